From an optimization exercise on the open Yosys and OpenROAD flow, aimed at small area; shortcuts taken in it are not production practice. At most, simulation tests tie the RTL to the original design; equivalence was not proved. The runs stand in the order in which they began. Some may have run side by side, so a run need not build on the results above it, and the first need not be the original design. Some runs may be left out. An edit can pass the tests and still lose a function that they never use. Function not checked in run 1: the RTL went through the layout flow alone. No driver is modelled on the clock port, so clocking that relies on it looks cheaper here than on a real chip. Power is estimated from default activity; no workload was simulated.

==> design/flow/run.sh <==
#!/bin/bash
# synth_recipe.tcl (not shown) runs the flow's synth.tcl, then flattens the netlist and writes it again
# the make line also repeats each setting of config.mk as NAME=value (left out here)
make -C /OpenROAD-flow-scripts/flow DESIGN_CONFIG=/design/flow/config.mk WORK_HOME=/design/flow/orfs CLKGATE_MAP_FILE= SYNTH_SCRIPT=/design/flow/synth_recipe.tcl finish
==> design/flow/config.mk <==
export PLATFORM = sky130hd
export DESIGN_NAME = fifo_top
export DESIGN_NICKNAME = fifo_top
export VERILOG_FILES = /design/flow/design.v
export SDC_FILE = /design/flow/constraint.sdc
export NUM_CORES = 4
export LEC_CHECK = 0
export CAP_MARGIN = 20
export CORE_MARGIN = 2
export CORE_UTILIZATION = 40
export SLEW_MARGIN = 20
==> design/flow/constraint.sdc <==
create_clock -name core_clock -period 6.0 [get_ports {clk}]
set_input_delay 1.2000 -clock core_clock [delete_from_list [all_inputs] [get_ports {clk}]]
set_output_delay 1.2000 -clock core_clock [all_outputs]
set_load 0.01 [all_outputs]
==> design/flow/design.v <==
module syncFIFO
#(parameter SIZE = 16, parameter DATA_WIDTH = 4, parameter FALL_THROUGH = 1, localparam ADDR_WIDTH = $clog2(SIZE))
(
	input logic clk,
	input logic rst,
	input logic en,
	input logic rw,
	input logic[ADDR_WIDTH - 1 : 0] addr,
	input logic [DATA_WIDTH - 1 : 0] in,
	output logic empty,
	output logic full,
	output logic[DATA_WIDTH - 1 : 0] out
);
logic [DATA_WIDTH - 1 : 0] mem [0 : SIZE - 1];
logic [ADDR_WIDTH : 0] tailPtr;
logic [ADDR_WIDTH : 0] headPtr;
logic[DATA_WIDTH - 1 : 0] out_r;
logic[DATA_WIDTH - 1 : 0] out_t;
assign empty = tailPtr == headPtr;
assign full = tailPtr[ADDR_WIDTH - 1 : 0] == headPtr[ADDR_WIDTH - 1 : 0] && tailPtr[ADDR_WIDTH] != headPtr[ADDR_WIDTH];
assign out_t = empty ? 'b0 : mem[headPtr[ADDR_WIDTH - 1 : 0]];
assign out = FALL_THROUGH ? out_t : out_r;
always_ff @(posedge clk or posedge rst)
begin
	if(rst)
	begin  
	for(int i = 0; i < SIZE; i++)
		mem[i] <= 'b0;
	tailPtr <= 0;
	headPtr <= 0;
	out_r <= 'b0;
        end
else
begin: run
	if(en)
	begin: enable
		if(rw)
		begin: write
			if(!full)
			begin 
			mem[tailPtr[ADDR_WIDTH - 1 : 0]] <= in;
			tailPtr <= tailPtr + 1;
		end
	end
	else
	begin: read
		if(!empty)
		begin                          
		out_r <= mem[headPtr[ADDR_WIDTH - 1 : 0]];
		headPtr <= headPtr + 1;
	end
end
	end
end
end
endmodule
module fifo_top
(
	input  logic clk,
	input  logic rst,
	input  logic en,
	input  logic rw,
	input  logic [4 : 0] addr,
	input  logic [31 : 0] in,
	output logic empty,
	output logic full,
	output logic [31 : 0] out
);
syncFIFO #(.SIZE(32), .DATA_WIDTH(32), .FALL_THROUGH(1)) u_fifo
(
	.clk(clk), .rst(rst), .en(en), .rw(rw), .addr(addr), .in(in),
	.empty(empty), .full(full), .out(out)
);
endmodule
==> summary.txt, run 1 <==
Crit. End Element: output pin
Post-CTS Hold Buffers: 0
Die W: 345.0 um
drt total wl: 176400 um
Buf/Inv on CP: 3
setup bufs post-CTS: 0
Pwr Total: 26.12 mW
Rows: 125
Clk pwr share: 28.0%
final instance area: 53320 um2
r2r startpoint: u_fifo.headPtr[4]
R2R Setup Slk: 1.66 ns
synth cell count leaders: 1036 x dfrtp_1, 979 x mux2_2, 161 x clkbuf_1
Buffers on Ports: 69
Final Cycle Share: 97.47%
total grt overflow: 0
crit path launch: u_fifo.headPtr[2]
VDD IR max: 0.2834 mV
Netlist Area Pre-Place: 46500 um2
post-placement cell area: 49520 um2
Worst-path clk slew: 0.06 ns
core area: 115700 um2
largest area contributor in the netlist: dfrtp_1
crit-path most repeated cell: buf_4
Hold Worst Slack: 0.4889 ns
routed len/inst: 34.61 um
CP max stage delay: 0.89 ns
layout cells sized above 1: 41.07%
Mean Syn Cell Area: 13.56 um2
internal cell power: 17.09 mW
post-route ant nets: 0
DRT Pass-1 Iters: 8
io pins: 75
Gate power share: 32.1%
number of synthesized flops with an enable pin: 0
vias in the first global route: 31990
Vias: 32480
Synth top area share: 55.75%
Required @ worst endpoint: 4.80 ns
GRT Util Overall: 29.61%
largest net degree at the start of global routing: 167
worst-path cell chain: buf_4 > nand2b_1 > nor2_2 > buf_4 > a22o_1 > a221oi_1 > nand4_1 > o221a_2 > clkdlybuf4s50_1
area occupied by registers: 25940 um2
routability cong.: 0.8692
Critical Path Fanout Max: 31
prevailing post-synth register cell: dfrtp_1
synth top area cells: dfrtp_1 56%, mux2_2 24%, a22oi_1 2.6%, mux2i_1 2.2%, mux2_1 1.6%
count leader, synth: dfrtp_1
root buf cell: clkbuf_16
final net count: 3535
fillers: 10430
FFs w/ async S/R, synth: 100.0%
fmax: 171.0 MHz
switching share of total power: 34.56%
Clock Path Buffers: 3
DP HPWL: 108500 um
post-cts repair resize count: 0
max cap viols: 0
HP Class: flip-flop to flip-flop
critical path arrival: 4.65 ns
final core utilization: 46.07%
startpoint types: flip-flop
Final Skew: 0.03016 ns
area growth from synthesis to layout: 14.68%
first-pass GRT wire length: 248500 um
CTS Buf Count: 110
routed vias/inst: 6.371
Top delay family on crit path: buffers and inverters
RSZ-0062 raised after global routing: no
clock latency (worst-skew pair): 0.71 ns
HP Start: u_fifo.mem[18][23]
final setup violation count: 0
crit path kind: flip-flop to output pin
min Tclk post-route: 5.848 ns
Syn Nets: 3483
H-Tree Depth: 3
Leak: 24.80 nW
initial antenna violation count: 3
worst slew pin tran: 1.183 ns
Crit-path slowest cell: nor2_2
Die Y: 345.0 um
final hold vios: 0
Seq/Total Area, Yosys: 55.75%
Synthesis Warnings: 2
CTS sink count: 1036
starting density of the core: 40.18%
total die area: 119000 um2
Post-Syn Instances: 3430
pwr/cell area: 489.8 nW/um2
Net Switching: 9.027 mW
CTS tree: done
max-slew violations: 0
sequential power share: 39.9%
Detailed Route Iter0 Violations: 3754
post-synthesis cell type count: 67
Slew HR: 20.92%
Synth Register Bits: 1036
multi-input logic area: 19290 um2
DRC viols: 0
run status: finished clean
==> registers in the layout, summed over array words and instances, names as in the netlist <==
name	cells
u_fifo.mem	1024
u_fifo.headPtr	6
u_fifo.tailPtr	6
==> placed cells by master, fill, tap and decap left out, drive strengths merged, types with 46 or more instances in the layout <==
cell,synthesis,layout
clkbuf,161,159
mux2,1046,1046
a221oi,52,52
dfrtp,1036,1036
nand2,94,94
a22o,54,54
o21ai,53,53
a22oi,159,159
clkdlybuf4s50,0,46
nor2,80,80
a21oi,48,48
buf,163,218
mux2i,101,101
==> cells by family (layout without fill, tap and decap cells) <==
logic type / Yosys count / after routing / share of synthesized area (%)
buf+inv: 338 / 480 / 3.374
fa+ha+maj: 12 / 12 / 0.3229
compound gates: 555 / 555 / 9.092
other cells: 0 / 2 / 0
mux: 1149 / 1149 / 27.61
flops: 1036 / 1036 / 55.75
xor+xnor: 14 / 14 / 0.2637
simple gates: 326 / 326 / 3.582
==> final timing paths <==
path | to | cells past startpoint
min in group asynchronous | u_fifo.mem[11][26] | 2
worst min-delay path | u_fifo.mem[18][23] | 1
max in group asynchronous | u_fifo.mem[22][2] | 4
worst max register to register | u_fifo.mem[14][10] | 8
worst max-delay path | out[9] | 9
worst min register to register | u_fifo.mem[18][23] | 1
==> power by group through the flow <==
| stage | registers [mW] | clock network, mW | logic (mW) |
|---|---|---|---|
| 2_1_floorplan | 10.1 | 0 | 4.87 |
| 3_3_place_gp | 10.4 | 0 | 8.13 |
| 3_5_place_dp | 10.5 | 0 | 8.24 |
| 4_1_cts | 10.4 | 7.36 | 8.27 |
| 5_1_grt | 10.6 | 7.65 | 8.70 |
| 6_report | 10.4 | 7.31 | 8.39 |
==> stage by stage <==
step	worst slack [ns]	std cells	TNS (ns)
2_1_floorplan	-9.482	3430	-9823.13
3_3_place_gp	0.9563	4892	0
3_5_place_dp	0.9555	4893	0
4_1_cts	0.2155	5095	0
5_1_grt	0.06071	5096	0
6_report	0.1520	5098	0
==> final cells by class <==
class                           count  area share, %
Inverter                           14         0.1056
Clock inverter                     43          1.178
Multi-Input combinational cell   2056          36.17
Timing Repair Buffer              264          4.252
Antenna cell                        2       0.009385
Sequential cell                  1036          48.64
Clock buffer                      159          6.072
Tap cell                         1524          3.576
==> layer usage <==
| layer | track usage, % | share of wire (%) | up-vias | wire length [um] |
|---|---|---|---|---|
| met4 | 13.99 | 5.5 | 6 | 9729 |
| met2 | 44.51 | 44 | 1683 | 77770 |
| met1 | 40.35 | 41 | 17500 | 72290 |
| met5 | 0 | 0.022 | - | 39 |
| li1 | - | - | 12880 | - |
| met3 | 7.135 | 9.4 | 409 | 16620 |
==> worst register-to-register path, delay by kind of cell, from the launching register on <==
kind,cells,cell delay (ns)
XOR/XNOR,1,0.21
AND/OR/NAND/NOR,4,1.59
flip-flops,1,0.87
buffers and inverters,2,1.11
multiplexers,1,0.43
==> run 2: changes to the inputs <==
==> design/flow/design.v (replaced) <==
module fifo_word
#(parameter DATA_WIDTH = 32)
(
	input logic clk,
	input logic wr,
	input logic hold_n,
	input logic [DATA_WIDTH - 1 : 0] x,
	output logic [DATA_WIDTH - 1 : 0] q
);
always_ff @(posedge clk)
	q <= ~((q | {DATA_WIDTH{wr}}) & (x | {DATA_WIDTH{hold_n}}));
endmodule
module fifo_read
#(parameter SIZE = 32, parameter DATA_WIDTH = 32)
(
	input logic [SIZE - 1 : 0] sel,
	input logic [SIZE * DATA_WIDTH - 1 : 0] d,
	output logic [DATA_WIDTH - 1 : 0] y
);
always_comb
begin
	y = 'b0;
	for (int i = 0; i < SIZE; i++)
		y = y | ({DATA_WIDTH{sel[i]}} & d[i * DATA_WIDTH +: DATA_WIDTH]);
end
endmodule
module syncFIFO
#(parameter SIZE = 16, parameter DATA_WIDTH = 4, parameter FALL_THROUGH = 1, localparam ADDR_WIDTH = $clog2(SIZE))
(
	input logic clk,
	input logic rst,
	input logic en,
	input logic rw,
	input logic[ADDR_WIDTH - 1 : 0] addr,
	input logic [DATA_WIDTH - 1 : 0] in,
	output logic empty,
	output logic full,
	output logic[DATA_WIDTH - 1 : 0] out
);
logic [ADDR_WIDTH : 0] tailPtr;
logic [ADDR_WIDTH : 0] headPtr;
logic pol;
logic push, pop;
logic [SIZE - 1 : 0] wr, hold_n, rsel;
logic [DATA_WIDTH - 1 : 0] x;
logic [SIZE * DATA_WIDTH - 1 : 0] q;
logic [DATA_WIDTH - 1 : 0] t;
assign empty = tailPtr == headPtr;
assign full = tailPtr[ADDR_WIDTH - 1 : 0] == headPtr[ADDR_WIDTH - 1 : 0] && tailPtr[ADDR_WIDTH] != headPtr[ADDR_WIDTH];
assign push = en && rw && !full;
assign pop = en && !rw && !empty;
assign x = in ^ {DATA_WIDTH{pol}};
genvar g;
generate
for (g = 0; g < SIZE; g++)
begin: word
	assign wr[g] = push && tailPtr[ADDR_WIDTH - 1 : 0] == g;
	assign hold_n[g] = !(push && tailPtr[ADDR_WIDTH - 1 : 0] == g);
	assign rsel[g] = !empty && headPtr[ADDR_WIDTH - 1 : 0] == g;
	fifo_word #(.DATA_WIDTH(DATA_WIDTH)) u_word
	(
		.clk(clk), .wr(wr[g]), .hold_n(hold_n[g]), .x(x), .q(q[g * DATA_WIDTH +: DATA_WIDTH])
	);
end
endgenerate
fifo_read #(.SIZE(SIZE), .DATA_WIDTH(DATA_WIDTH)) u_read (.sel(rsel), .d(q), .y(t));
assign out = t ^ {DATA_WIDTH{pol && !empty}};
always_ff @(posedge clk or posedge rst)
	if (rst)
	begin
		tailPtr <= 0;
		headPtr <= 0;
		pol <= 1'b0;
	end
	else
	begin
		pol <= !pol;
		if (push)
			tailPtr <= tailPtr + 1;
		if (pop)
			headPtr <= headPtr + 1;
	end
endmodule
module fifo_top
(
	input  logic clk,
	input  logic rst,
	input  logic en,
	input  logic rw,
	input  logic [4 : 0] addr,
	input  logic [31 : 0] in,
	output logic empty,
	output logic full,
	output logic [31 : 0] out
);
syncFIFO #(.SIZE(32), .DATA_WIDTH(32), .FALL_THROUGH(1)) u_fifo
(
	.clk(clk), .rst(rst), .en(en), .rw(rw), .addr(addr), .in(in),
	.empty(empty), .full(full), .out(out)
);
endmodule
--- a/design/flow/config.mk
+++ b/design/flow/config.mk
@@ -9,3 +9,5 @@
 export CORE_MARGIN = 2
 export CORE_UTILIZATION = 40
 export SLEW_MARGIN = 20
+export SYNTH_HIERARCHICAL = 1
+export SYNTH_MINIMUM_KEEP_SIZE = 0
==> run 2 against run 1 <==
  * Die area decreased by 22%
  * Synthesized cell count decreased by 3.5%
  * Final area decreased by 23%
  * Maximum frequency decreased by 1.3%
  * Highest routed layer is now met4
  * Still clean
  * Power decreased by 7.1%
  * Largest cell class unchanged
  * Global-route usage decreased by 3.4 points
==> summary.txt, run 2 <==
first-pass GRT wire length: 187000 um (was 248500 um)
Vias: 30390 (was 32480)
Synthesis Warnings: 9 (was 2)
DP HPWL: 72910 um (was 108500 um)
final net count: 3320 (was 3535)
Gate power share: 25.7% (was 32.1%)
Biggest register: u_fifo.word.u_word.q (was u_fifo.mem)
layout cells sized above 1: 10.92% (was 41.07%)
routability cong.: 0.9168 (was 0.8692)
Synth Register Bits: 1037 (was 1036)
DRT Pass-1 Iters: 6 (was 8)
vias in the first global route: 28940 (was 31990)
largest area contributor in the netlist: dfxtp_1 (was dfrtp_1)
HP Class: flip-flop to flip-flop (unchanged)
Net Switching: 7.779 mW (was 9.027 mW)
Post-Syn Instances: 3309 (was 3430)
sequential power share: 47.1% (was 39.9%)
total grt overflow: 0 (unchanged)
CTS Buf Count: 101 (was 110)
core area: 89740 um2 (was 115700 um2)
synth cell count leaders: 1024 x dfxtp_1, 1024 x o22ai_1, 512 x a22oi_1 (was 1036 x dfrtp_1, 979 x mux2_2, 161 x clkbuf_1)
largest net degree at the start of global routing: 33 (was 167)
Synth top area share: 56.71% (was 55.75%)
pwr/cell area: 588.1 nW/um2 (was 489.8 nW/um2)
max-slew violations: 0 (unchanged)
registers with the most flip-flops: u_fifo.word.u_word.q: 1024 flops, u_fifo.headPtr: 6 flops, u_fifo.tailPtr: 6 flops (was u_fifo.mem: 1024 flops, u_fifo.headPtr: 6 flops, u_fifo.tailPtr: 6 flops)
GRT Util Overall: 26.18% (was 29.61%)
initial antenna violation count: 0 (was 3)
root buf cell: clkbuf_16 (unchanged)
Post-CTS Hold Buffers: 0 (unchanged)
run status: finished clean (unchanged)
post-route setup TNS: 0 ns (unchanged)
io pins: 75 (unchanged)
FFs w/ async S/R, synth: 1.254% (was 100.0%)
Hold Worst Slack: 0.4424 ns (was 0.4889 ns)
global-route met2 utilization: 37.43% (was 44.51%)
Detailed Route Iter0 Violations: 3283 (was 3754)
Required @ worst endpoint: 4.80 ns (about the same)
Die W: 304.6 um (was 345.0 um)
post-placement cell area: 37660 um2 (was 49520 um2)
worst slew pin tran: 1.253 ns (was 1.183 ns)
Critical Path Fanout Max: 19 (was 31)
total die area: 92790 um2 (was 119000 um2)
Final Skew: 0.01621 ns (was 0.03016 ns)
final hold vios: 0 (unchanged)
Leak: 14.36 nW (was 24.80 nW)
Slew HR: 16.30% (was 20.92%)
area growth from synthesis to layout: 14.12% (was 14.68%)
final core utilization: 45.97% (was 46.07%)
Seq/Total Area, Yosys: 57.61% (was 55.75%)
internal cell power: 16.48 mW (was 17.09 mW)
M1 GR Usage: 37.10% (was 40.35%)
critical path arrival: 4.73 ns (was 4.65 ns)
Die Y: 304.6 um (was 345.0 um)
Crit. End Element: output pin (unchanged)
synth top area cells: dfxtp_1 57%, o22ai_1 18%, a22oi_1 11%, buf_6 3.5%, nand4_1 2.5% (was dfrtp_1 56%, mux2_2 24%, a22oi_1 2.6%, mux2i_1 2.2%, mux2_1 1.6%)
GR Layer Usage met3: 5.660% (was 7.135%)
commonest non-fill, non-tap cells in the layout: 1024 x o22ai_1, 1024 x dfxtp_1, 511 x a22oi_1, 145 x nand4_1, 102 x clkbuf_16 (was 1033 x dfrtp_1, 979 x mux2_2, 177 x buf_4, 159 x a22oi_1, 111 x clkbuf_16)
ant diodes: 0 (was 2)
fmax: 168.8 MHz (was 171.0 MHz)
fillers: 8434 (was 10430)
max cap viols: 0 (unchanged)
Rows: 110 (was 125)
Clock Path Buffers: 3 (unchanged)
Mean Syn Cell Area: 10.92 um2 (was 13.56 um2)
final setup violation count: 0 (unchanged)
VDD IR max: 0.5356 mV (was 0.2834 mV)
CTS tree: done (unchanged)
post-route ant nets: 0 (unchanged)
min Tclk post-route: 5.926 ns (was 5.848 ns)
clock latency (worst-skew pair): 0.68 ns (was 0.71 ns)
final instance area: 41250 um2 (was 53320 um2)
H-Tree Depth: 3 (unchanged)
drt total wl: 126500 um (was 176400 um)
Worst-path clk slew: 0.06 ns (about the same)
routed len/inst: 27.93 um (was 34.61 um)
switching share of total power: 32.06% (was 34.56%)
setup bufs post-CTS: 0 (unchanged)
Final Cycle Share: 98.76% (was 97.47%)
Clk pwr share: 27.2% (was 28.0%)
busiest grt layer: met2 (unchanged)
CTS sink count: 1037 (was 1036)
number of synthesized flops with an enable pin: 0 (unchanged)
routed vias/inst: 6.712 (was 6.371)
Syn Nets: 3362 (was 3483)
Netlist Area Pre-Place: 36150 um2 (was 46500 um2)
crit path kind: flip-flop to output pin (unchanged)
Buffers on Ports: 69 (unchanged)
DRC viols: 0 (unchanged)
startpoint types: flip-flop (unchanged)
starting density of the core: 40.28% (was 40.18%)
post-synthesis cell type count: 43 (was 67)
RSZ-0062 raised after global routing: no (unchanged)
Largest register FFs: 1024 (unchanged)
prevailing post-synth register cell: dfxtp_1 (was dfrtp_1)
-- run 2: final cells by class --
cell class | count | area [um2] | share of cell area [%]
tap | 1176 | 1471 | 3.567
timing repair buffer | 171 | 1541 | 3.737
inverter | 11 | 41.29 | 0.1001
clock buffer | 145 | 2944 | 7.136
clock inverter | 43 | 518.0 | 1.256
multi-input combinational | 1945 | 13910 | 33.72
sequential | 1037 | 20830 | 50.49
-- run 2: path summary, 6_finish.rpt --
check	from	endpoint	slack (ns)	cells after the start
max reg2reg	u_fifo.pol	u_fifo.word[5].u_word.q[14]	2.52	4
min in group asynchronous	rst	u_fifo.tailPtr[0]	0.89	2
min reg2reg	u_fifo.word[22].u_word.q[11]	u_fifo.word[22].u_word.q[11]	0.44	1
max in group asynchronous	rst	u_fifo.pol	4.67	2
min	u_fifo.word[22].u_word.q[11]	u_fifo.word[22].u_word.q[11]	0.44	1
max	u_fifo.headPtr[2]	out[0]	0.07	12
-- run 2: power by group through the flow --
| stage | logic [mW] | clock network, mW | registers [mW] |
|---|---|---|---|
| floorplan | 3.80 | 0 | 11.1 |
| global placement | 5.86 | 0 | 11.4 |
| detailed placement | 6.01 | 0 | 11.5 |
| CTS | 6.02 | 6.64 | 11.4 |
| global route | 6.61 | 6.93 | 11.8 |
| finish | 6.24 | 6.59 | 11.4 |
-- run 2: cell families after synthesis --
logic type	count (synthesis)	share of synthesized area, %
AO/OA/AOI/OAI	1555	28.84
XOR/XNOR	79	1.935
adder cells (fa/ha/maj)	12	0.4153
buffers and inverters	327	6.213
flip-flops	1037	57.61
multiplexers	4	0.1177
AND/OR/NAND/NOR	295	4.873
-- run 2: what timing repair did --
| item | 4_1_cts | 5_1_grt |
|---|---|---|
| hold endpoints to repair | 0 | 0 |
| resized for setup | 0 | 7 |
| endpoints found under the setup margin | 0 | 7 |
-- run 2: critical path: stages (launching register included) --
cell and delay (ns):
dfrtp_1 0.51, xnor2_1 0.27, nand4_2 0.19, buf_4 0.24, o21ai_1 0.17, buf_4 0.21, nor2_2 0.19, buf_4 0.31
a22oi_1 0.20, nand4_1 0.28, or4_1 0.62, xnor2_1 0.26, clkdlybuf4s50_1 0.58
-- run 2: through the flow --
stage,instances,power (mW),worst slack (ns)
CTS,4524,24.04,0.1477
finish,4528,24.26,0.07447
global placement,4336,17.27,0.8827
floorplan,3309,14.93,1.968
global route,4528,25.29,0.006833
detailed placement,4336,17.49,0.8959
-- run 2: layer usage --
metal  vias up  share of wire, %
li1      13310                 -
met1     15260                44
met2      1541                42
met3       279               9.5
met4         0               4.9
met5         -                 0
==> run 3: changes to the inputs <==
==> design/flow/design.v (replaced) <==
module fifo_word
#(parameter DATA_WIDTH = 32)
(
	input logic clk,
	input logic wr,
	input logic hold_n,
	input logic [DATA_WIDTH - 1 : 0] x,
	output logic [DATA_WIDTH - 1 : 0] q
);
always_ff @(posedge clk)
	q <= ~((q | {DATA_WIDTH{wr}}) & (x | {DATA_WIDTH{hold_n}}));
endmodule
module fifo_sel
#(parameter N = 3, parameter DATA_WIDTH = 32)
(
	input logic [N - 1 : 0] sel,
	input logic [N * DATA_WIDTH - 1 : 0] d,
	output logic [DATA_WIDTH - 1 : 0] y_n
);
logic [DATA_WIDTH - 1 : 0] y;
always_comb
begin
	y = 'b0;
	for (int i = 0; i < N; i++)
		y = y | ({DATA_WIDTH{sel[i]}} & d[i * DATA_WIDTH +: DATA_WIDTH]);
end
assign y_n = ~y;
endmodule
module fifo_read
#(parameter SIZE = 32, parameter DATA_WIDTH = 32, localparam NG = (SIZE + 2) / 3)
(
	input logic [SIZE - 1 : 0] sel,
	input logic [SIZE * DATA_WIDTH - 1 : 0] d,
	output logic [DATA_WIDTH - 1 : 0] y
);
logic [DATA_WIDTH - 1 : 0] g_n [0 : NG - 1];
fifo_dec #(.SIZE(SIZE), .INV(0)) u_wdec (.en(push), .a(tailPtr), .y(wr));
fifo_dec #(.SIZE(SIZE), .INV(1)) u_hdec (.en(push), .a(tailPtr), .y(hold_n));
fifo_dec #(.SIZE(SIZE), .INV(0)) u_rdec (.en(!empty_r), .a(headPtr), .y(rsel));
genvar g;
generate
for (g = 0; g < NG; g++)
begin: grp
	localparam int N = (3 * g + 3 <= SIZE) ? 3 : SIZE - 3 * g;
	fifo_sel #(.N(N), .DATA_WIDTH(DATA_WIDTH)) u_sel
	(
		.sel(sel[3 * g +: N]), .d(d[3 * g * DATA_WIDTH +: N * DATA_WIDTH]), .y_n(g_n[g])
	);
end
endgenerate
always_comb
begin
	y = 'b0;
	for (int i = 0; i < NG; i++)
		y = y | ~g_n[i];
end
endmodule
module fifo_dec
#(parameter SIZE = 32, parameter INV = 0, localparam ADDR_WIDTH = $clog2(SIZE))
(
	input logic en,
	input logic [ADDR_WIDTH - 1 : 0] a,
	output logic [SIZE - 1 : 0] y
);
always_comb
	for (int i = 0; i < SIZE; i++)
		y[i] = (en && a == i) ^ (INV != 0);
endmodule
module syncFIFO
#(parameter SIZE = 16, parameter DATA_WIDTH = 4, parameter FALL_THROUGH = 1, localparam ADDR_WIDTH = $clog2(SIZE))
(
	input logic clk,
	input logic rst,
	input logic en,
	input logic rw,
	input logic[ADDR_WIDTH - 1 : 0] addr,
	input logic [DATA_WIDTH - 1 : 0] in,
	output logic empty,
	output logic full,
	output logic[DATA_WIDTH - 1 : 0] out
);
logic [ADDR_WIDTH - 1 : 0] tailPtr;
logic [ADDR_WIDTH - 1 : 0] headPtr;
logic empty_r, full_r;
logic pol;
logic push, pop;
logic [ADDR_WIDTH - 1 : 0] tailNext, headNext;
logic [SIZE - 1 : 0] wr, hold_n, rsel;
logic [DATA_WIDTH - 1 : 0] x;
logic [SIZE * DATA_WIDTH - 1 : 0] q;
logic [DATA_WIDTH - 1 : 0] t;
assign empty = empty_r;
assign full = full_r;
assign push = en && rw && !full_r;
assign pop = en && !rw && !empty_r;
assign tailNext = tailPtr + 1'b1;
assign headNext = headPtr + 1'b1;
assign x = in ^ {DATA_WIDTH{pol}};
fifo_dec #(.SIZE(SIZE), .INV(0)) u_wdec (.en(push), .a(tailPtr), .y(wr));
fifo_dec #(.SIZE(SIZE), .INV(1)) u_hdec (.en(push), .a(tailPtr), .y(hold_n));
fifo_dec #(.SIZE(SIZE), .INV(0)) u_rdec (.en(!empty_r), .a(headPtr), .y(rsel));
genvar g;
generate
for (g = 0; g < SIZE; g++)
begin: word
	fifo_word #(.DATA_WIDTH(DATA_WIDTH)) u_word
	(
		.clk(clk), .wr(wr[g]), .hold_n(hold_n[g]), .x(x), .q(q[g * DATA_WIDTH +: DATA_WIDTH])
	);
end
endgenerate
fifo_read #(.SIZE(SIZE), .DATA_WIDTH(DATA_WIDTH)) u_read (.sel(rsel), .d(q), .y(t));
assign out = t ^ {DATA_WIDTH{pol && !empty_r}};
always_ff @(posedge clk or posedge rst)
	if (rst)
	begin
		tailPtr <= 0;
		headPtr <= 0;
		empty_r <= 1'b1;
		full_r <= 1'b0;
		pol <= 1'b0;
	end
	else
	begin
		pol <= !pol;
		if (push)
		begin
			tailPtr <= tailNext;
			empty_r <= 1'b0;
			full_r <= tailNext == headPtr;
		end
		if (pop)
		begin
			headPtr <= headNext;
			full_r <= 1'b0;
			empty_r <= headNext == tailPtr;
		end
	end
endmodule
module fifo_top
(
	input  logic clk,
	input  logic rst,
	input  logic en,
	input  logic rw,
	input  logic [4 : 0] addr,
	input  logic [31 : 0] in,
	output logic empty,
	output logic full,
	output logic [31 : 0] out
);
syncFIFO #(.SIZE(32), .DATA_WIDTH(32), .FALL_THROUGH(1)) u_fifo
(
	.clk(clk), .rst(rst), .en(en), .rw(rw), .addr(addr), .in(in),
	.empty(empty), .full(full), .out(out)
);
endmodule
==> design/flow/flow/run.sh (new file) <==
#!/bin/bash
# The standard layout, with a clock tree of small buffers and no dummy
# loads, and port buffers of the smallest buffer cell.
set -euo pipefail
export CTS_ARGS="-sink_clustering_enable -repair_clock_nets -dont_use_dummy_load -buf_list sky130_fd_sc_hd__clkbuf_4 -sink_clustering_size 20"
export BUFFER_PORTS_ARGS="-buffer_cell sky130_fd_sc_hd__buf_1"
bash standard.sh > standard.log 2>&1
==> design/flow/standard.sh (new file) <==
#!/bin/bash
# synth_recipe.tcl (not shown) runs the flow's synth.tcl, then flattens the netlist and writes it again
# the make line also repeats each setting of config.mk as NAME=value (left out here)
make -C /OpenROAD-flow-scripts/flow DESIGN_CONFIG=/design/flow/config.mk WORK_HOME=/design/flow/orfs CLKGATE_MAP_FILE= SYNTH_SCRIPT=/design/flow/synth_recipe.tcl "${@:-finish}"
--- a/design/flow/config.mk
+++ b/design/flow/config.mk
@@ -7,7 +7,7 @@
 export LEC_CHECK = 0
 export CAP_MARGIN = 20
 export CORE_MARGIN = 2
-export CORE_UTILIZATION = 40
+export CORE_UTILIZATION = 55
 export SLEW_MARGIN = 20
 export SYNTH_HIERARCHICAL = 1
 export SYNTH_MINIMUM_KEEP_SIZE = 0
removed: design/flow/run.sh
==> run 3 against run 2 <==
  * Synthesized area is 1.5% lower
  * Non-clock buffer count is 6 higher
  * Global-route usage is 12 points higher
  * Sequential power is 11% lower
  * Sequential share of layout area is 4.0 points higher
  * Clock skew is 0.070 ns higher
  * Register-to-register slack better by 0.28 ns
  * First-iteration DRC count is 74% higher
  * Via count is 3.1% higher
  * Die area is 28% lower
  * Wire length is 4.2% higher
  * Critical path type unchanged
  * Critical endpoint is now out[5]
  * Highest routed layer is now met5
==> summary.txt, run 3 <==
total die area: 66790 um2 (was 92790 um2)
max-slew violations: 0 (unchanged)
synth top area cells: dfxtp_1 58%, o22ai_1 18%, a222oi_1 9.0%, buf_6 5.1%, buf_2 1.9% (was dfxtp_1 57%, o22ai_1 18%, a22oi_1 11%, buf_6 3.5%, nand4_1 2.5%)
pwr/cell area: 517.6 nW/um2 (was 588.1 nW/um2)
DRC viols: 0 (unchanged)
setup bufs post-CTS: 0 (unchanged)
Worst-path clk slew: 0.05 ns (was 0.06 ns)
area growth from synthesis to layout: 7.446% (was 14.12%)
drt total wl: 131800 um (was 126500 um)
first-pass GRT wire length: 191900 um (was 187000 um)
Crit. End Element: output pin (unchanged)
layout cells sized above 1: 15.69% (was 10.92%)
io pins: 75 (unchanged)
Buffers on Ports: 69 (unchanged)
Syn Nets: 3138 (was 3362)
FFs w/ async S/R, synth: 1.254% (unchanged)
H-Tree Depth: 5 (was 3)
number of synthesized flops with an enable pin: 0 (unchanged)
Required @ worst endpoint: 4.80 ns (about the same)
routed vias/inst: 7.630 (was 6.712)
Placed Cells incl. Taps: 3809 (was 4336)
prevailing post-synth register cell: dfxtp_1 (unchanged)
post-cts repair resize count: 0 (unchanged)
most common cell after layout, fill and taps aside: o22ai_1
Leak: 13.58 nW (was 14.36 nW)
Synthesis Warnings: 34 (was 9)
post-synthesis cell type count: 39 (was 43)
count leader, synth: o22ai_1
DP HPWL: 70960 um (was 72910 um)
internal cell power: 13.01 mW (was 16.48 mW)
post-route setup TNS: 0 ns (unchanged)
Netlist Area Pre-Place: 35610 um2 (was 36150 um2)
Final Skew: 0.08598 ns (was 0.01621 ns)
Synth Register Bits: 1037 (unchanged)
CTS sink count: 1037 (unchanged)
Largest register FFs: 1024 (unchanged)
RSZ-0062 raised after global routing: no (unchanged)
Gate power share: 25.8% (was 25.7%)
Die W: 258.4 um (was 304.6 um)
CTS Buf Count: 280 (was 101)
Die Y: 258.4 um (was 304.6 um)
final net count: 3290 (was 3320)
Mean Syn Cell Area: 11.50 um2 (was 10.92 um2)
total grt overflow: 0 (unchanged)
Final Cycle Share: 95.62% (was 98.76%)
commonest non-fill, non-tap cells in the layout: 1026 x o22ai_1, 1024 x dfxtp_1, 320 x a222oi_1, 280 x clkbuf_4, 97 x buf_4 (was 1024 x o22ai_1, 1024 x dfxtp_1, 511 x a22oi_1, 145 x nand4_1, 102 x clkbuf_16)
Non-Filler Instances: 4108 (was 4528)
Rows: 93 (was 110)
Detailed Route Iter0 Violations: 5714 (was 3283)
Seq/Total Area, Yosys: 58.49% (was 57.61%)
Biggest register: u_fifo.word.u_word.q (unchanged)
worst slew pin tran: 1.230 ns (was 1.253 ns)
Post-CTS Hold Buffers: 0 (unchanged)
routability cong.: 0.8742 (was 0.9168)
root buf cell: clkbuf_4 (was clkbuf_16)
routed len/inst: 32.09 um (was 27.93 um)
startpoint types: flip-flop (unchanged)
min Tclk post-route: 5.737 ns (was 5.926 ns)
Clock Path Buffers: 4 (was 3)
largest area contributor in the netlist: dfxtp_1 (unchanged)
fmax: 174.3 MHz (was 168.8 MHz)
registers with the most flip-flops: u_fifo.word.u_word.q: 1024 flops, u_fifo.headPtr: 5 flops, u_fifo.tailPtr: 5 flops (was u_fifo.word.u_word.q: 1024 flops, u_fifo.headPtr: 6 flops, u_fifo.tailPtr: 6 flops)
Slew HR: 17.85% (was 16.30%)
largest net degree at the start of global routing: 33 (unchanged)
Post-Syn Instances: 3095 (was 3309)
final hold vios: 0 (unchanged)
max cap viols: 0 (unchanged)
Critical Path Fanout Max: 32 (was 19)
Net Switching: 6.791 mW (was 7.779 mW)
VDD IR max: 0.3096 mV (was 0.5356 mV)
CTS tree: done (unchanged)
vias in the first global route: 31100 (was 28940)
crit path kind: flip-flop to output pin (unchanged)
post-route ant nets: 0 (unchanged)
starting density of the core: 55.43% (was 40.28%)
sequential power share: 51.1% (was 47.1%)
HP Class: primary input to asynchronous set/reset pin (was flip-flop to flip-flop)
final setup violation count: 0 (unchanged)
initial antenna violation count: 12 (was 0)
clock latency (worst-skew pair): 1.11 ns (was 0.68 ns)
switching share of total power: 34.29% (was 32.06%)
GRT Util Overall: 38.08% (was 26.18%)
Vias: 31340 (was 30390)
synth cell count leaders: 1026 x o22ai_1, 1024 x dfxtp_1, 320 x a222oi_1 (was 1024 x dfxtp_1, 1024 x o22ai_1, 512 x a22oi_1)
pre-CTS WS: 1.478 ns (was 0.8959 ns)
Synth top area share: 57.57% (was 56.71%)
critical path arrival: 4.54 ns (was 4.73 ns)
core area: 64230 um2 (was 89740 um2)
Clk pwr share: 23.2% (was 27.2%)
Pwr Total: 19.80 mW (was 24.26 mW)
DRT Pass-1 Iters: 10 (was 6)
final worst slack: 0.2629 ns (was 0.07447 ns)
run status: finished clean (unchanged)
Hold Worst Slack: 0.2590 ns (was 0.4424 ns)
==> run 3: layout make-up <==
type,count,area [um2]
antenna,8,20.02
clock buffer,280,2102
fill,5399,25970
inverter,4,15.01
multi-input combinational,1747,12960
sequential,1037,20830
tap,855,1070
timing repair buffer,177,1262
==> run 3: power by group through the flow <==
stage	combinational [mW]	sequential [mW]	clock (mW)
after CTS	4.91	10.0	4.65
after global placement	4.73	10.0	0
after floorplan	3.35	9.86	0
after detailed placement	4.90	10.2	0
final	5.10	10.1	4.59
after global routing	5.34	10.3	4.99
==> run 3: logic make-up after synthesis <==
group                      Yosys count  share of synthesized area (%)
xor gates and xnor gates            81                          2.014
DFF                               1037                          58.49
buffers and inverters              311                          7.158
AOI/OAI and AO/OA                 1381                          27.75
muxes                                2                        0.06325
and+or+nand+nor                    281                          4.449
adders and majority gates            2                        0.07027
==> run 3: worst paths after layout <==
path,to,slack (ns),start,cells after the start
worst max-delay path,out[5],0.26,u_fifo.empty_r,9
worst min-delay path,u_fifo.headPtr[2],0.26,rst,2
min in group core_clock,u_fifo.word[7].u_word.q[8],0.44,u_fifo.word[7].u_word.q[8],1
worst min register to register,u_fifo.word[7].u_word.q[8],0.44,u_fifo.word[7].u_word.q[8],1
worst max register to register,u_fifo.word[6].u_word.q[28],2.80,u_fifo.pol,3
max in group asynchronous,u_fifo.pol,5.28,rst,2
==> run 3: metal layers <==
layer / vias to the layer above / share of wire (%) / global-route usage [%]
met5: - / 0.049 / 0
met4: 10 / 5.8 / 23.91
met3: 465 / 12 / 11.27
met2: 2295 / 44 / 57.39
met1: 15390 / 38 / 47.99
li1: 13190 / - / -
==> run 3: per-stage QoR <==
step	area [um2]	util [%]
after floorplan	35610	-
after global placement	35860	55.83
after detailed placement	35860	55.83
after CTS	37960	59.10
after global routing	38250	59.55
final	38260	59.56
==> run 3: worst max-delay path, stage by stage, from the launching register on <==
cell and delay (ns):
dfstp_2 0.57, inv_1 0.18, nand4b_1 0.30, nor2_2 0.06, buf_4 0.31, a222oi_1 0.45, nand4_1 0.56, or3_1 0.57
xnor2_1 0.22, buf_1 0.20
==> run 4: changes to the inputs <==
==> design/flow/flow/run.sh (replaced) <==
#!/bin/bash
# The standard layout, with a clock tree of small buffers and no dummy
# loads (leaf buffers upsized after CTS only where the clock edge at the
# flip-flops would be slow), and port buffers of the smallest buffer cell.
set -euo pipefail
here=$(pwd)
export CTS_ARGS="-sink_clustering_enable -repair_clock_nets -dont_use_dummy_load -buf_list sky130_fd_sc_hd__clkbuf_4 -sink_clustering_size 10 -sink_clustering_max_diameter 50"
export POST_CTS_TCL="$here/flow/post_cts.tcl"
export CLK_SLEW_TARGET=0.105
export BUFFER_PORTS_ARGS="-buffer_cell sky130_fd_sc_hd__buf_1"
bash standard.sh > standard.log 2>&1
==> design/flow/flow/post_cts.tcl (new file) <==
# Upsize clock buffers whose sinks see a slow clock edge, then legalize.
estimate_parasitics -placement
set sizes {sky130_fd_sc_hd__clkbuf_2 sky130_fd_sc_hd__clkbuf_4 sky130_fd_sc_hd__clkbuf_8 sky130_fd_sc_hd__clkbuf_16}
set target 0.09
if { [info exists ::env(CLK_SLEW_TARGET)] } { set target $::env(CLK_SLEW_TARGET) }
for {set it 0} {$it < 4} {incr it} {
  set changed 0
  foreach inst [get_cells *] {
    set m [get_property $inst ref_name]
    set idx [lsearch $sizes $m]
    if { $idx < 0 || $idx == [llength $sizes] - 1 } { continue }
    set out [get_pins -of_objects $inst -filter "direction == output"]
    set worst 0
    foreach p [get_pins -of_objects [get_nets -of_objects $out] -filter "direction == input"] {
      foreach pr {slew_max_rise slew_max_fall} {
        set v [get_property $p $pr]
        if { $v > $worst } { set worst $v }
      }
    }
    if { $worst > $target } {
      replace_cell $inst [lindex $sizes [expr { $idx + 1 }]]
      incr changed
    }
  }
  puts "post_cts: pass $it upsized $changed clock buffers"
  if { $changed == 0 } { break }
  estimate_parasitics -placement
}
detailed_placement
==> run 4 against run 3 <==
  * Utilization down 1.6 points
  * Sequential cell count unchanged
  * Wire length down 1.3%
  * Critical path depth unchanged
  * Synthesized area unchanged
  * Clock-buffer cell count down 165
  * Cell count down 4.2%
  * Via count down 2.8%
  * Worst setup slack better by 0.51 ns
  * Clock power down 25%
  * Largest cell class unchanged
  * First-iteration DRC count down 5.1%
==> summary.txt, run 4 <==
clock latency (worst-skew pair): 0.64 ns (was 1.11 ns)
most common cell after layout, fill and taps aside: o22ai_1 (unchanged)
core area: 64230 um2 (unchanged)
pwr/cell area: 500.0 nW/um2 (was 517.6 nW/um2)
routed len/inst: 33.04 um (was 32.09 um)
Netlist Area Pre-Place: 35610 um2 (unchanged)
Detailed Route Iter0 Violations: 5420 (was 5714)
io pins: 75 (unchanged)
max cap viols: 0 (unchanged)
Top delay family on crit path: simple AND/OR/NAND/NOR gates (unchanged)
post-placement cell area: 35860 um2 (unchanged)
RSZ-0062 raised after global routing: no (unchanged)
Synth top area share: 57.57% (unchanged)
post-route setup TNS: 0 ns (unchanged)
routability cong.: 0.8742 (unchanged)
synth top area cells: dfxtp_1 58%, o22ai_1 18%, a222oi_1 9.0%, buf_6 5.1%, buf_2 1.9% (unchanged)
Leak: 12.90 nW (was 13.58 nW)
min Tclk post-route: 5.230 ns (was 5.737 ns)
Vias: 30460 (was 31340)
r2r startpoint: u_fifo.pol (unchanged)
registers with the most flip-flops: u_fifo.word.u_word.q: 1024 flops, u_fifo.headPtr: 5 flops, u_fifo.tailPtr: 5 flops (unchanged)
CP max stage delay: 0.57 ns (about the same)
Final Skew: 0.06292 ns (was 0.08598 ns)
Synthesis Warnings: 34 (unchanged)
run status: finished clean (unchanged)
Placed Cells incl. Taps: 3809 (unchanged)
Synth Register Bits: 1037 (unchanged)
CTS tree: done (unchanged)
Critical Path Fanout Max: 32 (unchanged)
Seq/Total Area, Yosys: 58.49% (unchanged)
crit path kind: flip-flop to output pin (unchanged)
final setup violation count: 0 (unchanged)
Non-Filler Instances: 3936 (was 4108)
Post-Syn Instances: 3095 (unchanged)
hold path depth: 1
DRC viols: 0 (unchanged)
Crit-path slowest cell: dfstp_2 (unchanged)
Die W: 258.4 um (unchanged)
post-synthesis cell type count: 39 (unchanged)
DRT Pass-1 Iters: 9 (was 10)
prevailing post-synth register cell: dfxtp_1 (unchanged)
DP HPWL: 70960 um (unchanged)
fillers: 5408 (was 5399)
Crit. End Element: output pin (unchanged)
Syn Nets: 3138 (unchanged)
WHS Endpoint: u_fifo.word[17].u_word.q[15]
worst-path cell chain: inv_1 > nand4b_1 > nor2_2 > buf_4 > a222oi_1 > nand4_1 > or3_1 > xnor2_1 > buf_1 (unchanged)
initial antenna violation count: 14 (was 12)
starting density of the core: 55.43% (unchanged)
area occupied by registers: 20830 um2 (unchanged)
largest net degree at the start of global routing: 33 (unchanged)
multi-input logic area: 12960 um2 (unchanged)
synth cell count leaders: 1026 x o22ai_1, 1024 x dfxtp_1, 320 x a222oi_1 (unchanged)
Largest register FFs: 1024 (unchanged)
HP Class: flip-flop to flip-flop (was primary input to asynchronous set/reset pin)
FFs w/ async S/R, synth: 1.254% (unchanged)
total die area: 66790 um2 (unchanged)
VDD IR max: 0.2832 mV (was 0.3096 mV)
Pwr Total: 18.61 mW (was 19.80 mW)
R2R Setup Slk: 2.75 ns (was 2.80 ns)
fmax: 191.2 MHz (was 174.3 MHz)
number of synthesized flops with an enable pin: 0 (unchanged)
final instance area: 37220 um2 (was 38260 um2)
Worst-path clk slew: 0.07 ns (was 0.05 ns)
drt total wl: 130100 um (was 131800 um)
Rows: 93 (unchanged)
Biggest register: u_fifo.word.u_word.q (unchanged)
Slew HR: 17.35% (was 17.85%)
commonest non-fill, non-tap cells in the layout: 1026 x o22ai_1, 1024 x dfxtp_1, 320 x a222oi_1, 97 x buf_4, 84 x clkbuf_4 (was 1026 x o22ai_1, 1024 x dfxtp_1, 320 x a222oi_1, 280 x clkbuf_4, 97 x buf_4)
post-route ant nets: 0 (unchanged)
startpoint types: flip-flop (unchanged)
HP Start: u_fifo.word[17].u_word.q[15]
Buffers on Ports: 69 (unchanged)
largest area contributor in the netlist: dfxtp_1 (unchanged)
Buf/Inv on CP: 3 (unchanged)
first-pass GRT wire length: 189000 um (was 191900 um)
layout cells sized above 1: 11.05% (was 15.69%)
final hold vios: 0 (unchanged)
count leader, synth: o22ai_1 (unchanged)
area growth from synthesis to layout: 4.523% (was 7.446%)
Final Cycle Share: 87.17% (was 95.62%)
Reg2Reg Depth: 3 (unchanged)
max-slew violations: 0 (unchanged)
CP Depth: 9 (unchanged)
routed vias/inst: 7.740 (was 7.630)
CTS sink count: 1037 (unchanged)
total grt overflow: 0 (unchanged)
GRT Util Overall: 37.49% (was 38.08%)
worst flop-to-flop path endpoint: u_fifo.word[11].u_word.q[20] (was u_fifo.word[6].u_word.q[28])
Mean Syn Cell Area: 11.50 um2 (unchanged)
Required @ worst endpoint: 4.80 ns (about the same)
critical path arrival: 4.03 ns (was 4.54 ns)
worst slew pin tran: 1.238 ns (was 1.230 ns)
final net count: 3121 (was 3290)
Die Y: 258.4 um (unchanged)
vias in the first global route: 29560 (was 31100)
run 4: cell count changes in the layout (fill, tap and decap cells not counted):
| cell | change |
|---|---|
| clkbuf_4 | -196 |
| clkbuf_8 | +22 |
| clkbuf_16 | +9 |
| diode_2 | -3 |
| buf_16 | -2 |
| buf_12 | -1 |
| buf_8 | -1 |
run 4: kinds of logic after synthesis:
kind of cell | after synthesis | synth area share, %
AO/OA/AOI/OAI | 1381 | 27.75
XOR/XNOR | 81 | 2.014
adder cells (fa/ha/maj) | 2 | 0.07027
buffers and inverters | 311 | 7.158
flip-flops | 1037 | 58.49
multiplexers | 2 | 0.06325
AND/OR/NAND/NOR | 281 | 4.449
run 4: report_power, final:
part / switching (mW) / internal (mW) / total, mW
combinational: 3.13 / 1.96 / 5.08
sequential: 1.18 / 8.91 / 10.1
clock: 2.19 / 1.25 / 3.44
total: 6.49 / 12.1 / 18.6
run 4: metal layers:
metal	global-route usage [%]	vias to the layer above	part of all wire, %
li1	-	12820	-
met1	47.97	15120	38
met2	56.53	2141	44
met3	11.25	373	12
met4	21.40	16	5.0
met5	0	-	0.087
run 4: worst max-delay path by stage:
stage                         startpoint       to
after detailed placement  u_fifo.empty_r   out[5]
after global routing      u_fifo.empty_r  out[29]
final                     u_fifo.empty_r   out[5]
after global placement    u_fifo.empty_r   out[5]
after floorplan           u_fifo.empty_r  out[10]
run 4: through the flow:
stage | utilization (%) | hold slack (ns) | worst slack [ns]
final | 57.94 | 0.4429 | 0.7701
after global placement | 55.83 | 0.4285 | 1.516
after floorplan | - | 0.4206 | 2.590
after detailed placement | 55.83 | 0.4360 | 1.478
after global routing | 57.92 | 0.4561 | 0.7000
run 4: layout make-up:
cell class / count / area share, %
Sequential cell: 1037 / 55.97
Multi-Input combinational cell: 1747 / 34.82
Timing Repair Buffer: 173 / 3.150
Clock buffer: 115 / 3.113
Tap cell: 855 / 2.875
Inverter: 4 / 0.04034
Antenna cell: 5 / 0.03362
==> run 5: changes to the inputs <==
==> design/flow/flow/run.sh (replaced) <==
#!/bin/bash
# The standard layout, with a clock tree of small buffers and no dummy
# loads (leaf buffers upsized after CTS only where the clock edge at the
# flip-flops would be slow), port buffers of the smallest buffer cell, and non-critical gates
# downsized after global routing.
set -euo pipefail
here=$(pwd)
export CTS_ARGS="-sink_clustering_enable -repair_clock_nets -dont_use_dummy_load -buf_list sky130_fd_sc_hd__clkbuf_4 -sink_clustering_size 10 -sink_clustering_max_diameter 50"
export POST_CTS_TCL="$here/flow/post_cts.tcl"
export CLK_SLEW_TARGET=0.10
export RECOVER_POWER=100
export BUFFER_PORTS_ARGS="-buffer_cell sky130_fd_sc_hd__buf_1"
bash standard.sh > standard.log 2>&1
==> design/flow/config.mk (replaced) <==
export PLATFORM = sky130hd
export DESIGN_NAME = fifo_top
export DESIGN_NICKNAME = fifo_top
export VERILOG_FILES = /design/flow/design.v
export SDC_FILE = /design/flow/constraint.sdc
export NUM_CORES = 4
export LEC_CHECK = 0
export CAP_MARGIN = 5
export CORE_MARGIN = 2
export CORE_UTILIZATION = 70
export SLEW_MARGIN = 5
export SYNTH_HIERARCHICAL = 1
export SYNTH_MINIMUM_KEEP_SIZE = 0
==> run 5 against run 4 <==
  * Now fails the layout checks on capacitance limit, slew limit
  * Sequential power about the same
  * Synthesized area unchanged
  * Register-to-register slack worse by 1.8 ns
  * Largest cell class unchanged
==> summary.txt, run 5 <==
run status: failed layout checks (was finished clean)
Failed Checks: capacitance limit, slew limit
startpoint types: flip-flop (unchanged)
Detailed Route Iter0 Violations: 6385 (was 5420)
Slew HR: -76.78% (was 17.35%)
simple-gate share of the synthesized area: 4.449% (unchanged)
worst flop-to-flop path endpoint: u_fifo.word[28].u_word.q[19] (was u_fifo.word[11].u_word.q[20])
largest area contributor in the netlist: dfxtp_1 (unchanged)
Final Cycle Share: 92.33% (was 87.17%)
fillers: 3604 (was 5408)
CTS tree: done (unchanged)
HP Class: flip-flop to flip-flop (unchanged)
GRT Util Overall: 44.81% (was 37.49%)
Die Y: 229.5 um (was 258.4 um)
largest family of logic cells by synthesized area: compound AO/OA/AOI/OAI gates (unchanged)
worst slew pin tran: 2.643 ns (was 1.238 ns)
compound-cell area share of the yosys netlist: 27.75% (unchanged)
post-synthesis mux area share: 0.06325% (unchanged)
VDD IR max: 0.3567 mV (was 0.2832 mV)
Post-Syn Instances: 3095 (unchanged)
Rows: 82 (was 93)
max-slew violations: 1696 (was 0)
area occupied by registers: 20830 um2 (about the same)
Syn Nets: 3138 (unchanged)
final worst slack: 0.4603 ns (was 0.7701 ns)
Critical Path Fanout Max: 32 (unchanged)
final net count: 3126 (was 3121)
final core utilization: 72.90% (was 57.94%)
Biggest register: u_fifo.word.u_word.q (unchanged)
hold path depth: 1 (unchanged)
Reg2Reg Depth: 3 (unchanged)
pre-CTS WS: 1.555 ns (was 1.478 ns)
RSZ-0062 raised after global routing: no (unchanged)
final setup violation count: 0 (unchanged)
Seq/Total Area, Yosys: 58.49% (unchanged)
Synth Register Bits: 1037 (unchanged)
Mean Syn Cell Area: 11.50 um2 (unchanged)
fmax: 180.5 MHz (was 191.2 MHz)
min Tclk post-route: 5.540 ns (was 5.230 ns)
commonest non-fill, non-tap cells in the layout: 1026 x o22ai_1, 1024 x dfxtp_1, 320 x a222oi_1, 71 x nand4_1, 69 x buf_1 (was 1026 x o22ai_1, 1024 x dfxtp_1, 320 x a222oi_1, 97 x buf_4, 84 x clkbuf_4)
WHS Endpoint: u_fifo.word[5].u_word.q[20] (was u_fifo.word[17].u_word.q[15])
DRT Pass-1 Iters: 12 (was 9)
total die area: 52680 um2 (was 66790 um2)
Worst-path clk slew: 0.10 ns (was 0.07 ns)
routed len/inst: 32.43 um (was 33.04 um)
synth cell count leaders: 1026 x o22ai_1, 1024 x dfxtp_1, 320 x a222oi_1 (unchanged)
R2R Setup Slk: 0.96 ns (was 2.75 ns)
Required @ worst endpoint: 4.80 ns (about the same)
Synth Area in Adders: 0.07028% (unchanged)
max cap viols: 52 (was 0)
Die W: 229.5 um (was 258.4 um)
count leader, synth: o22ai_1 (unchanged)
Synth top area share: 57.57% (unchanged)
most common cell after layout, fill and taps aside: o22ai_1 (unchanged)
Netlist Area Pre-Place: 35610 um2 (unchanged)
post-route setup TNS: 0 ns (unchanged)
total grt overflow: 0 (unchanged)
initial antenna violation count: 9 (was 14)
routability cong.: 0.9045 (was 0.8742)
core area: 50170 um2 (was 64230 um2)
largest net degree at the start of global routing: 33 (unchanged)
io pins: 75 (unchanged)
starting density of the core: 70.97% (was 55.43%)
clock latency (worst-skew pair): 0.62 ns (was 0.64 ns)
FFs w/ async S/R, synth: 1.254% (unchanged)
routed vias/inst: 8.239 (was 7.740)
Buffers on Ports: 69 (unchanged)
final hold vios: 0 (unchanged)
synth top area cells: dfxtp_1 58%, o22ai_1 18%, a222oi_1 9.0%, buf_6 5.1%, buf_2 1.9% (unchanged)
vias in the first global route: 30610 (was 29560)
Leak: 12.73 nW (was 12.90 nW)
HP Start: u_fifo.word[5].u_word.q[20] (was u_fifo.word[17].u_word.q[15])
registers with the most flip-flops: u_fifo.word.u_word.q: 1024 flops, u_fifo.headPtr: 5 flops, u_fifo.tailPtr: 5 flops (unchanged)
pwr/cell area: 508.9 nW/um2 (was 500.0 nW/um2)
CTS sink count: 1037 (unchanged)
number of synthesized flops with an enable pin: 0 (unchanged)
DRC viols: 0 (unchanged)
layout cells sized above 1: 9.445% (was 11.05%)
Vias: 30940 (was 30460)
crit path kind: flip-flop to output pin (unchanged)
critical path arrival: 4.34 ns (was 4.03 ns)
DP HPWL: 67480 um (was 70960 um)
area growth from synthesis to layout: 2.716% (was 4.523%)
post-route ant nets: 0 (unchanged)
Largest register FFs: 1024 (unchanged)
first-pass GRT wire length: 181400 um (was 189000 um)
multi-input logic area: 12640 um2 (was 12960 um2)
post-synthesis cell type count: 39 (unchanged)
Final Skew: 0.05097 ns (was 0.06292 ns)
prevailing post-synth register cell: dfxtp_1 (unchanged)
drt total wl: 121800 um (was 130100 um)
Synthesis Warnings: 34 (unchanged)
r2r startpoint: u_fifo.pol (unchanged)
Crit. End Element: output pin (unchanged)
XOR/XNOR share of the synthesized area: 2.014% (unchanged)
[run 5: where the power goes]
part,internal (mW),total [mW],switching (mW)
logic,1.94,4.88,2.95
registers,8.91,10.1,1.20
clock network,1.43,3.61,2.18
total,12.3,18.6,6.33
[run 5: critical path, cell delays in order (launching register included)]
cell      delay (ns)
dfstp_1         0.55
inv_1           0.19
nand4b_1        0.28
nor2_2          0.07
clkbuf_2        0.60
a222oi_1        0.57
nand4_1         0.48
or3_1           0.58
xnor2_1         0.20
buf_1           0.17
[run 5: cell type report]
class	instances	area share [%]
sequential	1037	56.94
multi-input combinational	1747	34.56
clock buffer	115	3.613
timing repair buffer	178	2.532
tap	672	2.299
inverter	4	0.04105
antenna	2	0.01368
[run 5: worst max-delay path by stage]
stage	cells after the start	to	slack, ns	from
after floorplan	8	out[10]	2.59	u_fifo.empty_r
after global placement	8	out[12]	1.63	u_fifo.headPtr[0]
after detailed placement	8	out[12]	1.55	u_fifo.headPtr[0]
after global routing	9	out[6]	0.35	u_fifo.empty_r
final	9	out[6]	0.46	u_fifo.empty_r
[run 5: logic make-up (layout without fill, tap and decap cells)]
| kind of cell | Yosys count | in the layout |
|---|---|---|
| compound gates | 1381 | 1381 |
| xor+xnor | 81 | 81 |
| simple gates | 281 | 281 |
| fa+ha+maj | 2 | 2 |
| flops | 1037 | 1037 |
| mux | 2 | 2 |
| buf+inv | 311 | 297 |
| other cells | 0 | 2 |
[run 5: metrics by stage]
step	area, um2	hold slack (ns)	total power, mW	instances
after floorplan	35610	0.4206	13.21	3095
after global placement	35560	0.4284	14.55	3638
after detailed placement	35560	0.4363	14.89	3638
after global routing	36570	0.4549	19.30	3753
final	36570	0.4453	18.61	3755
[run 5: metal layers]
layer | global-route usage, % | routed length (um)
met1 | 56.44 | 43720
met2 | 66.08 | 51320
met3 | 14.60 | 17700
met4 | 29.30 | 8983
met5 | 0.3676 | 53
==> run 6: changes to the inputs <==
--- a/design/flow/design.v
+++ b/design/flow/design.v
@@ -9,6 +9,29 @@
 );
 always_ff @(posedge clk)
 	q <= ~((q | {DATA_WIDTH{wr}}) & (x | {DATA_WIDTH{hold_n}}));
+endmodule
+module fifo_bank
+#(parameter NW = 16, parameter DATA_WIDTH = 32)
+(
+	input logic clk,
+	input logic pol,
+	input logic [DATA_WIDTH - 1 : 0] in,
+	input logic [NW - 1 : 0] wr,
+	input logic [NW - 1 : 0] hold_n,
+	output logic [NW * DATA_WIDTH - 1 : 0] q
+);
+logic [DATA_WIDTH - 1 : 0] x;
+assign x = in ^ {DATA_WIDTH{pol}};
+genvar g;
+generate
+for (g = 0; g < NW; g++)
+begin: word
+	fifo_word #(.DATA_WIDTH(DATA_WIDTH)) u_word
+	(
+		.clk(clk), .wr(wr[g]), .hold_n(hold_n[g]), .x(x), .q(q[g * DATA_WIDTH +: DATA_WIDTH])
+	);
+end
+endgenerate
 endmodule
 module fifo_sel
 #(parameter N = 3, parameter DATA_WIDTH = 32)
@@ -86,7 +109,6 @@
 logic push, pop;
 logic [ADDR_WIDTH - 1 : 0] tailNext, headNext;
 logic [SIZE - 1 : 0] wr, hold_n, rsel;
-logic [DATA_WIDTH - 1 : 0] x;
 logic [SIZE * DATA_WIDTH - 1 : 0] q;
 logic [DATA_WIDTH - 1 : 0] t;
 assign empty = empty_r;
@@ -95,17 +117,17 @@
 assign pop = en && !rw && !empty_r;
 assign tailNext = tailPtr + 1'b1;
 assign headNext = headPtr + 1'b1;
-assign x = in ^ {DATA_WIDTH{pol}};
 fifo_dec #(.SIZE(SIZE), .INV(0)) u_wdec (.en(push), .a(tailPtr), .y(wr));
 fifo_dec #(.SIZE(SIZE), .INV(1)) u_hdec (.en(push), .a(tailPtr), .y(hold_n));
 fifo_dec #(.SIZE(SIZE), .INV(0)) u_rdec (.en(!empty_r), .a(headPtr), .y(rsel));
 genvar g;
 generate
-for (g = 0; g < SIZE; g++)
-begin: word
-	fifo_word #(.DATA_WIDTH(DATA_WIDTH)) u_word
+for (g = 0; g < SIZE / 16; g++)
+begin: bank
+	fifo_bank #(.NW(16), .DATA_WIDTH(DATA_WIDTH)) u_bank
 	(
-		.clk(clk), .wr(wr[g]), .hold_n(hold_n[g]), .x(x), .q(q[g * DATA_WIDTH +: DATA_WIDTH])
+		.clk(clk), .pol(pol), .in(in), .wr(wr[16 * g +: 16]), .hold_n(hold_n[16 * g +: 16]),
+		.q(q[16 * g * DATA_WIDTH +: 16 * DATA_WIDTH])
 	);
 end
 endgenerate
==> run 6 against run 5 <==
  * Still fails the layout checks on capacitance limit, slew limit
  * Synthesized cell count grew 1.1%
  * Clock power barely moved
  * Global-route usage decreased by 0.70 points
  * Sequential power hardly changed
  * Maximum frequency barely moved
  * Die area up 1.1%
  * Highest routed layer unchanged
  * Utilization down 1.0 points
  * Critical path type unchanged
  * Wire length grew 0.59%
  * Largest power group unchanged
==> summary.txt, run 6 <==
registers with the most flip-flops: u_fifo.bank.u_bank.word.u_word.q: 1024 flops, u_fifo.headPtr: 5 flops, u_fifo.tailPtr: 5 flops (was u_fifo.word.u_word.q: 1024 flops, u_fifo.headPtr: 5 flops, u_fifo.tailPtr: 5 flops)
synth cell count leaders: 1026 x o22ai_1, 1024 x dfxtp_1, 320 x a222oi_1 (unchanged)
routed vias/inst: 8.204 (was 8.239)
XOR/XNOR share of the synthesized area: 2.794% (was 2.014%)
hold path depth: 1 (unchanged)
Die W: 230.8 um (was 229.5 um)
Biggest register: u_fifo.bank.u_bank.word.u_word.q (was u_fifo.word.u_word.q)
min Tclk post-route: 5.541 ns (was 5.540 ns)
layout cells sized above 1: 8.794% (was 9.445%)
simple-gate share of the synthesized area: 4.312% (was 4.449%)
final hold vios: 0 (unchanged)
Crit. End Element: output pin (unchanged)
Detailed Route Iter0 Violations: 6062 (was 6385)
switching share of total power: 34.41% (was 33.99%)
Syn Nets: 3172 (was 3138)
Final Skew: 0.04345 ns (was 0.05097 ns)
Synth Register Bits: 1037 (unchanged)
Failed Checks: capacitance limit, slew limit (unchanged)
largest net degree at the start of global routing: 51 (was 33)
final worst slack: 0.4593 ns (was 0.4603 ns)
Buffers on Ports: 69 (unchanged)
io pins: 75 (unchanged)
max cap viols: 33 (was 52)
Netlist Area Pre-Place: 36010 um2 (was 35610 um2)
FFs w/ async S/R, synth: 1.254% (unchanged)
post-route setup TNS: 0 ns (unchanged)
total grt overflow: 0 (unchanged)
post-route ant nets: 0 (unchanged)
drt total wl: 122500 um (was 121800 um)
Synth Area in Adders: 0.06950% (was 0.07028%)
total die area: 53270 um2 (was 52680 um2)
Final Cycle Share: 92.35% (was 92.33%)
routed len/inst: 32.17 um (was 32.43 um)
Slew HR: -50.03% (was -76.78%)
pre-CTS WS: 1.543 ns (was 1.555 ns)
pwr/cell area: 504.9 nW/um2 (was 508.9 nW/um2)
post-synthesis mux area share: 0.09035% (was 0.06325%)
Required @ worst endpoint: 4.80 ns (about the same)
prevailing post-synth register cell: dfxtp_1 (unchanged)
worst-path cell chain: or2_0 > nor2_2 > buf_4 > a222oi_1 > nand4_1 > or3_1 > xnor2_1 > buf_1 (was inv_1 > nand4b_1 > nor2_2 > clkbuf_2 > a222oi_1 > nand4_1 > or3_1 > xnor2_1 > buf_1)
worst slew pin tran: 2.250 ns (was 2.643 ns)
Synthesis Warnings: 34 (unchanged)
Mean Syn Cell Area: 11.51 um2 (was 11.50 um2)
synth top area cells: dfxtp_1 57%, o22ai_1 18%, a222oi_1 8.9%, buf_6 5.1%, buf_2 1.8% (was dfxtp_1 58%, o22ai_1 18%, a222oi_1 9.0%, buf_6 5.1%, buf_2 1.9%)
initial antenna violation count: 4 (was 9)
Synth top area share: 56.93% (was 57.57%)
first-pass GRT wire length: 179500 um (was 181400 um)
commonest non-fill, non-tap cells in the layout: 1026 x o22ai_1, 1024 x dfxtp_1, 320 x a222oi_1, 85 x buf_4, 72 x nand4_1 (was 1026 x o22ai_1, 1024 x dfxtp_1, 320 x a222oi_1, 71 x nand4_1, 69 x buf_1)
Vias: 31240 (was 30940)
clock latency (worst-skew pair): 0.63 ns (was 0.62 ns)
area growth from synthesis to layout: 1.967% (was 2.716%)
Non-Filler Instances: 3808 (was 3755)
CP max stage delay: 0.82 ns (was 0.60 ns)
Gate power share: 26.6% (was 26.2%)
Critical Path Fanout Max: 32 (unchanged)
Worst-path clk slew: 0.07 ns (was 0.10 ns)
post-synthesis cell type count: 41 (was 39)
Leak: 12.82 nW (was 12.73 nW)
Rows: 83 (was 82)
CTS tree: done (unchanged)
CTS sink count: 1037 (unchanged)
Placed Cells incl. Taps: 3688 (was 3638)
GRT Util Overall: 44.11% (was 44.81%)
largest family of logic cells by synthesized area: compound AO/OA/AOI/OAI gates (unchanged)
largest area contributor in the netlist: dfxtp_1 (unchanged)
Hold Worst Slack: 0.4434 ns (was 0.4453 ns)
internal cell power: 12.16 mW (was 12.28 mW)
number of synthesized flops with an enable pin: 0 (unchanged)
crit path kind: flip-flop to output pin (unchanged)
fmax: 180.5 MHz (about the same)
DRT Pass-1 Iters: 13 (was 12)
max-slew violations: 1097 (was 1696)
final setup violation count: 0 (unchanged)
DRC viols: 0 (unchanged)
Largest register FFs: 1024 (unchanged)
startpoint types: flip-flop (unchanged)
Die Y: 230.8 um (was 229.5 um)
DP HPWL: 68090 um (was 67480 um)
most common cell after layout, fill and taps aside: o22ai_1 (unchanged)
VDD IR max: 0.3296 mV (was 0.3567 mV)
starting density of the core: 70.47% (was 70.97%)
Seq/Total Area, Yosys: 57.84% (was 58.49%)
RSZ-0062 raised after global routing: no (unchanged)
Reg2Reg Depth: 6 (was 3)
compound-cell area share of the yosys netlist: 27.45% (was 27.75%)
Post-Syn Instances: 3129 (was 3095)
Net Switching: 6.379 mW (was 6.326 mW)
vias in the first global route: 30190 (was 30610)
HP Class: flip-flop to flip-flop (unchanged)
count leader, synth: o22ai_1 (unchanged)
run status: failed layout checks (unchanged)
sequential power share: 53.8% (was 54.4%)
final net count: 3172 (was 3126)
Crit-path slowest cell: or2_0 (was clkbuf_2)
critical path arrival: 4.34 ns (about the same)
Clk pwr share: 19.6% (was 19.4%)
routability cong.: 0.8982 (was 0.9045)
core area: 51090 um2 (was 50170 um2)
==> run 6: logic make-up (layout without fill, tap and decap cells) <==
kind of cell | after synthesis | after routing
flops | 1037 | 1037
compound gates | 1381 | 1381
xor+xnor | 114 | 114
mux | 3 | 3
buf+inv | 315 | 313
simple gates | 277 | 277
fa+ha+maj | 2 | 2
other cells | 0 | 1
==> run 6: worst max-delay path: cells and delay by family (launching register included) <==
family | cells | cell delay [ns]
and+or+nand+nor | 4 | 1.78
DFF | 1 | 0.55
buffers and inverters | 2 | 0.52
AOI/OAI and AO/OA | 1 | 0.41
xor gates and xnor gates | 1 | 0.41
==> run 6: per-stage QoR <==
stage / instance area [um2] / total power, mW / utilization [%]
after floorplan: 36010 / 13.00 / -
after global placement: 35560 / 14.47 / 69.59
after detailed placement: 35560 / 14.78 / 69.59
after global routing: 36710 / 19.14 / 71.85
final: 36710 / 18.54 / 71.86
==> run 6: metal layers <==
| layer | up-vias | routed length [um] | share of wire [%] | GRT usage, % |
|---|---|---|---|---|
| met1 | 15240 | 44770 | 37 | 56.34 |
| met2 | 2586 | 54830 | 45 | 68.39 |
| met5 | - | 26 | 0.021 | 0 |
| met4 | 6 | 5744 | 4.7 | 22.08 |
| li1 | 12900 | - | - | - |
| met3 | 510 | 17120 | 14 | 12.92 |
==> run 6: power groups by stage <==
stage / Combinational, mW / Clock, mW / Sequential, mW
after floorplan: 3.30 / 0 / 9.70
after global placement: 4.59 / 0 / 9.89
after detailed placement: 4.75 / 0 / 10.0
after global routing: 5.14 / 3.89 / 10.1
final: 4.93 / 3.64 / 9.97
==> run 6: area by class of cell <==
class	instances	area, um2
Tap cell	680	850.8
Antenna cell	1	2.502
Timing Repair Buffer	194	1050
Fill cell	3760	14380
Clock buffer	115	1328
Multi-Input combinational cell	1777	12640
Sequential cell	1037	20830
Inverter	4	15.01
==> run 6: path summary, 6_finish.rpt <==
path                                                              from                                     endpoint  slack [ns]
setup / recovery                                     u_fifo.headPtr[1]                                       out[7]        0.46
hold / removal             u_fifo.bank[1].u_bank.word[13].u_word.q[11]  u_fifo.bank[1].u_bank.word[13].u_word.q[11]        0.44
setup reg to reg                                         u_fifo.full_r   u_fifo.bank[0].u_bank.word[6].u_word.q[27]        1.91
hold reg to reg            u_fifo.bank[1].u_bank.word[13].u_word.q[11]  u_fifo.bank[1].u_bank.word[13].u_word.q[11]        0.44
max in group asynchronous                                          rst                               u_fifo.empty_r        4.95
min in group asynchronous                                          rst                            u_fifo.tailPtr[4]        0.66
==> run 7: changes to the inputs <==
--- a/design/flow/design.v
+++ b/design/flow/design.v
@@ -9,29 +9,6 @@
 );
 always_ff @(posedge clk)
 	q <= ~((q | {DATA_WIDTH{wr}}) & (x | {DATA_WIDTH{hold_n}}));
-endmodule
-module fifo_bank
-#(parameter NW = 16, parameter DATA_WIDTH = 32)
-(
-	input logic clk,
-	input logic pol,
-	input logic [DATA_WIDTH - 1 : 0] in,
-	input logic [NW - 1 : 0] wr,
-	input logic [NW - 1 : 0] hold_n,
-	output logic [NW * DATA_WIDTH - 1 : 0] q
-);
-logic [DATA_WIDTH - 1 : 0] x;
-assign x = in ^ {DATA_WIDTH{pol}};
-genvar g;
-generate
-for (g = 0; g < NW; g++)
-begin: word
-	fifo_word #(.DATA_WIDTH(DATA_WIDTH)) u_word
-	(
-		.clk(clk), .wr(wr[g]), .hold_n(hold_n[g]), .x(x), .q(q[g * DATA_WIDTH +: DATA_WIDTH])
-	);
-end
-endgenerate
 endmodule
 module fifo_sel
 #(parameter N = 3, parameter DATA_WIDTH = 32)
@@ -109,6 +86,7 @@
 logic push, pop;
 logic [ADDR_WIDTH - 1 : 0] tailNext, headNext;
 logic [SIZE - 1 : 0] wr, hold_n, rsel;
+logic [DATA_WIDTH - 1 : 0] x;
 logic [SIZE * DATA_WIDTH - 1 : 0] q;
 logic [DATA_WIDTH - 1 : 0] t;
 assign empty = empty_r;
@@ -117,17 +95,17 @@
 assign pop = en && !rw && !empty_r;
 assign tailNext = tailPtr + 1'b1;
 assign headNext = headPtr + 1'b1;
+assign x = in ^ {DATA_WIDTH{pol}};
 fifo_dec #(.SIZE(SIZE), .INV(0)) u_wdec (.en(push), .a(tailPtr), .y(wr));
 fifo_dec #(.SIZE(SIZE), .INV(1)) u_hdec (.en(push), .a(tailPtr), .y(hold_n));
 fifo_dec #(.SIZE(SIZE), .INV(0)) u_rdec (.en(!empty_r), .a(headPtr), .y(rsel));
 genvar g;
 generate
-for (g = 0; g < SIZE / 16; g++)
-begin: bank
-	fifo_bank #(.NW(16), .DATA_WIDTH(DATA_WIDTH)) u_bank
+for (g = 0; g < SIZE; g++)
+begin: word
+	fifo_word #(.DATA_WIDTH(DATA_WIDTH)) u_word
 	(
-		.clk(clk), .pol(pol), .in(in), .wr(wr[16 * g +: 16]), .hold_n(hold_n[16 * g +: 16]),
-		.q(q[16 * g * DATA_WIDTH +: 16 * DATA_WIDTH])
+		.clk(clk), .wr(wr[g]), .hold_n(hold_n[g]), .x(x), .q(q[g * DATA_WIDTH +: DATA_WIDTH])
 	);
 end
 endgenerate
==> design/flow/flow/run.sh (replaced) <==
#!/bin/bash
# The standard layout, with a clock tree of small buffers and no dummy
# loads (leaf buffers upsized after CTS only where the clock edge at the
# flip-flops would be slow), and port buffers of the smallest buffer cell.
set -euo pipefail
here=$(pwd)
export CTS_ARGS="-sink_clustering_enable -repair_clock_nets -dont_use_dummy_load -buf_list sky130_fd_sc_hd__clkbuf_4 -sink_clustering_size 10 -sink_clustering_max_diameter 50"
export POST_CTS_TCL="$here/flow/post_cts.tcl"
export CLK_SLEW_TARGET=0.10
export BUFFER_PORTS_ARGS="-buffer_cell sky130_fd_sc_hd__buf_1"
bash standard.sh > standard.log 2>&1
==> run 7 against run 6 <==
  * The run now finishes clean
  * Wire length decreased by 0.76%
  * Sequential power about the same
  * Sequential share of layout area decreased by 0.26 points
  * Non-clock buffer count decreased by 16
  * Clock skew increased by 0.0092 ns
  * Clock-buffer cell count unchanged
  * Critical path depth unchanged
==> summary.txt, run 7 <==
run status: finished clean (was failed layout checks)
Seq/Total Area, Yosys: 58.49% (was 57.84%)
Die Y: 229.5 um (was 230.8 um)
prevailing post-synth register cell: dfxtp_1 (unchanged)
hold path depth: 1 (unchanged)
Synthesis Warnings: 34 (unchanged)
min Tclk post-route: 5.245 ns (was 5.541 ns)
synth top area cells: dfxtp_1 58%, o22ai_1 18%, a222oi_1 9.0%, buf_6 5.1%, buf_2 1.9% (was dfxtp_1 57%, o22ai_1 18%, a222oi_1 8.9%, buf_6 5.1%, buf_2 1.8%)
commonest non-fill, non-tap cells in the layout: 1026 x o22ai_1, 1024 x dfxtp_1, 320 x a222oi_1, 109 x buf_4, 71 x nand4_1 (was 1026 x o22ai_1, 1024 x dfxtp_1, 320 x a222oi_1, 85 x buf_4, 72 x nand4_1)
routed vias/inst: 8.255 (was 8.204)
Required @ worst endpoint: 4.80 ns (about the same)
most common cell after layout, fill and taps aside: o22ai_1 (unchanged)
DP HPWL: 67480 um (was 68090 um)
total die area: 52680 um2 (was 53270 um2)
starting density of the core: 70.97% (was 70.47%)
vias in the first global route: 30610 (was 30190)
DRC viols: 0 (unchanged)
Slew HR: 10.92% (was -50.03%)
synth cell count leaders: 1026 x o22ai_1, 1024 x dfxtp_1, 320 x a222oi_1 (unchanged)
registers with the most flip-flops: u_fifo.word.u_word.q: 1024 flops, u_fifo.headPtr: 5 flops, u_fifo.tailPtr: 5 flops (was u_fifo.bank.u_bank.word.u_word.q: 1024 flops, u_fifo.headPtr: 5 flops, u_fifo.tailPtr: 5 flops)
Worst-path clk slew: 0.08 ns (was 0.07 ns)
R2R Setup Slk: 2.97 ns (was 1.91 ns)
CP max stage delay: 0.53 ns (was 0.82 ns)
Final Skew: 0.05265 ns (was 0.04345 ns)
CTS sink count: 1037 (unchanged)
first-pass GRT wire length: 181400 um (was 179500 um)
Crit. End Element: output pin (unchanged)
Critical Path Fanout Max: 20 (was 32)
Crit-path slowest cell: nand2b_1 (was or2_0)
FFs w/ async S/R, synth: 1.254% (unchanged)
RSZ-0062 raised after global routing: no (unchanged)
number of synthesized flops with an enable pin: 0 (unchanged)
initial antenna violation count: 9 (was 4)
GRT Util Overall: 44.81% (was 44.11%)
Synth top area share: 57.57% (was 56.93%)
post-route setup TNS: 0 ns (unchanged)
startpoint types: flip-flop (unchanged)
pwr/cell area: 504.4 nW/um2 (was 504.9 nW/um2)
clock latency (worst-skew pair): 0.62 ns (was 0.63 ns)
Reg2Reg Depth: 3 (was 6)
total grt overflow: 0 (unchanged)
max-slew violations: 0 (was 1097)
count leader, synth: o22ai_1 (unchanged)
fmax: 190.7 MHz (was 180.5 MHz)
Detailed Route Iter0 Violations: 5888 (was 6062)
final hold vios: 0 (unchanged)
worst slew pin tran: 1.334 ns (was 2.250 ns)
Vias: 31020 (was 31240)
post-route ant nets: 0 (unchanged)
Biggest register: u_fifo.word.u_word.q (was u_fifo.bank.u_bank.word.u_word.q)
Final Cycle Share: 87.42% (was 92.35%)
critical path arrival: 4.05 ns (was 4.34 ns)
Die W: 229.5 um (was 230.8 um)
Largest register FFs: 1024 (unchanged)
worst flop-to-flop path endpoint: u_fifo.word[30].u_word.q[10] (was u_fifo.bank[0].u_bank.word[6].u_word.q[27])
Mean Syn Cell Area: 11.50 um2 (was 11.51 um2)
io pins: 75 (unchanged)
Rows: 82 (was 83)
layout cells sized above 1: 11.13% (was 8.794%)
crit path kind: flip-flop to output pin (unchanged)
Syn Nets: 3138 (was 3172)
VDD IR max: 0.3563 mV (was 0.3296 mV)
fillers: 3533 (was 3760)
routability cong.: 0.9045 (was 0.8982)
largest area contributor in the netlist: dfxtp_1 (unchanged)
final net count: 3126 (was 3172)
CTS tree: done (unchanged)
Buffers on Ports: 69 (unchanged)
DRT Pass-1 Iters: 13 (unchanged)
final worst slack: 0.7549 ns (was 0.4593 ns)
Buf/Inv on CP: 2 (unchanged)
Netlist Area Pre-Place: 35610 um2 (was 36010 um2)
drt total wl: 121600 um (was 122500 um)
core area: 50170 um2 (was 51090 um2)
largest net degree at the start of global routing: 33 (was 51)
r2r startpoint: u_fifo.pol (was u_fifo.full_r)
HP Start: u_fifo.word[5].u_word.q[20] (was u_fifo.bank[1].u_bank.word[13].u_word.q[11])
post-synthesis cell type count: 39 (was 41)
routed len/inst: 32.35 um (was 32.17 um)
final setup violation count: 0 (unchanged)
Leak: 12.91 nW (was 12.82 nW)
Synth Register Bits: 1037 (unchanged)
final core utilization: 73.53% (was 71.86%)
Post-Syn Instances: 3095 (was 3129)
max cap viols: 0 (was 33)
HP Class: flip-flop to flip-flop (unchanged)
worst-path cell chain: nand2b_1 > nor2_2 > buf_4 > a222oi_1 > nand3_1 > or3_1 > xnor2_1 > buf_1 (was or2_0 > nor2_2 > buf_4 > a222oi_1 > nand4_1 > or3_1 > xnor2_1 > buf_1)
Top delay family on crit path: simple AND/OR/NAND/NOR gates (unchanged)
WHS Endpoint: u_fifo.word[5].u_word.q[20] (was u_fifo.bank[1].u_bank.word[13].u_word.q[11])
pre-CTS WS: 1.555 ns (was 1.543 ns)
area growth from synthesis to layout: 3.616% (was 1.967%)
## run 7: cell count changes in the layout (fill, tap and decap cells not counted), sizes merged, moves of 3 or more
cell    change
buf        +24
diode       +3
clkbuf     -40
xor2       -32
nand2b      +3
## run 7: logic make-up (layout without fill, tap and decap cells)
group	Yosys count	after routing	share of synthesized area [%]
AO/OA/AOI/OAI	1381	1381	27.75
flip-flops	1037	1037	58.49
buffers and inverters	311	297	7.158
AND/OR/NAND/NOR	281	281	4.449
XOR/XNOR	81	81	2.014
adder cells (fa/ha/maj)	2	2	0.07027
multiplexers	2	2	0.06325
other	0	4	0
## run 7: worst register-to-register path: stages (launching register included)
cell,delay [ns]
dfrtp_4,0.76
buf_4,0.76
xor2_4,1.00
o22ai_1,0.30
## run 7: worst max-delay path by stage
stage | startpoint | end | slack [ns] | cells past startpoint
6_report | u_fifo.headPtr[0] | out[12] | 0.75 | 8
5_1_grt | u_fifo.headPtr[0] | out[12] | 0.70 | 8
3_5_place_dp | u_fifo.headPtr[0] | out[12] | 1.55 | 8
2_1_floorplan | u_fifo.empty_r | out[10] | 2.59 | 8
3_3_place_gp | u_fifo.headPtr[0] | out[12] | 1.63 | 8
## run 7: report_power, final
group          leakage (nW)  internal (mW)  total, mW  switching, mW
Combinational          2.87           1.95       4.89           2.94
Sequential             9.32           8.91       10.1           1.21
Clock                 0.723           1.43       3.61           2.17
Total                  12.9           12.3       18.6           6.32
## run 7: per-stage QoR
stage          hold slack, ns  power, mW  std cells  area, um2
2_1_floorplan          0.4206      13.21       3095      35610
3_3_place_gp           0.4284      14.55       3638      35560
3_5_place_dp           0.4363      14.89       3638      35560
5_1_grt                0.4549      19.31       3753      36880
6_report               0.4457      18.61       3757      36890
## run 7: metal layers
layer / share of wire [%] / vias up / global-route usage [%]
li1: - / 12780 / -
met1: 36 / 15120 / 56.44
met2: 43 / 2584 / 66.08
met3: 15 / 530 / 14.60
met4: 6.9 / 6 / 29.30
met5: 0.039 / - / 0.3676
## run 7: layout make-up
class | count | area (um2) | area share, %
antenna | 4 | 10.01 | 0.02713
sequential | 1037 | 20830 | 56.46
inverter | 4 | 15.01 | 0.04070
multi-input combinational | 1747 | 12800 | 34.69
timing repair buffer | 178 | 1077 | 2.920
tap | 672 | 840.8 | 2.279
clock buffer | 115 | 1321 | 3.581
==> run 8: changes to the inputs <==
--- a/design/flow/design.v
+++ b/design/flow/design.v
@@ -9,6 +9,29 @@
 );
 always_ff @(posedge clk)
 	q <= ~((q | {DATA_WIDTH{wr}}) & (x | {DATA_WIDTH{hold_n}}));
+endmodule
+module fifo_bank
+#(parameter NW = 16, parameter DATA_WIDTH = 32)
+(
+	input logic clk,
+	input logic pol,
+	input logic [DATA_WIDTH - 1 : 0] in,
+	input logic [NW - 1 : 0] wr,
+	input logic [NW - 1 : 0] hold_n,
+	output logic [NW * DATA_WIDTH - 1 : 0] q
+);
+logic [DATA_WIDTH - 1 : 0] x;
+assign x = in ^ {DATA_WIDTH{pol}};
+genvar g;
+generate
+for (g = 0; g < NW; g++)
+begin: word
+	fifo_word #(.DATA_WIDTH(DATA_WIDTH)) u_word
+	(
+		.clk(clk), .wr(wr[g]), .hold_n(hold_n[g]), .x(x), .q(q[g * DATA_WIDTH +: DATA_WIDTH])
+	);
+end
+endgenerate
 endmodule
 module fifo_sel
 #(parameter N = 3, parameter DATA_WIDTH = 32)
@@ -86,7 +109,6 @@
 logic push, pop;
 logic [ADDR_WIDTH - 1 : 0] tailNext, headNext;
 logic [SIZE - 1 : 0] wr, hold_n, rsel;
-logic [DATA_WIDTH - 1 : 0] x;
 logic [SIZE * DATA_WIDTH - 1 : 0] q;
 logic [DATA_WIDTH - 1 : 0] t;
 assign empty = empty_r;
@@ -95,17 +117,17 @@
 assign pop = en && !rw && !empty_r;
 assign tailNext = tailPtr + 1'b1;
 assign headNext = headPtr + 1'b1;
-assign x = in ^ {DATA_WIDTH{pol}};
 fifo_dec #(.SIZE(SIZE), .INV(0)) u_wdec (.en(push), .a(tailPtr), .y(wr));
 fifo_dec #(.SIZE(SIZE), .INV(1)) u_hdec (.en(push), .a(tailPtr), .y(hold_n));
 fifo_dec #(.SIZE(SIZE), .INV(0)) u_rdec (.en(!empty_r), .a(headPtr), .y(rsel));
 genvar g;
 generate
-for (g = 0; g < SIZE; g++)
-begin: word
-	fifo_word #(.DATA_WIDTH(DATA_WIDTH)) u_word
+for (g = 0; g < SIZE / 16; g++)
+begin: bank
+	fifo_bank #(.NW(16), .DATA_WIDTH(DATA_WIDTH)) u_bank
 	(
-		.clk(clk), .wr(wr[g]), .hold_n(hold_n[g]), .x(x), .q(q[g * DATA_WIDTH +: DATA_WIDTH])
+		.clk(clk), .pol(pol), .in(in), .wr(wr[16 * g +: 16]), .hold_n(hold_n[16 * g +: 16]),
+		.q(q[16 * g * DATA_WIDTH +: 16 * DATA_WIDTH])
 	);
 end
 endgenerate
--- a/design/flow/flow/run.sh
+++ b/design/flow/flow/run.sh
@@ -1,7 +1,7 @@
 #!/bin/bash
 # The standard layout, with a clock tree of small buffers and no dummy
 # loads (leaf buffers upsized after CTS only where the clock edge at the
-# flip-flops would be slow), and port buffers of the smallest buffer cell.
+# flip-flops would be slow), port buffers of the smallest buffer cell.
 set -euo pipefail
 here=$(pwd)
 export CTS_ARGS="-sink_clustering_enable -repair_clock_nets -dont_use_dummy_load -buf_list sky130_fd_sc_hd__clkbuf_4 -sink_clustering_size 10 -sink_clustering_max_diameter 50"
==> run 8 against run 7 <==
  * Via count barely moved
  * Clock-buffer cell count is the same
  * Synthesized cell count up 1.1%
  * Clock power is essentially flat
  * Still clean on timing, DRC and antenna
  * Register-to-register slack lost 0.08 ns
  * Worst hold slack got worse by 0.0015 ns
  * Wire length increased by 0.71%
  * Final area up 0.20%
  * Clock skew down 0.0090 ns
==> summary.txt, run 8 <==
post-route ant nets: 0 (unchanged)
synth top area cells: dfxtp_1 57%, o22ai_1 18%, a222oi_1 8.9%, buf_6 5.1%, buf_2 1.8% (was dfxtp_1 58%, o22ai_1 18%, a222oi_1 9.0%, buf_6 5.1%, buf_2 1.9%)
first-pass GRT wire length: 179500 um (was 181400 um)
HP Start: u_fifo.bank[1].u_bank.word[13].u_word.q[11] (was u_fifo.word[5].u_word.q[20])
Leak: 12.99 nW (was 12.91 nW)
CP Depth: 8 (unchanged)
largest net degree at the start of global routing: 51 (was 33)
post-synthesis cell type count: 41 (was 39)
run status: finished clean (unchanged)
CTS tree: done (unchanged)
VDD IR max: 0.3270 mV (was 0.3563 mV)
Seq/Total Area, Yosys: 57.84% (was 58.49%)
Detailed Route Iter0 Violations: 5717 (was 5888)
Post-Syn Instances: 3129 (was 3095)
routed len/inst: 32.16 um (was 32.35 um)
largest area contributor in the netlist: dfxtp_1 (unchanged)
Placed Cells incl. Taps: 3688 (was 3638)
critical path arrival: 4.11 ns (was 4.05 ns)
DP HPWL: 68090 um (was 67480 um)
CTS sink count: 1037 (unchanged)
min Tclk post-route: 5.308 ns (was 5.245 ns)
Worst-path clk slew: 0.07 ns (was 0.08 ns)
Largest register FFs: 1024 (unchanged)
RSZ-0062 raised after global routing: no (unchanged)
Net Switching: 6.413 mW (was 6.319 mW)
worst flop-to-flop path endpoint: u_fifo.bank[0].u_bank.word[9].u_word.q[13] (was u_fifo.word[30].u_word.q[10])
HP Class: flip-flop to flip-flop (unchanged)
starting density of the core: 70.47% (was 70.97%)
R2R Setup Slk: 2.89 ns (was 2.97 ns)
clock latency (worst-skew pair): 0.64 ns (was 0.62 ns)
startpoint types: flip-flop (unchanged)
Gate power share: 26.7% (was 26.3%)
Required @ worst endpoint: 4.80 ns (about the same)
DRT Pass-1 Iters: 12 (was 13)
vias in the first global route: 30190 (was 30610)
r2r startpoint: u_fifo.pol (unchanged)
Top Layer Used: met5 (unchanged)
routability cong.: 0.8982 (was 0.9045)
max-slew violations: 0 (unchanged)
Buf/Inv on CP: 2 (unchanged)
total grt overflow: 0 (unchanged)
drt total wl: 122400 um (was 121600 um)
Die Y: 230.8 um (was 229.5 um)
total die area: 53270 um2 (was 52680 um2)
Die W: 230.8 um (was 229.5 um)
FFs w/ async S/R, synth: 1.254% (unchanged)
core area: 51090 um2 (was 50170 um2)
Reg2Reg Depth: 3 (unchanged)
worst-path cell chain: or2_1 > nor2_2 > buf_4 > a222oi_1 > nand4_1 > or3_1 > xnor2_1 > buf_1 (was nand2b_1 > nor2_2 > buf_4 > a222oi_1 > nand3_1 > or3_1 > xnor2_1 > buf_1)
area growth from synthesis to layout: 2.672% (was 3.616%)
internal cell power: 12.16 mW (was 12.29 mW)
worst slew pin tran: 1.388 ns (was 1.334 ns)
Synth Register Bits: 1037 (unchanged)
DRC viols: 0 (unchanged)
switching share of total power: 34.52% (was 33.96%)
post-route setup TNS: 0 ns (unchanged)
Crit-path slowest cell: or2_1 (was nand2b_1)
sequential power share: 53.7% (was 54.4%)
GRT Util Overall: 44.11% (was 44.81%)
routed length on met3: 16760 um (was 17850 um)
Clk pwr share: 19.6% (was 19.4%)
Vias: 30990 (was 31020)
most common cell after layout, fill and taps aside: o22ai_1 (unchanged)
fillers: 3697 (was 3533)
Synthesis Warnings: 34 (unchanged)
final hold vios: 0 (unchanged)
Buffers on Ports: 69 (unchanged)
Non-Filler Instances: 3807 (was 3757)
end of the critical path: out[7] (was out[12])
Crit. End Element: output pin (unchanged)
max cap viols: 0 (unchanged)
Mean Syn Cell Area: 11.51 um2 (was 11.50 um2)
synth cell count leaders: 1026 x o22ai_1, 1024 x dfxtp_1, 320 x a222oi_1 (unchanged)
initial antenna violation count: 4 (was 9)
Final Cycle Share: 88.46% (was 87.42%)
Syn Nets: 3172 (was 3138)
crit path kind: flip-flop to output pin (unchanged)
Synth top area share: 56.93% (was 57.57%)
Critical Path Fanout Max: 32 (was 20)
Slew HR: 7.129% (was 10.92%)
crit path launch: u_fifo.headPtr[1] (was u_fifo.headPtr[0])
ant diodes: 0 (was 4)
CP max stage delay: 0.57 ns (was 0.53 ns)
WL met1: 45310 um (was 43560 um)
commonest non-fill, non-tap cells in the layout: 1026 x o22ai_1, 1024 x dfxtp_1, 320 x a222oi_1, 125 x buf_4, 72 x nand4_1 (was 1026 x o22ai_1, 1024 x dfxtp_1, 320 x a222oi_1, 109 x buf_4, 71 x nand4_1)
layout cells sized above 1: 10.94% (was 11.13%)
met2 routed WL: 54640 um (was 51750 um)
Biggest register: u_fifo.bank.u_bank.word.u_word.q (was u_fifo.word.u_word.q)
Netlist Area Pre-Place: 36010 um2 (was 35610 um2)
pwr/cell area: 502.5 nW/um2 (was 504.4 nW/um2)
Top delay family on crit path: simple AND/OR/NAND/NOR gates (unchanged)
registers with the most flip-flops: u_fifo.bank.u_bank.word.u_word.q: 1024 flops, u_fifo.headPtr: 5 flops, u_fifo.tailPtr: 5 flops (was u_fifo.word.u_word.q: 1024 flops, u_fifo.headPtr: 5 flops, u_fifo.tailPtr: 5 flops)
io pins: 75 (unchanged)
fmax: 188.4 MHz (was 190.7 MHz)
routed vias/inst: 8.139 (was 8.255)
final net count: 3172 (was 3126)
prevailing post-synth register cell: dfxtp_1 (unchanged)
Rows: 83 (was 82)
Final Skew: 0.04364 ns (was 0.05265 ns)
number of synthesized flops with an enable pin: 0 (unchanged)
count leader, synth: o22ai_1 (unchanged)
final setup violation count: 0 (unchanged)
run 8: changes by cell type after synthesis, moves of 3 or more:
cell / before / now
buf_6: 160 / 163
buf_12: 0 / 6
nand2b_1: 7 / 4
buf_2: 135 / 129
xor2_1: 36 / 68
run 8: per-layer routing:
layer,up-vias,global-route usage (%)
met5,-,0
met4,8,22.08
met3,499,12.92
met2,2469,68.39
met1,15090,56.34
li1,12920,-
run 8: area by class of cell:
class | count | area [um2] | share of cell area [%]
Tap cell | 680 | 850.8 | 2.301
Clock buffer | 115 | 1328 | 3.591
Sequential cell | 1037 | 20830 | 56.35
Timing Repair Buffer | 194 | 1197 | 3.239
Inverter | 4 | 15.01 | 0.04061
Multi-Input combinational cell | 1777 | 12750 | 34.48
run 8: through the flow:
step / power (mW) / instance area, um2 / setup slack [ns] / hold WS (ns) / util (%)
floorplan: 13.00 / 36010 / 2.615 / 0.4206 / -
global placement: 14.47 / 35560 / 1.563 / 0.4284 / 69.59
detailed placement: 14.78 / 35560 / 1.543 / 0.4363 / 69.59
global route: 19.17 / 36970 / 0.6643 / 0.4556 / 72.35
finish: 18.58 / 36970 / 0.6924 / 0.4442 / 72.35
run 8: worst min path at each step:
stage | to | slack, ns | cells past startpoint
floorplan | u_fifo.bank[0].u_bank.word[0].u_word.q[30] | 0.42 | 1
detailed placement | u_fifo.bank[0].u_bank.word[9].u_word.q[17] | 0.44 | 1
global placement | u_fifo.bank[1].u_bank.word[0].u_word.q[11] | 0.43 | 1
global route | u_fifo.bank[1].u_bank.word[15].u_word.q[17] | 0.46 | 1
finish | u_fifo.bank[1].u_bank.word[13].u_word.q[11] | 0.44 | 1
run 8: power groups by stage:
stage	combinational (mW)	sequential, mW	clock, mW
3_3_place_gp	4.59	9.89	0
2_1_floorplan	3.30	9.70	0
5_1_grt	5.16	10.1	3.89
6_report	4.96	9.98	3.64
3_5_place_dp	4.75	10.0	0
run 8: cells by family after synthesis:
group	Yosys count	synth area share, %
adder cells (fa/ha/maj)	2	0.06949
XOR/XNOR	114	2.794
flip-flops	1037	57.84
buffers and inverters	315	7.443
AO/OA/AOI/OAI	1381	27.45
AND/OR/NAND/NOR	277	4.312
multiplexers	3	0.09035
run 8: worst register-to-register path, cell delays in order (launching register included):
cell and delay (ns):
dfrtp_4 0.60, buf_4 0.83, xor2_1 1.21, o22ai_1 0.27
==> run 9: changes to the inputs <==
--- a/design/flow/design.v
+++ b/design/flow/design.v
@@ -9,29 +9,6 @@
 );
 always_ff @(posedge clk)
 	q <= ~((q | {DATA_WIDTH{wr}}) & (x | {DATA_WIDTH{hold_n}}));
-endmodule
-module fifo_bank
-#(parameter NW = 16, parameter DATA_WIDTH = 32)
-(
-	input logic clk,
-	input logic pol,
-	input logic [DATA_WIDTH - 1 : 0] in,
-	input logic [NW - 1 : 0] wr,
-	input logic [NW - 1 : 0] hold_n,
-	output logic [NW * DATA_WIDTH - 1 : 0] q
-);
-logic [DATA_WIDTH - 1 : 0] x;
-assign x = in ^ {DATA_WIDTH{pol}};
-genvar g;
-generate
-for (g = 0; g < NW; g++)
-begin: word
-	fifo_word #(.DATA_WIDTH(DATA_WIDTH)) u_word
-	(
-		.clk(clk), .wr(wr[g]), .hold_n(hold_n[g]), .x(x), .q(q[g * DATA_WIDTH +: DATA_WIDTH])
-	);
-end
-endgenerate
 endmodule
 module fifo_sel
 #(parameter N = 3, parameter DATA_WIDTH = 32)
@@ -109,6 +86,7 @@
 logic push, pop;
 logic [ADDR_WIDTH - 1 : 0] tailNext, headNext;
 logic [SIZE - 1 : 0] wr, hold_n, rsel;
+logic [DATA_WIDTH - 1 : 0] x;
 logic [SIZE * DATA_WIDTH - 1 : 0] q;
 logic [DATA_WIDTH - 1 : 0] t;
 assign empty = empty_r;
@@ -117,17 +95,17 @@
 assign pop = en && !rw && !empty_r;
 assign tailNext = tailPtr + 1'b1;
 assign headNext = headPtr + 1'b1;
+assign x = in ^ {DATA_WIDTH{pol}};
 fifo_dec #(.SIZE(SIZE), .INV(0)) u_wdec (.en(push), .a(tailPtr), .y(wr));
 fifo_dec #(.SIZE(SIZE), .INV(1)) u_hdec (.en(push), .a(tailPtr), .y(hold_n));
 fifo_dec #(.SIZE(SIZE), .INV(0)) u_rdec (.en(!empty_r), .a(headPtr), .y(rsel));
 genvar g;
 generate
-for (g = 0; g < SIZE / 16; g++)
-begin: bank
-	fifo_bank #(.NW(16), .DATA_WIDTH(DATA_WIDTH)) u_bank
+for (g = 0; g < SIZE; g++)
+begin: word
+	fifo_word #(.DATA_WIDTH(DATA_WIDTH)) u_word
 	(
-		.clk(clk), .pol(pol), .in(in), .wr(wr[16 * g +: 16]), .hold_n(hold_n[16 * g +: 16]),
-		.q(q[16 * g * DATA_WIDTH +: 16 * DATA_WIDTH])
+		.clk(clk), .wr(wr[g]), .hold_n(hold_n[g]), .x(x), .q(q[g * DATA_WIDTH +: DATA_WIDTH])
 	);
 end
 endgenerate
--- a/design/flow/flow/run.sh
+++ b/design/flow/flow/run.sh
@@ -1,7 +1,7 @@
 #!/bin/bash
 # The standard layout, with a clock tree of small buffers and no dummy
 # loads (leaf buffers upsized after CTS only where the clock edge at the
-# flip-flops would be slow), port buffers of the smallest buffer cell.
+# flip-flops would be slow), and port buffers of the smallest buffer cell.
 set -euo pipefail
 here=$(pwd)
 export CTS_ARGS="-sink_clustering_enable -repair_clock_nets -dont_use_dummy_load -buf_list sky130_fd_sc_hd__clkbuf_4 -sink_clustering_size 10 -sink_clustering_max_diameter 50"
--- a/design/flow/config.mk
+++ b/design/flow/config.mk
@@ -8,6 +8,7 @@
 export CAP_MARGIN = 5
 export CORE_MARGIN = 2
 export CORE_UTILIZATION = 70
+export GPL_TIMING_DRIVEN = 0
 export SLEW_MARGIN = 5
 export SYNTH_HIERARCHICAL = 1
 export SYNTH_MINIMUM_KEEP_SIZE = 0
==> run 9 against run 8 <==
  * Now fails the layout checks on capacitance limit, slew limit
  * Critical path type unchanged
  * Wire length rose by 1.2%
  * Largest power group unchanged
  * Non-clock buffer count increased by 211
  * Global-route usage rose by 1.5 points
  * Critical endpoint is now out[30]
  * Highest routed layer unchanged
  * Register-to-register slack got worse by 0.11 ns
==> summary.txt, run 9 <==
run status: failed layout checks (was finished clean)
Failed Checks: capacitance limit, slew limit
post-synthesis cell type count: 39 (was 41)
commonest non-fill, non-tap cells in the layout: 1026 x o22ai_1, 1024 x dfxtp_1, 320 x a222oi_1, 160 x buf_6, 135 x buf_2 (was 1026 x o22ai_1, 1024 x dfxtp_1, 320 x a222oi_1, 125 x buf_4, 72 x nand4_1)
final net count: 3352 (was 3172)
post-route ant nets: 0 (unchanged)
Critical Path Fanout Max: 10 (was 32)
pwr/cell area: 479.7 nW/um2 (was 502.5 nW/um2)
count leader, synth: o22ai_1 (unchanged)
Worst-path clk slew: 0.10 ns (was 0.07 ns)
CTS tree: done (unchanged)
busiest grt layer: met2 (unchanged)
GR Layer Usage met3: 13.79% (was 12.92%)
prevailing post-synth register cell: dfxtp_1 (unchanged)
Mean Syn Cell Area: 11.50 um2 (was 11.51 um2)
Netlist Area Pre-Place: 35610 um2 (was 36010 um2)
post-route setup TNS: 0 ns (unchanged)
Leak: 14.12 nW (was 12.99 nW)
Required @ worst endpoint: 4.80 ns (about the same)
CTS sink count: 1037 (unchanged)
Seq/Total Area, Yosys: 58.49% (was 57.84%)
R2R Setup Slk: 2.78 ns (was 2.89 ns)
DRC viols: 0 (unchanged)
Synth top area share: 57.57% (was 56.93%)
initial antenna violation count: 2 (was 4)
final hold vios: 0 (unchanged)
Detailed Route Iter0 Violations: 5996 (was 5717)
drt total wl: 123900 um (was 122400 um)
area occupied by registers: 20830 um2 (about the same)
number of synthesized flops with an enable pin: 0 (unchanged)
fillers: 3162 (was 3697)
registers with the most flip-flops: u_fifo.word.u_word.q: 1024 flops, u_fifo.headPtr: 5 flops, u_fifo.tailPtr: 5 flops (was u_fifo.bank.u_bank.word.u_word.q: 1024 flops, u_fifo.headPtr: 5 flops, u_fifo.tailPtr: 5 flops)
total grt overflow: 0 (unchanged)
Biggest register: u_fifo.word.u_word.q (was u_fifo.bank.u_bank.word.u_word.q)
largest net degree at the start of global routing: 33 (was 51)
Post-Syn Instances: 3095 (was 3129)
critical path arrival: 4.05 ns (was 4.11 ns)
Final Skew: 0.07607 ns (was 0.04364 ns)
Rows: 82 (was 83)
vias in the first global route: 30240 (was 30190)
largest area contributor in the netlist: dfxtp_1 (unchanged)
final core utilization: 78.19% (was 72.35%)
max cap viols: 3 (was 0)
final setup violation count: 0 (unchanged)
min Tclk post-route: 5.253 ns (was 5.308 ns)
Buffers on Ports: 69 (unchanged)
RSZ-0062 raised after global routing: no (unchanged)
most common cell after layout, fill and taps aside: o22ai_1 (unchanged)
global-route met2 utilization: 68.21% (was 68.39%)
HP Class: flip-flop to flip-flop (unchanged)
first-pass GRT wire length: 184500 um (was 179500 um)
routability cong.: 1.044 (was 0.8982)
Die W: 229.5 um (was 230.8 um)
Pwr Total: 18.82 mW (was 18.58 mW)
worst slew pin tran: 1.704 ns (was 1.388 ns)
clock latency (worst-skew pair): 0.67 ns (was 0.64 ns)
synth cell count leaders: 1026 x o22ai_1, 1024 x dfxtp_1, 320 x a222oi_1 (unchanged)
core area: 50170 um2 (was 51090 um2)
DP HPWL: 84920 um (was 68090 um)
Syn Nets: 3138 (was 3172)
Largest register FFs: 1024 (unchanged)
area growth from synthesis to layout: 10.17% (was 2.672%)
Synthesis Warnings: 34 (unchanged)
crit path kind: flip-flop to output pin (unchanged)
Placed Cells incl. Taps: 3863 (was 3688)
io pins: 75 (unchanged)
VDD IR max: 0.4120 mV (was 0.3270 mV)
fmax: 190.4 MHz (was 188.4 MHz)
DRT Pass-1 Iters: 15 (was 12)
synth top area cells: dfxtp_1 58%, o22ai_1 18%, a222oi_1 9.0%, buf_6 5.1%, buf_2 1.9% (was dfxtp_1 57%, o22ai_1 18%, a222oi_1 8.9%, buf_6 5.1%, buf_2 1.8%)
starting density of the core: 70.97% (was 70.47%)
startpoint types: flip-flop (unchanged)
Vias: 31850 (was 30990)
FFs w/ async S/R, synth: 1.254% (unchanged)
Crit. End Element: output pin (unchanged)
routed len/inst: 31.12 um (was 32.16 um)
Non-Filler Instances: 3982 (was 3807)
max-slew violations: 13 (was 0)
multi-input logic area: 12810 um2 (was 12750 um2)
routed vias/inst: 7.999 (was 8.139)
total die area: 52680 um2 (was 53270 um2)
layout cells sized above 1: 14.82% (was 10.94%)
GRT Util Overall: 45.65% (was 44.11%)
Final Cycle Share: 87.55% (was 88.46%)
M1 GR Usage: 59.03% (was 56.34%)
Die Y: 229.5 um (was 230.8 um)
Synth Register Bits: 1037 (unchanged)
Slew HR: -14.05% (was 7.129%)
==> run 9: changes by cell type after synthesis, moves of 3 or more <==
cell / change
buf_2: +6
nand2b_1: +3
xor2_1: -32
buf_12: -6
buf_6: -3
==> run 9: logic make-up after synthesis <==
group | share of synthesized area [%]
buffers and inverters | 7.158
muxes | 0.06325
and+or+nand+nor | 4.449
xor gates and xnor gates | 2.014
AOI/OAI and AO/OA | 27.75
DFF | 58.49
adders and majority gates | 0.07027
==> run 9: worst paths after layout <==
kind / startpoint / to / cells past startpoint
setup / recovery: u_fifo.headPtr[1] / out[30] / 9
hold / removal: u_fifo.word[14].u_word.q[3] / u_fifo.word[14].u_word.q[3] / 1
setup reg to reg: u_fifo.full_r / u_fifo.word[2].u_word.q[22] / 7
hold reg to reg: u_fifo.word[14].u_word.q[3] / u_fifo.word[14].u_word.q[3] / 1
max in group asynchronous: rst / u_fifo.empty_r / 2
min in group asynchronous: rst / u_fifo.tailPtr[1] / 2
==> run 9: layout make-up <==
type,count,share of cell area [%]
buffer,307,6.459
multi-input combinational,1747,32.66
tap,672,2.143
clock buffer,114,3.317
inverter,4,0.03828
timing repair buffer,98,2.268
antenna,3,0.01914
sequential,1037,53.09
==> run 9: metal layers <==
metal	part of all wire [%]	vias to the layer above
met5	0.14	-
met4	6.5	8
met3	14	564
met2	43	2722
met1	36	15290
li1	-	13270
==> run 9: critical path, cell delays in order, from the launching register on <==
cell and delay [ns]:
dfrtp_1 0.52, or2_1 0.15, clkbuf_1 0.30, nor2_1 0.38, buf_6 0.27, a222oi_1 0.79
nand4_1 0.15, or3_1 0.49, xnor2_1 0.19, buf_1 0.17
==> run 9: power by group <==
| part | internal, mW | switching (mW) |
|---|---|---|
| logic | 2.17 | 2.85 |
| registers | 8.91 | 1.26 |
| clock network | 1.41 | 2.21 |
==> run 9: per-stage QoR <==
step | setup slack (ns) | hold WS, ns | instance area, um2
6_report | 0.7468 | 0.4454 | 39230
3_3_place_gp | 1.652 | 0.4283 | 36710
5_1_grt | 0.6546 | 0.4505 | 39220
3_5_place_dp | 1.650 | 0.4360 | 37900
2_1_floorplan | 2.590 | 0.4206 | 35610
==> run 10: changes to the inputs <==
--- a/design/flow/flow/run.sh
+++ b/design/flow/flow/run.sh
@@ -6,6 +6,6 @@
 here=$(pwd)
 export CTS_ARGS="-sink_clustering_enable -repair_clock_nets -dont_use_dummy_load -buf_list sky130_fd_sc_hd__clkbuf_4 -sink_clustering_size 10 -sink_clustering_max_diameter 50"
 export POST_CTS_TCL="$here/flow/post_cts.tcl"
-export CLK_SLEW_TARGET=0.10
+export CLK_SLEW_TARGET=0.105
 export BUFFER_PORTS_ARGS="-buffer_cell sky130_fd_sc_hd__buf_1"
 bash standard.sh > standard.log 2>&1
--- a/design/flow/config.mk
+++ b/design/flow/config.mk
@@ -8,7 +8,6 @@
 export CAP_MARGIN = 5
 export CORE_MARGIN = 2
 export CORE_UTILIZATION = 70
-export GPL_TIMING_DRIVEN = 0
 export SLEW_MARGIN = 5
 export SYNTH_HIERARCHICAL = 1
 export SYNTH_MINIMUM_KEEP_SIZE = 0
==> run 10 against run 9 <==
  * Worst hold slack better by 0.00067 ns
  * Die area stayed put
  * Utilization is 5.1 points lower
  * Wire length is 2.1% lower
  * Final area is 6.6% lower
  * Now clean on timing, DRC and antenna
  * Global-route usage is 0.95 points lower
  * Via count is 2.9% lower
==> summary.txt, run 10 <==
sequential power share: 55.3% (was 54.1%)
synth cell count leaders: 1026 x o22ai_1, 1024 x dfxtp_1, 320 x a222oi_1 (unchanged)
Synth top area share: 57.57% (unchanged)
post-route ant nets: 0 (unchanged)
count leader, synth: o22ai_1 (unchanged)
routed vias/inst: 8.239 (was 7.999)
WL met1: 43470 um (was 44940 um)
Gate power share: 26.7% (about the same)
Die Y: 229.5 um (unchanged)
DRC viols: 0 (unchanged)
fmax: 189.6 MHz (was 190.4 MHz)
FFs w/ async S/R, synth: 1.254% (unchanged)
min Tclk post-route: 5.275 ns (was 5.253 ns)
startpoint types: flip-flop (unchanged)
GRT Util Overall: 44.70% (was 45.65%)
Die W: 229.5 um (unchanged)
Worst-path clk slew: 0.10 ns (about the same)
Top Layer Used: met5 (unchanged)
total die area: 52680 um2 (unchanged)
routed len/inst: 32.32 um (was 31.12 um)
number of synthesized flops with an enable pin: 0 (unchanged)
Clk pwr share: 18.0% (was 19.2%)
crit path kind: flip-flop to output pin (unchanged)
Largest register FFs: 1024 (unchanged)
HP Class: flip-flop to flip-flop (unchanged)
starting density of the core: 70.97% (unchanged)
Slew HR: 9.676% (was -14.05%)
Hold Worst Slack: 0.4461 ns (was 0.4454 ns)
routed length on met3: 17850 um (was 17010 um)
Synth Register Bits: 1037 (unchanged)
max cap viols: 0 (was 3)
switching share of total power: 34.32% (was 33.63%)
routability cong.: 0.9045 (was 1.044)
Mean Syn Cell Area: 11.50 um2 (unchanged)
Critical Path Fanout Max: 32 (was 10)
area growth from synthesis to layout: 2.917% (was 10.17%)
post-synthesis cell type count: 39 (unchanged)
final worst slack: 0.7255 ns (was 0.7468 ns)
DP HPWL: 67480 um (was 84920 um)
RSZ-0062 raised after global routing: no (unchanged)
internal cell power: 12.01 mW (was 12.49 mW)
final net count: 3126 (was 3352)
met2 routed WL: 51760 um (was 53700 um)
CTS sink count: 1037 (unchanged)
pwr/cell area: 499.0 nW/um2 (was 479.7 nW/um2)
total grt overflow: 0 (unchanged)
Required @ worst endpoint: 4.80 ns (about the same)
post-route setup TNS: 0 ns (unchanged)
prevailing post-synth register cell: dfxtp_1 (unchanged)
run status: finished clean (was failed layout checks)
commonest non-fill, non-tap cells in the layout: 1026 x o22ai_1, 1024 x dfxtp_1, 320 x a222oi_1, 109 x buf_4, 97 x clkbuf_4 (was 1026 x o22ai_1, 1024 x dfxtp_1, 320 x a222oi_1, 160 x buf_6, 135 x buf_2)
DRT Pass-1 Iters: 10 (was 15)
io pins: 75 (unchanged)
first-pass GRT wire length: 181000 um (was 184500 um)
drt total wl: 121300 um (was 123900 um)
final setup violation count: 0 (unchanged)
CTS tree: done (unchanged)
Rows: 82 (unchanged)
Leak: 12.81 nW (was 14.12 nW)
Final Cycle Share: 87.91% (was 87.55%)
pre-CTS WS: 1.555 ns (was 1.650 ns)
registers with the most flip-flops: u_fifo.word.u_word.q: 1024 flops, u_fifo.headPtr: 5 flops, u_fifo.tailPtr: 5 flops (unchanged)
most common cell after layout, fill and taps aside: o22ai_1 (unchanged)
Final Skew: 0.04648 ns (was 0.07607 ns)
vias in the first global route: 30590 (was 30240)
Biggest register: u_fifo.word.u_word.q (unchanged)
largest area contributor in the netlist: dfxtp_1 (unchanged)
Netlist Area Pre-Place: 35610 um2 (unchanged)
Synthesis Warnings: 34 (unchanged)
Buffers on Ports: 69 (unchanged)
Vias: 30940 (was 31850)
Net Switching: 6.276 mW (was 6.328 mW)
Syn Nets: 3138 (unchanged)
Pwr Total: 18.29 mW (was 18.82 mW)
fillers: 3586 (was 3162)
VDD IR max: 0.3562 mV (was 0.4120 mV)
clock latency (worst-skew pair): 0.61 ns (was 0.67 ns)
max-slew violations: 0 (was 13)
critical path arrival: 4.07 ns (was 4.05 ns)
core area: 50170 um2 (unchanged)
Crit. End Element: output pin (unchanged)
synth top area cells: dfxtp_1 58%, o22ai_1 18%, a222oi_1 9.0%, buf_6 5.1%, buf_2 1.9% (unchanged)
Seq/Total Area, Yosys: 58.49% (unchanged)
Detailed Route Iter0 Violations: 6193 (was 5996)
largest net degree at the start of global routing: 33 (unchanged)
worst slew pin tran: 1.353 ns (was 1.704 ns)
Post-Syn Instances: 3095 (unchanged)
final hold vios: 0 (unchanged)
layout cells sized above 1: 11.13% (was 14.82%)
initial antenna violation count: 10 (was 2)
run 10: changes by cell type in the layout (fill, tap and decap cells not counted), sizes merged:
cell	previous run	this run
clkbuf	123	115
buf	396	178
diode	3	2
run 10: worst paths after layout:
path,startpoint,endpoint,slack [ns],cells after the start
worst max-delay path,u_fifo.empty_r,out[6],0.73,9
worst min-delay path,u_fifo.word[19].u_word.q[12],u_fifo.word[19].u_word.q[12],0.45,1
worst max register to register,u_fifo.pol,u_fifo.word[0].u_word.q[20],2.98,3
worst min register to register,u_fifo.word[19].u_word.q[12],u_fifo.word[19].u_word.q[12],0.45,1
max in group asynchronous,rst,u_fifo.pol,4.94,2
min in group asynchronous,rst,u_fifo.pol,0.66,2
run 10: through the flow:
step	utilization (%)	area, um2	instances
6_report	73.04	36640	3755
5_1_grt	73.03	36640	3753
3_5_place_dp	70.88	35560	3638
3_3_place_gp	70.88	35560	3638
2_1_floorplan	-	35610	3095
run 10: area by class of cell:
cell class	instances	area [um2]	area share [%]
Tap cell	672	840.8	2.295
Timing Repair Buffer	178	1077	2.940
Multi-Input combinational cell	1747	12800	34.93
Clock buffer	115	1077	2.940
Sequential cell	1037	20830	56.84
Inverter	4	15.01	0.04097
Antenna cell	2	5.005	0.01366
run 10: cells by family (layout without fill, tap and decap cells):
kind of cell / Yosys count / count (layout) / share of synthesized area (%)
xor gates and xnor gates: 81 / 81 / 2.014
DFF: 1037 / 1037 / 58.49
AOI/OAI and AO/OA: 1381 / 1381 / 27.75
other: 0 / 2 / 0
buffers and inverters: 311 / 297 / 7.158
muxes: 2 / 2 / 0.06325
and+or+nand+nor: 281 / 281 / 4.449
adders and majority gates: 2 / 2 / 0.07027
run 10: layer usage:
| layer | vias to the layer above | track usage (%) |
|---|---|---|
| li1 | 12790 | - |
| met1 | 15070 | 56.27 |
| met2 | 2561 | 65.90 |
| met3 | 505 | 14.42 |
| met4 | 10 | 29.59 |
| met5 | - | 0.3676 |
run 10: critical path, stage by stage, from the launching register on:
cell,delay [ns]
dfstp_2,0.58
inv_1,0.17
nand4bb_1,0.33
nor2_2,0.06
buf_4,0.32
a222oi_1,0.43
nand4_1,0.56
or3_1,0.62
xnor2_1,0.21
buf_1,0.17
run 10: power by group through the flow:
stage          clock [mW]  combinational (mW)  sequential [mW]
2_1_floorplan           0                3.35             9.86
3_3_place_gp            0                4.52             10.0
3_5_place_dp            0                4.70             10.2
5_1_grt              3.56                5.12             10.3
6_report             3.29                4.89             10.1
==> run 11: changes to the inputs <==
--- a/design/flow/flow/run.sh
+++ b/design/flow/flow/run.sh
@@ -6,6 +6,6 @@
 here=$(pwd)
 export CTS_ARGS="-sink_clustering_enable -repair_clock_nets -dont_use_dummy_load -buf_list sky130_fd_sc_hd__clkbuf_4 -sink_clustering_size 10 -sink_clustering_max_diameter 50"
 export POST_CTS_TCL="$here/flow/post_cts.tcl"
-export CLK_SLEW_TARGET=0.105
+export CLK_SLEW_TARGET=0.10
 export BUFFER_PORTS_ARGS="-buffer_cell sky130_fd_sc_hd__buf_1"
 bash standard.sh > standard.log 2>&1
--- a/design/flow/config.mk
+++ b/design/flow/config.mk
@@ -7,7 +7,7 @@
 export LEC_CHECK = 0
 export CAP_MARGIN = 5
 export CORE_MARGIN = 2
-export CORE_UTILIZATION = 70
+export CORE_UTILIZATION = 80
 export SLEW_MARGIN = 5
 export SYNTH_HIERARCHICAL = 1
 export SYNTH_MINIMUM_KEEP_SIZE = 0
==> run 11 against run 10 <==
  * Worst setup slack improved by 0.082 ns
  * Critical path type unchanged
  * Final area hardly changed
  * Worst hold slack lost 0.0022 ns
  * Critical path depth unchanged
  * Sequential power barely moved
  * Critical endpoint is now out[4]
==> summary.txt, run 11 <==
run status: finished clean (unchanged)
CTS sink count: 1037 (unchanged)
Buffers on Ports: 69 (unchanged)
max-slew violations: 0 (unchanged)
Required @ worst endpoint: 4.80 ns (about the same)
r2r startpoint: u_fifo.full_r (was u_fifo.pol)
CTS tree: done (unchanged)
Clk pwr share: 18.6% (was 18.0%)
Leak: 12.87 nW (was 12.81 nW)
starting density of the core: 80.87% (was 70.97%)
Post-Syn Instances: 3095 (unchanged)
startpoint types: flip-flop (unchanged)
Die W: 215.0 um (was 229.5 um)
crit path kind: flip-flop to output pin (unchanged)
clock latency (worst-skew pair): 0.64 ns (was 0.61 ns)
DP HPWL: 66780 um (was 67480 um)
hold path depth: 1 (unchanged)
worst flop-to-flop path endpoint: u_fifo.word[22].u_word.q[5] (was u_fifo.word[0].u_word.q[20])
DRT Pass-1 Iters: 17 (was 10)
final worst slack: 0.8072 ns (was 0.7255 ns)
synth cell count leaders: 1026 x o22ai_1, 1024 x dfxtp_1, 320 x a222oi_1 (unchanged)
Gate power share: 26.5% (was 26.7%)
DRC viols: 0 (unchanged)
number of synthesized flops with an enable pin: 0 (unchanged)
Net Switching: 6.364 mW (was 6.276 mW)
R2R Setup Slk: 2.94 ns (was 2.98 ns)
RSZ-0062 raised after global routing: no (unchanged)
initial antenna violation count: 5 (was 10)
Reg2Reg Depth: 5 (was 3)
final net count: 3133 (was 3126)
final hold vios: 0 (unchanged)
routed len/inst: 32.47 um (was 32.32 um)
Top delay family on crit path: simple AND/OR/NAND/NOR gates (unchanged)
XOR/XNOR share of the synthesized area: 2.014% (unchanged)
critical path arrival: 3.99 ns (was 4.07 ns)
first-pass GRT wire length: 177300 um (was 181000 um)
Detailed Route Iter0 Violations: 7574 (was 6193)
CP max stage delay: 0.60 ns (was 0.62 ns)
HP Class: flip-flop to flip-flop (unchanged)
Buf/Inv on CP: 3 (unchanged)
most common cell after layout, fill and taps aside: o22ai_1 (unchanged)
Netlist Area Pre-Place: 35610 um2 (unchanged)
worst slew pin tran: 1.212 ns (was 1.353 ns)
multi-input logic area: 12690 um2 (was 12800 um2)
post-synthesis cell type count: 39 (unchanged)
min Tclk post-route: 5.193 ns (was 5.275 ns)
count leader, synth: o22ai_1 (unchanged)
final core utilization: 83.17% (was 73.04%)
post-route ant nets: 0 (unchanged)
post-route setup TNS: 0 ns (unchanged)
Synth Register Bits: 1037 (unchanged)
Seq/Total Area, Yosys: 58.49% (unchanged)
total die area: 46210 um2 (was 52680 um2)
Crit. End Element: output pin (unchanged)
sequential power share: 54.9% (was 55.3%)
HP Start: u_fifo.word[10].u_word.q[17] (was u_fifo.word[19].u_word.q[12])
routed vias/inst: 8.546 (was 8.239)
Final Cycle Share: 86.55% (was 87.91%)
Critical Path Fanout Max: 32 (unchanged)
Rows: 77 (was 82)
fmax: 192.6 MHz (was 189.6 MHz)
Mean Syn Cell Area: 11.50 um2 (unchanged)
vias in the first global route: 30850 (was 30590)
compound-cell area share of the yosys netlist: 27.75% (unchanged)
VDD IR max: 0.3619 mV (was 0.3562 mV)
Synth Area in Adders: 0.07028% (unchanged)
FFs w/ async S/R, synth: 1.254% (unchanged)
final instance area: 36620 um2 (was 36640 um2)
switching share of total power: 34.40% (was 34.32%)
prevailing post-synth register cell: dfxtp_1 (unchanged)
layout cells sized above 1: 11.17% (was 11.13%)
routability cong.: 0.9281 (was 0.9045)
Vias: 31470 (was 30940)
area growth from synthesis to layout: 2.839% (was 2.917%)
Synth top area share: 57.57% (unchanged)
post-synthesis mux area share: 0.06325% (unchanged)
core area: 44030 um2 (was 50170 um2)
WHS Endpoint: u_fifo.word[10].u_word.q[17] (was u_fifo.word[19].u_word.q[12])
pre-CTS WS: 1.640 ns (was 1.555 ns)
Largest register FFs: 1024 (unchanged)
max cap viols: 0 (unchanged)
Final Skew: 0.07203 ns (was 0.04648 ns)
GRT Util Overall: 49.74% (was 44.70%)
area occupied by registers: 20830 um2 (unchanged)
final setup violation count: 0 (unchanged)
io pins: 75 (unchanged)
Biggest register: u_fifo.word.u_word.q (unchanged)
synth top area cells: dfxtp_1 58%, o22ai_1 18%, a222oi_1 9.0%, buf_6 5.1%, buf_2 1.9% (unchanged)
largest net degree at the start of global routing: 34 (was 33)
largest family of logic cells by synthesized area: compound AO/OA/AOI/OAI gates (unchanged)
Worst-path clk slew: 0.10 ns (about the same)
largest area contributor in the netlist: dfxtp_1 (unchanged)
fillers: 2584 (was 3586)
simple-gate share of the synthesized area: 4.449% (unchanged)
Slew HR: 18.99% (was 9.676%)
drt total wl: 119600 um (was 121300 um)
Die Y: 215.0 um (was 229.5 um)
registers with the most flip-flops: u_fifo.word.u_word.q: 1024 flops, u_fifo.headPtr: 5 flops, u_fifo.tailPtr: 5 flops (unchanged)
worst-path cell chain: inv_1 > nand4bb_1 > nor2_2 > buf_4 > a222oi_1 > nand4_1 > or3_1 > xnor2_1 > buf_1 (unchanged)
post-placement cell area: 35420 um2 (was 35560 um2)
Synthesis Warnings: 34 (unchanged)
internal cell power: 12.14 mW (was 12.01 mW)
total grt overflow: 0 (unchanged)
Crit-path slowest cell: or3_1 (unchanged)
pwr/cell area: 505.3 nW/um2 (was 499.0 nW/um2)
commonest non-fill, non-tap cells in the layout: 1026 x o22ai_1, 1024 x dfxtp_1, 320 x a222oi_1, 118 x buf_4, 75 x clkbuf_4 (was 1026 x o22ai_1, 1024 x dfxtp_1, 320 x a222oi_1, 109 x buf_4, 97 x clkbuf_4)
Syn Nets: 3138 (unchanged)
-- run 11: cell types whose count changed in the layout (fill, tap and decap cells not counted), sizes merged --
cell	before	now
buf	178	187
diode	2	3
clkbuf	115	113
-- run 11: how the worst max path moves through the flow --
stage / endpoint / cells past startpoint / start
detailed placement: out[4] / 8 / u_fifo.headPtr[0]
global route: out[4] / 8 / u_fifo.headPtr[0]
finish: out[4] / 9 / u_fifo.empty_r
floorplan: out[10] / 8 / u_fifo.empty_r
global placement: out[4] / 8 / u_fifo.headPtr[0]
-- run 11: logic make-up after synthesis --
group | after synthesis
AOI/OAI and AO/OA | 1381
xor gates and xnor gates | 81
adders and majority gates | 2
and+or+nand+nor | 281
buffers and inverters | 311
muxes | 2
DFF | 1037
-- run 11: power by group through the flow --
stage	registers (mW)	logic (mW)	clock network, mW
5_1_grt	10.3	5.07	3.64
6_report	10.2	4.91	3.44
3_3_place_gp	10.0	4.48	0
3_5_place_dp	10.2	4.67	0
2_1_floorplan	9.86	3.35	0
-- run 11: final cells by class --
cell class	count	area share, %
sequential	1037	56.89
multi-input combinational	1747	34.66
clock buffer	113	3.243
timing repair buffer	187	3.127
tap	592	2.023
inverter	4	0.04100
antenna	3	0.02050
-- run 11: through the flow --
step | hold WS (ns) | power, mW | instances
after floorplan | 0.4206 | 13.21 | 3095
after global placement | 0.4286 | 14.50 | 3567
after detailed placement | 0.4365 | 14.89 | 3567
after global routing | 0.4562 | 19.02 | 3681
final | 0.4439 | 18.50 | 3683
-- run 11: per-layer routing --
layer	share of wire, %	GRT usage (%)	up-vias
met3	16	15.87	622
li1	-	-	12800
met5	0.018	0	-
met1	34	61.89	14950
met2	42	73.20	3101
met4	7.9	36.16	4
-- run 11: worst reg2reg max path: cells and delay by family, from the launching register on --
kind | cells | cell delay, ns
and+or+nand+nor | 3 | 2.13
DFF | 1 | 0.42
AOI/OAI and AO/OA | 1 | 0.26
buffers and inverters | 1 | 0.09
==> run 12: changes to the inputs <==
--- a/design/flow/flow/run.sh
+++ b/design/flow/flow/run.sh
@@ -6,6 +6,6 @@
 here=$(pwd)
 export CTS_ARGS="-sink_clustering_enable -repair_clock_nets -dont_use_dummy_load -buf_list sky130_fd_sc_hd__clkbuf_4 -sink_clustering_size 10 -sink_clustering_max_diameter 50"
 export POST_CTS_TCL="$here/flow/post_cts.tcl"
-export CLK_SLEW_TARGET=0.10
+export CLK_SLEW_TARGET=0.105
 export BUFFER_PORTS_ARGS="-buffer_cell sky130_fd_sc_hd__buf_1"
 bash standard.sh > standard.log 2>&1
==> run 12 against run 11 <==
  * Clock power down 6.1%
  * Sequential cell count is the same
  * Sequential power hardly changed
  * Non-clock buffer count did not move
  * Still clean
  * Clock skew is 0.012 ns lower
  * Via count increased by 0.47%
  * Combinational power about the same
  * Global-route usage is 0.078 points lower
  * Sequential share of layout area rose by 0.25 points
  * Synthesized area stayed put
==> summary.txt, run 12 <==
run status: finished clean (unchanged)
worst-path cell chain: inv_1 > or4b_4 > nor2_4 > a222oi_1 > nand4_1 > or3_1 > xnor2_1 > buf_1 (was inv_1 > nand4bb_1 > nor2_2 > buf_4 > a222oi_1 > nand4_1 > or3_1 > xnor2_1 > buf_1)
largest area contributor in the netlist: dfxtp_1 (unchanged)
routed len/inst: 32.44 um (was 32.47 um)
Buf/Inv on CP: 2 (was 3)
Syn Nets: 3138 (unchanged)
Largest register FFs: 1024 (unchanged)
final instance area: 36460 um2 (was 36620 um2)
VDD IR max: 0.3598 mV (was 0.3619 mV)
Hold Worst Slack: 0.4462 ns (was 0.4439 ns)
WHS Endpoint: u_fifo.word[10].u_word.q[17] (unchanged)
Leak: 12.81 nW (was 12.87 nW)
number of synthesized flops with an enable pin: 0 (unchanged)
Die W: 215.0 um (unchanged)
io pins: 75 (unchanged)
post-route setup TNS: 0 ns (unchanged)
Detailed Route Iter0 Violations: 7144 (was 7574)
Top delay family on crit path: simple AND/OR/NAND/NOR gates (unchanged)
core area: 44030 um2 (unchanged)
internal cell power: 11.96 mW (was 12.14 mW)
largest net degree at the start of global routing: 34 (unchanged)
Seq/Total Area, Yosys: 58.49% (unchanged)
switching share of total power: 34.60% (was 34.40%)
Worst-path clk slew: 0.10 ns (about the same)
total die area: 46210 um2 (unchanged)
Netlist Area Pre-Place: 35610 um2 (unchanged)
CP max stage delay: 0.93 ns (was 0.60 ns)
fmax: 189.6 MHz (was 192.6 MHz)
starting density of the core: 80.87% (unchanged)
HP Class: flip-flop to flip-flop (unchanged)
post-synthesis cell type count: 39 (unchanged)
Die Y: 215.0 um (unchanged)
Final Skew: 0.06038 ns (was 0.07203 ns)
HP Start: u_fifo.word[10].u_word.q[17] (unchanged)
Synthesis Warnings: 34 (unchanged)
synth top area cells: dfxtp_1 58%, o22ai_1 18%, a222oi_1 9.0%, buf_6 5.1%, buf_2 1.9% (unchanged)
r2r startpoint: u_fifo.full_r (unchanged)
CTS tree: done (unchanged)
max-slew violations: 0 (unchanged)
RSZ-0062 raised after global routing: no (unchanged)
prevailing post-synth register cell: dfxtp_1 (unchanged)
final net count: 3133 (unchanged)
vias in the first global route: 30840 (was 30850)
Slew HR: 17.03% (was 18.99%)
Clk pwr share: 17.7% (was 18.6%)
Post-Syn Instances: 3095 (unchanged)
sequential power share: 55.5% (was 54.9%)
startpoint types: flip-flop (unchanged)
crit path kind: flip-flop to output pin (unchanged)
final setup violation count: 0 (unchanged)
GRT Util Overall: 49.66% (was 49.74%)
DRC viols: 0 (unchanged)
initial antenna violation count: 6 (was 5)
Reg2Reg Depth: 5 (unchanged)
final core utilization: 82.80% (was 83.17%)
commonest non-fill, non-tap cells in the layout: 1026 x o22ai_1, 1024 x dfxtp_1, 320 x a222oi_1, 118 x buf_4, 100 x clkbuf_4 (was 1026 x o22ai_1, 1024 x dfxtp_1, 320 x a222oi_1, 118 x buf_4, 75 x clkbuf_4)
DRT Pass-1 Iters: 16 (was 17)
Rows: 77 (unchanged)
Critical Path Fanout Max: 32 (unchanged)
worst flop-to-flop path endpoint: u_fifo.word[22].u_word.q[5] (unchanged)
worst slew pin tran: 1.242 ns (was 1.212 ns)
Crit-path slowest cell: nor2_4 (was or3_1)
CTS sink count: 1037 (unchanged)
post-placement cell area: 35420 um2 (unchanged)
first-pass GRT wire length: 176900 um (was 177300 um)
clock latency (worst-skew pair): 0.64 ns (about the same)
critical path arrival: 4.08 ns (was 3.99 ns)
FFs w/ async S/R, synth: 1.254% (unchanged)
Final Cycle Share: 87.92% (was 86.55%)
Vias: 31620 (was 31470)
Required @ worst endpoint: 4.80 ns (about the same)
hold path depth: 1 (unchanged)
Net Switching: 6.325 mW (was 6.364 mW)
final hold vios: 0 (unchanged)
routability cong.: 0.9281 (unchanged)
R2R Setup Slk: 2.86 ns (was 2.94 ns)
drt total wl: 119500 um (was 119600 um)
Gate power share: 26.8% (was 26.5%)
Synth Register Bits: 1037 (unchanged)
pwr/cell area: 501.4 nW/um2 (was 505.3 nW/um2)
post-route ant nets: 0 (unchanged)
min Tclk post-route: 5.275 ns (was 5.193 ns)
Biggest register: u_fifo.word.u_word.q (unchanged)
routed vias/inst: 8.588 (was 8.546)
Synth top area share: 57.57% (unchanged)
count leader, synth: o22ai_1 (unchanged)
area growth from synthesis to layout: 2.393% (was 2.839%)
Buffers on Ports: 69 (unchanged)
max cap viols: 0 (unchanged)
most common cell after layout, fill and taps aside: o22ai_1 (unchanged)
synth cell count leaders: 1026 x o22ai_1, 1024 x dfxtp_1, 320 x a222oi_1 (unchanged)
DP HPWL: 66780 um (unchanged)
registers with the most flip-flops: u_fifo.word.u_word.q: 1024 flops, u_fifo.headPtr: 5 flops, u_fifo.tailPtr: 5 flops (unchanged)
total grt overflow: 0 (unchanged)
Crit. End Element: output pin (unchanged)
Pwr Total: 18.28 mW (was 18.50 mW)
layout cells sized above 1: 11.17% (unchanged)
Mean Syn Cell Area: 11.50 um2 (unchanged)
run 12: changes by cell type in the layout (fill, tap and decap cells not counted):
cell,delta
clkbuf_4,+25
diode_2,-1
clkbuf_8,-25
run 12: how the worst max path moves through the flow:
stage	start	end	slack, ns	cells after the start
2_1_floorplan	u_fifo.empty_r	out[10]	2.59	8
3_3_place_gp	u_fifo.headPtr[0]	out[4]	1.66	8
3_5_place_dp	u_fifo.headPtr[0]	out[4]	1.64	8
5_1_grt	u_fifo.empty_r	out[25]	0.82	8
6_report	u_fifo.empty_r	out[25]	0.72	8
run 12: cell families after synthesis:
| logic type | synth area share [%] |
|---|---|
| xor+xnor | 2.014 |
| fa+ha+maj | 0.07027 |
| buf+inv | 7.158 |
| compound gates | 27.75 |
| flops | 58.49 |
| mux | 0.06325 |
| simple gates | 4.449 |
run 12: power by group through the flow:
stage / logic [mW] / registers, mW / clock network [mW]
5_1_grt: 5.06 / 10.3 / 3.44
6_report: 4.90 / 10.2 / 3.23
3_5_place_dp: 4.67 / 10.2 / 0
3_3_place_gp: 4.48 / 10.0 / 0
2_1_floorplan: 3.35 / 9.86 / 0
run 12: final cells by class:
cell class,count,area [um2]
well taps,592,740.7
diodes,2,5.005
clock buffers,113,1031
multi-input cells,1747,12690
inverters,4,15.01
repair buffers,187,1145
flip-flops and latches,1037,20830
fillers,2616,7571
run 12: per-layer routing:
metal,GRT usage [%],up-vias,share of wire (%)
li1,-,12790,-
met1,61.48,15040,34
met2,72.70,3140,42
met3,16.87,652,16
met4,36.02,4,7.9
met5,0,-,0.023
run 12: stage by stage:
step / setup WS (ns) / cells
global placement: 1.661 / 3567
floorplan: 2.590 / 3095
global route: 0.8249 / 3680
detailed placement: 1.640 / 3567
finish: 0.7246 / 3682

## port drivers added, routing unchanged
How much do the figures lean on ideal ports? The routed layouts below were timed once more, with nothing changed but the port constraints. Step 1 (the two cells are an assumption about what drives the block):
set clk [get_ports {clk}]
set_driving_cell -lib_cell sky130_fd_sc_hd__clkbuf_16 $clk
set_driving_cell -lib_cell sky130_fd_sc_hd__buf_2 [delete_from_list [all_inputs] $clk]
Step 2 moves the port delays by t, midway between the first and last clock arrival at a register: inputs arrive t later, outputs are due t later. That takes back most of the time a late clock gives input paths. Slacks: no drivers / after step 1 / after step 2; pairs: no drivers / after step 1.
run | t (ns) | slack for setup (ns) | hold slack, ns | worst setup path at the end
run 1 | 0.773 | 0.152 / 0.077 / 0.850 | 0.489 / 0.489 / 0.489 | register to output
run 2 | 0.736 | 0.074 / 0.007 / 0.743 | 0.442 / 0.442 / 0.442 | register to output
run 3 | 1.119 | 0.263 / 0.204 / 1.323 | 0.259 / 0.223 / 0.441 | register to output
run 4 | 0.685 | 0.770 / 0.698 / 1.383 | 0.443 / 0.443 / 0.443 | register to output
run 5 | 0.672 | 0.460 / 0.392 / 0.941 | 0.445 / 0.445 / 0.445 | input to register
run 6 | 0.679 | 0.459 / 0.391 / 0.975 | 0.443 / 0.443 / 0.443 | input to register
run 7 | 0.671 | 0.755 / 0.689 / 1.360 | 0.446 / 0.446 / 0.446 | register to output
run 8 | 0.682 | 0.692 / 0.625 / 1.307 | 0.444 / 0.444 / 0.444 | register to output
run 9 | 0.694 | 0.747 / 0.679 / 1.373 | 0.445 / 0.445 / 0.445 | register to output
run 10 | 0.666 | 0.725 / 0.660 / 1.326 | 0.446 / 0.446 / 0.446 | register to output
run 11 | 0.670 | 0.807 / 0.744 / 1.414 | 0.444 / 0.444 / 0.444 | register to output
run 12 | 0.673 | 0.725 / 0.662 / 1.336 | 0.446 / 0.446 / 0.446 | register to output
